This is an optimization exercise on Yosys and OpenROAD, whose aim is small area, not a production implementation.
Only simulation tests tie the RTL to the original design; equivalence was not proved.
Runs are listed by start time; runs that overlapped did not see each other's results, and the first one shown may already differ from the original design.
The series may have gaps, and a smaller design here may also do less where the tests do not look.
The flow treats the clock pin as an ideal source. Dropping or thinning the clock tree relies on that and would not hold on a real chip.
Power is estimated from default activity; no workload was simulated.

File: design/flow/design.v
module db_fsm
(
	input clk,
	input reset_n,
	input sw,
	output reg db
);
localparam [2:0]
				zero = 3'b000,
				wait_1_1 = 3'b001,
				wait_1_2 = 3'b010,
				wait_1_3 = 3'b011,
				one = 3'b100,
				wait_0_1 =3'b101,
				wait_0_2 = 3'b110,
				wait_0_3=3'b111;
localparam N=12;
reg [N-1:0] q_reg;
wire [N-1:0] q_next;
wire m_tick;
reg [2:0] current_state,next_state;
reg [1:0] sync_sw;
always @(posedge clk or negedge reset_n)
begin
	if(!reset_n)
		sync_sw <= 2'b00;
	else
		sync_sw <= {sync_sw[0],sw};
end
always @(posedge clk or negedge reset_n)
begin
	if(!reset_n)
		q_reg <= 0;
	else
		q_reg<=q_next;
end
assign q_next = q_reg + 1;
assign m_tick = (q_reg==0);
always @(posedge clk or negedge reset_n)
begin
	if(!reset_n)
		current_state <= zero;
	else
		current_state <= next_state;
end
always @*
begin
	next_state = current_state;
	db=1'b0;
	case(current_state)
		zero:
			if(sync_sw[1])
				next_state = wait_1_1;
		wait_1_1:
			if(~sync_sw[1])
				next_state = zero;
			else if(m_tick)
				next_state = wait_1_2;
		wait_1_2:
			if(~sync_sw[1])
				next_state = zero;
			else if(m_tick)	
				next_state = wait_1_3;
		wait_1_3:
			if(~sync_sw[1])
				next_state = zero;
			else if(m_tick)
				next_state = one;
		one:
		begin
			db=1;
			if(~sync_sw[1])
				next_state = wait_0_1;
		end
		wait_0_1:
		begin
			db=1'b1;
			if(sync_sw[1])
				next_state = one;
			else if(m_tick)
				next_state = wait_0_2;
		end
		wait_0_2:
		begin
			db=1'b1;
			if(sync_sw[1])
				next_state = one;
			else if(m_tick)
				next_state = wait_0_3;
		end
		wait_0_3:
		begin
			db=1'b1;
			if(sync_sw[1])
				next_state = one;
			else if(m_tick)
				next_state = zero;
		end
		default: next_state = zero;
	endcase
end
endmodule
module polynom_solver
  (
    input wire        clk, reset_n,
    input wire        start,
    output reg        done_tick,
    input wire[1:0]   in,
    output wire[19:0] out
  );
  localparam[1:0]
    idle = 2'b00,
    calc = 2'b01,
    done = 2'b10;
  localparam H0 = 1, F1 = 5, G2 = 10, G_INC = 6;
  reg[1:0]  state_reg, state_next;
  reg[5:0]  n_reg, n_next;
  reg[5:0]  i_reg, i_next;
  reg[19:0] h_reg, h_next;
  reg[19:0] f_reg, f_next;
  reg[19:0] g_reg, g_next;
  always @(posedge clk, negedge reset_n)
    if (!reset_n)
      begin
        state_reg <= idle;
        n_reg     <= 0;
        i_reg     <= 0;
        h_reg     <= 0;
        f_reg     <= 0;
        g_reg     <= 0;
      end
    else
      begin
        state_reg <= state_next;
        n_reg     <= n_next;
        i_reg     <= i_next;
        h_reg     <= h_next;
        f_reg     <= f_next;
        g_reg     <= g_next;
      end
  always @*
  begin
    state_next = state_reg;
    n_next     = n_reg;
    i_next     = i_reg;
    h_next     = h_reg;
    f_next     = f_reg;
    g_next     = g_reg;
    done_tick  = 1'b0;
    case (state_reg)
      idle:
        if (start)
          begin
            state_next = calc;
            n_next     = in;
            i_next     = 0;
            h_next     = H0;
            f_next     = F1;
            g_next     = G2;
          end
      calc:
        if (n_reg == i_reg)
          state_next = done;
        else
          begin
            i_next = i_reg + 1;
            h_next = h_reg + f_reg;
            f_next = f_reg + g_reg;
            g_next = g_reg + G_INC;
          end
      done:
        begin
          state_next = idle;
          done_tick  = 1'b1;
        end
      default:
        state_next = idle;
    endcase
  end
assign out = h_reg;
endmodule
module bin2bcd
    (
     input  wire       clk, reset_n,
     input  wire       start,
     input  wire[13:0] bin,
     output reg        ready, done_tick,
     output wire[3:0]  bcd3, bcd2, bcd1, bcd0
    );
    localparam[1:0]
        idle = 2'b00,
        op   = 2'b01,
        done = 2'b10;
    reg[1:0]  state_reg, state_next;
    reg[13:0] p2s_reg, p2s_next;
    reg[3:0]  n_reg, n_next;
    reg[3:0]  bcd3_reg, bcd2_reg, bcd1_reg, bcd0_reg;
    reg[3:0]  bcd3_next, bcd2_next, bcd1_next, bcd0_next;
    wire[3:0] bcd3_tmp, bcd2_tmp, bcd1_tmp, bcd0_tmp;
    always @(posedge clk, negedge reset_n)
        if (!reset_n)
            begin
                state_reg <= idle;
                p2s_reg   <= 0;
                n_reg     <= 0;
                bcd3_reg  <= 0;
                bcd2_reg  <= 0;
                bcd1_reg  <= 0;
                bcd0_reg  <= 0;
            end
        else
            begin
                state_reg <= state_next;
                p2s_reg   <= p2s_next;
                n_reg     <= n_next;
                bcd3_reg  <= bcd3_next;
                bcd2_reg  <= bcd2_next;
                bcd1_reg  <= bcd1_next;
                bcd0_reg  <= bcd0_next;
            end
    always @*
    begin
        state_next = state_reg;
        ready      = 1'b0;
        done_tick  = 1'b0;
        p2s_next   = p2s_reg;
        bcd0_next  = bcd0_reg;
        bcd1_next  = bcd1_reg;
        bcd2_next  = bcd2_reg;
        bcd3_next  = bcd3_reg;
        n_next     = n_reg;
        case (state_reg)
            idle:
                begin
                    ready = 1'b1;
                    if (start)
                        begin
                            state_next = op;
                            bcd3_next  = 0;
                            bcd2_next  = 0;
                            bcd1_next  = 0;
                            bcd0_next  = 0;
                            n_next     = 4'b1110;  
                            p2s_next   = bin;      
                        end
                end
            op:
                begin
                    p2s_next = p2s_reg << 1;
                    bcd0_next = {bcd0_tmp[2:0], p2s_reg[13]};
                    bcd1_next = {bcd1_tmp[2:0], bcd0_tmp[3]};
                    bcd2_next = {bcd2_tmp[2:0], bcd1_tmp[3]};
                    bcd3_next = {bcd3_tmp[2:0], bcd2_tmp[3]};
                    n_next = n_reg - 1;
                    if (n_next == 0)
                        state_next = done;
                end
            done:
                begin
                    done_tick  = 1'b1;
                    state_next = idle;
                end
            default: 
                state_next = idle;
        endcase
    end
    assign bcd0_tmp = (bcd0_reg > 4) ? bcd0_reg + 3 : bcd0_reg;
    assign bcd1_tmp = (bcd1_reg > 4) ? bcd1_reg + 3 : bcd1_reg;
    assign bcd2_tmp = (bcd2_reg > 4) ? bcd2_reg + 3 : bcd2_reg;
    assign bcd3_tmp = (bcd3_reg > 4) ? bcd3_reg + 3 : bcd3_reg;
    assign bcd0 = bcd0_reg;
    assign bcd1 = bcd1_reg;
    assign bcd2 = bcd2_reg;
    assign bcd3 = bcd3_reg;
endmodule
module disp_hex_mux
    (
    input  wire      clk, reset_n,
    input  wire      active, mesg,
    input  wire[3:0] hex3, hex2, hex1, hex0,
    input  wire[3:0] dp_in,
    output reg[3:0]  an,
    output reg[7:0]  sseg
    );
    localparam N = 11;
    reg[N-1:0]  q_reg;
    wire[N-1:0] q_next;
    reg[3:0]    hex_in;
    reg         dp;
    always @(posedge clk, negedge  reset_n)
        if (!reset_n)
            q_reg <= 0;
        else
            q_reg <= q_next;
    assign q_next = q_reg + 1;
    always @*
        case (q_reg[N-1:N-2])
            2'b00:
                begin
                    an     = 4'b1110;
                    hex_in = hex0;
                    dp     = dp_in[0];
                end
            2'b01:
                begin
                    an   = 4'b1101;
                    hex_in = hex1;
                    dp     = dp_in[1];
                end
            2'b10:
                begin
                    an   = 4'b1011;
                    hex_in = hex2;
                    dp     = dp_in[2];
                end
            default:
                begin
                    an   = 4'b0111;
                    hex_in = hex3;
                    dp     = dp_in[3];
                end
        endcase
    always @*
    begin
        if (active)
            if (mesg)
                case (an)
                    4'b1110: sseg[7:0] = 8'b11111111;  
                    4'b1101: sseg[7:0] = 8'b11001111;  
                    4'b1011: sseg[7:0] = 8'b11001000;  
                    4'b0111: sseg[7:0] = 8'b11111111;  
                    default: sseg[7:0] = 8'b11111111;  
                endcase
            else
                begin
                    case (hex_in)
                        4'h0: sseg[6:0] = 7'b0000001;
                        4'h1: sseg[6:0] = 7'b1001111;
                        4'h2: sseg[6:0] = 7'b0010010;
                        4'h3: sseg[6:0] = 7'b0000110;
                        4'h4: sseg[6:0] = 7'b1001100;
                        4'h5: sseg[6:0] = 7'b0100100;
                        4'h6: sseg[6:0] = 7'b0100000;
                        4'h7: sseg[6:0] = 7'b0001111;
                        4'h8: sseg[6:0] = 7'b0000000;
                        4'h9: sseg[6:0] = 7'b0000100;
                        4'ha: sseg[6:0] = 7'b0001000;
                        4'hb: sseg[6:0] = 7'b1100000;
                        4'hc: sseg[6:0] = 7'b0110001;
                        4'hd: sseg[6:0] = 7'b1000010;
                        4'he: sseg[6:0] = 7'b0110000;
                        default: sseg[6:0] = 7'b0111000;   
                    endcase
                    sseg[7] = dp;
                end
        else
            sseg[7:0] = 8'b11111111;
    end
endmodule
module polynom_solver_top
(
	input clk,
	input reset_n,
	input start,
	input [1:0] sw,
	output [3:0] sel,
	output [7:0] sseg
);
wire start_db;
wire [3:0] bcd0,bcd1,bcd2,bcd3;
reg calc_start; wire calc_done; reg bcd_start; wire bcd_done;
wire [19:0] calc_out;
db_fsm db_fsm_inst
(.clk(clk), .reset_n(reset_n), .sw(!start), 
	 .db(start_db));
polynom_solver polynom_solver_inst
(.clk(clk), .reset_n(reset_n), .start(calc_start),
     .done_tick(calc_done), .in(~sw), .out(calc_out));
bin2bcd bin2bcd_unit
 (.clk(clk), .reset_n(reset_n), .start(bcd_start),
     .bin(calc_out[13:0]), .ready(), .done_tick(bcd_done),
     .bcd3(bcd3), .bcd2(bcd2), .bcd1(bcd1), .bcd0(bcd0));
disp_hex_mux disp_unit
(.clk(clk), .reset_n(reset_n), .active(1), .mesg(0), .dp_in(4'b1111),
     .hex3(bcd3), .hex2(bcd2), .hex1(bcd1), .hex0(bcd0),
     .an(sel), .sseg(sseg));
localparam [1:0] idle=2'b00,
calc=2'b01,
bin2bcd=2'b10;
reg [1:0] current_state,next_state;
always @(posedge clk or negedge reset_n)
begin
	if(!reset_n)
		current_state <= idle;
	else
		current_state <= next_state;
end
always @(*)
begin
	next_state = current_state;
	calc_start = 0;
	bcd_start = 0;
	case(current_state)
		idle:
			if(start_db)
			begin
				calc_start = 1;
				next_state = calc;
			end
		calc:
		begin
			if(calc_done)
			begin
				next_state = bin2bcd;
				bcd_start = 1;
			end
		end
		bin2bcd:
			if(bcd_done)
				next_state=idle;
	endcase
end
endmodule
File: design/flow/run.sh
#!/bin/bash
# synth_recipe.tcl (not shown) runs the flow's synth.tcl, then flattens the netlist and writes it again
# the make line also repeats each setting of config.mk as NAME=value (left out here)
make -C /OpenROAD-flow-scripts/flow DESIGN_CONFIG=/design/flow/config.mk WORK_HOME=/design/flow/orfs CLKGATE_MAP_FILE= SYNTH_SCRIPT=/design/flow/synth_recipe.tcl finish
File: design/flow/config.mk
export PLATFORM = sky130hd
export DESIGN_NAME = polynom_solver_top
export DESIGN_NICKNAME = polynom_solver_top
export VERILOG_FILES = /design/flow/design.v
export SDC_FILE = /design/flow/constraint.sdc
export NUM_CORES = 4
export LEC_CHECK = 0
export CAP_MARGIN = 20
export CORE_MARGIN = 2
export CORE_UTILIZATION = 40
export PLACE_DENSITY = 0.6
export SLEW_MARGIN = 20
File: design/flow/constraint.sdc
create_clock -name core_clock -period 10.0 [get_ports {clk}]
set_input_delay 2.0000 -clock core_clock [delete_from_list [all_inputs] [get_ports {clk}]]
set_output_delay 2.0000 -clock core_clock [all_outputs]
set_load 0.01 [all_outputs]
==> results of run 1 <==
-- layout by cell type (no fill, tap or decap), types with 5 or more instances in the layout --
cell type,n
sky130_fd_sc_hd__clkbuf_16,17
sky130_fd_sc_hd__xor2_1,22
sky130_fd_sc_hd__and3_1,8
sky130_fd_sc_hd__o31ai_1,13
sky130_fd_sc_hd__dfrtp_1,117
sky130_fd_sc_hd__mux4_2,5
sky130_fd_sc_hd__nand2_1,79
sky130_fd_sc_hd__nand3_1,39
sky130_fd_sc_hd__o21ai_0,34
sky130_fd_sc_hd__clkdlybuf4s50_1,14
sky130_fd_sc_hd__ha_1,45
sky130_fd_sc_hd__nand4_1,10
sky130_fd_sc_hd__a21oi_1,41
sky130_fd_sc_hd__nor3_1,13
sky130_fd_sc_hd__mux2i_1,17
sky130_fd_sc_hd__inv_1,36
sky130_fd_sc_hd__o22ai_1,13
sky130_fd_sc_hd__xnor2_1,45
sky130_fd_sc_hd__nand2b_1,8
sky130_fd_sc_hd__nor2_1,39
sky130_fd_sc_hd__o21ai_1,21
-- logic make-up (layout without fill, tap and decap cells) --
kind of cell	Yosys count	after routing	share of synthesized area
flip-flops	117	117	0.427
multiplexers	25	25	0.0467
adder cells (fa/ha/maj)	47	47	0.0879
buffers and inverters	64	86	0.0407
AND/OR/NAND/NOR	228	228	0.163
XOR/XNOR	67	67	0.0855
AO/OA/AOI/OAI	159	159	0.149
other	2	2	0.00109
-- worst max-delay path: cells and delay by family, from the launching register on --
kind / cells / cell delay (ns)
simple gates: 1 / 0.18
mux: 1 / 0.62
fa+ha+maj: 1 / 0.23
compound gates: 2 / 0.23
flops: 1 / 0.56
buf+inv: 2 / 0.67
-- area by class of cell --
class                           count  share of cell area
Inverter                           36              0.0174
Clock buffer                       19              0.0557
Sequential cell                   117               0.377
Timing Repair Buffer               18              0.0219
Clock inverter                     13              0.0205
Tap cell                          220              0.0354
Multi-Input combinational cell    528               0.472
-- metrics by stage --
stage,instances,area (um^2),hold slack [ns]
after CTS,951,7760,0.353
after detailed placement,919,7170,0.340
after global placement,919,7170,0.336
after floorplan,709,6860,0.331
after global routing,951,7770,0.366
final,951,7770,0.349
-- metal layers --
layer,wire length (um),vias to the layer above
met5,0,-
met1,6570,2494
met3,335,6
met4,114,0
li1,-,2528
met2,6850,55
-- worst max-delay path by stage --
stage	from	to	slack, ns	cells after the start
after floorplan	disp_unit.q_reg[10]	sseg[3]	6.23	7
after global placement	disp_unit.q_reg[9]	sseg[3]	5.64	6
after detailed placement	disp_unit.q_reg[10]	sseg[3]	5.52	7
after CTS	disp_unit.q_reg[10]	sseg[3]	5.08	7
after global routing	disp_unit.q_reg[10]	sseg[3]	4.95	7
final	disp_unit.q_reg[10]	sseg[3]	5.10	7
==> qor.txt, run 1 <==
maximum clock insertion buffer count = 2
proportion of layout cells with a drive suffix above 1 = 0.0889
number of inserted filler cells in the final layout = 1564
number of library cell types mapped by synthesis = 65
DR vias = 5083
Sink Count = 117
Antenna Violating Nets Remaining = 0
achievable clock frequency = 0.204 GHz
Reg2Reg Depth = 6
Final Worst Setup Slack = 5.10 ns
endpoint class of the critical path = output port
sequential share of the synthesized area = 0.427
maximum fanout along the worst path = 10
multi-input gate area in the final layout = 3670 um^2
final critical delay including setup and external delays = 4.90 ns
count of final hold-check violations = 0
CTS buffer count = 17
fraction of synthesis flops using an asynchronous set or reset pin = 1.00
number of enable flip-flop cells after synthesis = 0
area growth from synthesis to layout = 13.2%
post-DR vias/cell = 5.34
worst reg2reg startpoint = polynom_solver_inst.i_reg[2]
ordered list of cells on the worst path = mux4_2, inv_1, ha_1, nor2b_1, a211oi_1, a31oi_1, clkdlybuf4s50_1
Core Region = 16700 um^2
largest net degree at the start of global routing = 61
residual DRC count = 0
Initial Utilization = 0.411
maximum capacitance violations = 0
H-Tree Depth = 4
CTS clock-pin slew for the worst setup and hold paths = 0.05 ns
RSZ-0062 raised after global routing = no
leading area contributor after synthesis = sky130_fd_sc_hd__dfrtp_1
clock tree from TritonCTS = built
most area-consuming cells after synthesis = sky130_fd_sc_hd__dfrtp_1 43%, sky130_fd_sc_hd__ha_1 8.2%, sky130_fd_sc_hd__xnor2_1 5.7%
Startpoint Class = register
outcome = no timing/DRC/antenna violations
weighted congestion reported at the end of routability-driven placement = 0.882
vias in the first global route = 5055
# hold bufs at CTS = 0
post-CTS setup-driven buffer insertion count = 0
number of gates given a new drive strength after cts = 0
overall routing resource usage = 0.163
number of endpoints failing setup at the final stage = 0
HPWL after DPL = 9700 um
number of iterations in the first detailed-routing pass = 4
average detailed-routed wire length per instance = 14.6 um
slew at the pin closest to its max-slew limit = 0.979 ns
most frequent cell after synthesis = sky130_fd_sc_hd__dfrtp_1
slack of the worst reg-to-reg path = 7.48 ns
worst slew slack as a fraction of its limit = 0.347
endpoint of the worst register-to-register path = polynom_solver_inst.f_reg[13]
max-slew violation total from the final report = 0
Core Util, Final = 0.465
final setup TNS = 0 ns
setup clock skew after layout = 0.0111 ns
M2 GR Usage = 0.275
total number of yosys warnings = 7
share of the cycle needed by the critical path after routing = 0.490
Die Footprint = 18200 um^2
initial antenna violation count = 0
largest stage delay on the critical path = 0.62 ns
synthesis-stage register bit count = 117
boundary pin count = 17
worst endpoint data arrival time = 2.90 ns
start point of the worst min-delay path = db_fsm_inst.sync_sw[0]
wire length of the first global-routing pass = 23900 um
Hold Path Sink = db_fsm_inst.sync_sw[1]
Skew-Pair Late Insertion Delay = 0.42 ns
number of buffers added on ports = 15
endpoint required time on the critical path = 8.00 ns
drt initial violations = 218
Tightest Hold Check Type = register to register
hold path depth = 0
mean area per synthesized cell = 9.68 um^2
Die Height = 135 um
CTS root buffer = sky130_fd_sc_hd__clkbuf_16
number of instances in the synthesized netlist = 709
total standard cell area after synthesis = 6860 um^2
top-area cell type share of the netlist area = 0.427
syn_nets = 761
Remaining Overflow, GRT = 0
Die X = 135 um
critical path start-end classification = register to output port
critical path's slowest cell = sky130_fd_sc_hd__mux4_2
Reg area = 2930 um^2
met1 usage in global routing = 0.201
met3 usage in global routing = 0.0503
most instantiated cells after synthesis = 117 x sky130_fd_sc_hd__dfrtp_1, 79 x sky130_fd_sc_hd__nand2_1, 45 x sky130_fd_sc_hd__ha_1, 45 x sky130_fd_sc_hd__xnor2_1, 41 x sky130_fd_sc_hd__a21oi_1
Post-synth top flop = sky130_fd_sc_hd__dfrtp_1
total routed wirelength = 13900 um
pre-CTS setup slack = 5.52 ns
busiest layer in global routing = met2
Inserted Diodes = 0
number of rows created at floorplan = 47
count of nets after finishing = 770
Power of run 1 is not shown: the default activity estimate is doubtful for this run.
==> run 2: changes to the inputs <==
==> design/flow/design.v (replaced) <==
module polynom_solver_top
(
	input clk,
	input reset_n,
	input start,
	input [1:0] sw,
	output [3:0] sel,
	output [7:0] sseg
);
reg [8:0] l;
reg [2:0] u;
wire l_z8   = (l[7:0] == 8'd0);
wire l_last = l_z8 & l[8];           
always @(posedge clk or negedge reset_n)
	if (!reset_n) begin
		l <= 9'd0;
		u <= 3'd0;
	end else begin
		l <= {l[7:0], l[8] ^ l[4] ^ l_z8};
		if (l_last) u <= u + 1'b1;
	end
wire tick = l_z8 & ~l[8] & (u == 3'd0);
reg [1:0] sync;
reg db;
reg [1:0] c;
wire e = sync[1] ^ db;
always @(posedge clk or negedge reset_n)
	if (!reset_n) begin
		sync <= 2'b00;
		db <= 1'b0;
		c <= 2'b00;
	end else begin
		sync <= {sync[0], ~start};
		if (!e) c <= 2'b00;
		else if (c == 2'b00 || tick) c <= c + 1'b1;
		if (e && tick && c == 2'b11) db <= ~db;
	end
reg [1:0] p;
reg [3:0] k;
reg [1:0] a;        
reg valid;          
wire idle = (p == 2'b00);
wire done = (p == 2'b11);
wire conv = (p == 2'b10);
wire x3 = (k[1:0] == 2'b11);
always @(posedge clk or negedge reset_n)
	if (!reset_n) begin
		p <= 2'b00;
		k <= 4'd0;
		a <= 2'd0;
		valid <= 1'b0;
	end else begin
		case (p)
			2'b00: if (db) p <= 2'b01;
			2'b01: if (x3) p <= 2'b11;
			2'b11: p <= 2'b10;
			2'b10: if (k == 4'd15) p <= 2'b00;
		endcase
		k[1:0] <= idle ? sw : k[1:0] + 1'b1;
		k[3:2] <= idle ? ~sw : done ? 2'b00 : conv ? k[3:2] + x3 : k[3:2];
		if (done) a <= k[3:2];
		if (done) valid <= 1'b1;
	end
wire [3:0] s = conv ? k : {4{valid}};
reg [3:0] d1, d0;   
always @*
	case ({a, s})
		6'd15: begin d1 = 4'd0; d0 = 4'd1; end    
		6'd29: begin d1 = 4'd0; d0 = 4'd1; end    
		6'd30: begin d1 = 4'd0; d0 = 4'd3; end
		6'd31: begin d1 = 4'd0; d0 = 4'd6; end
		6'd43: begin d1 = 4'd0; d0 = 4'd1; end    
		6'd44: begin d1 = 4'd0; d0 = 4'd2; end
		6'd45: begin d1 = 4'd0; d0 = 4'd5; end
		6'd46: begin d1 = 4'd1; d0 = 4'd0; end
		6'd47: begin d1 = 4'd2; d0 = 4'd1; end
		6'd58: begin d1 = 4'd0; d0 = 4'd1; end    
		6'd59: begin d1 = 4'd0; d0 = 4'd3; end
		6'd60: begin d1 = 4'd0; d0 = 4'd6; end
		6'd61: begin d1 = 4'd1; d0 = 4'd3; end
		6'd62: begin d1 = 4'd2; d0 = 4'd6; end
		6'd63: begin d1 = 4'd5; d0 = 4'd2; end
		default: begin d1 = 4'd0; d0 = 4'd0; end
	endcase
wire [1:0] dsel = {u[1], u[0]};    
wire [3:0] digit = dsel[1] ? 4'd0 : (dsel[0] ? d1 : d0);
reg [6:0] seg;
always @*
	case (digit)
		4'd0: seg = 7'b0000001;
		4'd1: seg = 7'b1001111;
		4'd2: seg = 7'b0010010;
		4'd3: seg = 7'b0000110;
		4'd5: seg = 7'b0100100;
		default: seg = 7'b0100000;    
	endcase
assign sel = ~(4'b0001 << dsel);
assign sseg = {1'b1, seg};    
endmodule
==> run 2 against run 1 <==
Die area is 74% lower. Utilization is 0.15 points lower. Hold slack better by 0.0053 ns. Clock skew is 0.0071 ns lower. First-iteration DRC count is 28% lower. Fmax is 8.4% lower. Highest routed layer unchanged.
==> qor.txt, run 2 <==
number of buffers added on ports = 15 (unchanged)
mean area per synthesized cell = 10.2 um^2 (was 9.68 um^2)
maximum clock insertion buffer count = 2 (unchanged)
area growth from synthesis to layout = 12.0% (was 13.2%)
setup clock skew after layout = 0.00404 ns (was 0.0111 ns)
Post-synth top flop = sky130_fd_sc_hd__dfrtp_1 (unchanged)
endpoint of the worst register-to-register path = u[1] (was polynom_solver_inst.f_reg[13])
most frequent cell after synthesis = sky130_fd_sc_hd__dfrtp_1 (unchanged)
drt initial violations = 157 (was 218)
clock tree from TritonCTS = built (unchanged)
leading area contributor after synthesis = sky130_fd_sc_hd__dfrtp_1 (unchanged)
P_leak = 0.785 nW
leading cell type in the layout, fill and taps excluded = sky130_fd_sc_hd__dfrtp_1 (unchanged)
CTS buffer count = 3 (was 17)
worst vdd rail ir drop = 0.0000658 V
most area-consuming cells after synthesis = sky130_fd_sc_hd__dfrtp_1 39%, sky130_fd_sc_hd__ha_1 11%, sky130_fd_sc_hd__inv_1 3.9% (was sky130_fd_sc_hd__dfrtp_1 43%, sky130_fd_sc_hd__ha_1 8.2%, sky130_fd_sc_hd__xnor2_1 5.7%)
power density of the placed cells = 122 nW/um^2
worst reg2reg startpoint = l[4] (was polynom_solver_inst.i_reg[2])
Core Util, Final = 0.464 (was 0.465)
number of gates given a new drive strength after cts = 0 (unchanged)
placed inst area = 1780 um^2 (was 7170 um^2)
Sink Count = 26 (was 117)
endpoint required time on the critical path = 8.00 ns (about the same)
number of rows created at floorplan = 23 (was 47)
largest net degree at the start of global routing = 27 (was 61)
Die X = 68.3 um (was 135 um)
H-Tree Depth = 1 (was 4)
slack of the worst reg-to-reg path = 8.17 ns (was 7.48 ns)
share of the cycle needed by the critical path after routing = 0.535 (was 0.490)
commonest cells after routing, fill and taps aside = 26 x sky130_fd_sc_hd__dfrtp_1, 17 x sky130_fd_sc_hd__inv_1, 14 x sky130_fd_sc_hd__ha_1, 14 x sky130_fd_sc_hd__clkdlybuf4s50_1, 11 x sky130_fd_sc_hd__nor2_1 (was 117 x sky130_fd_sc_hd__dfrtp_1, 79 x sky130_fd_sc_hd__nand2_1, 45 x sky130_fd_sc_hd__xnor2_1, 45 x sky130_fd_sc_hd__ha_1, 41 x sky130_fd_sc_hd__a21oi_1)
boundary pin count = 17 (unchanged)
number of enable flip-flop cells after synthesis = 0 (unchanged)
residual DRC count = 0 (unchanged)
CTS clock-pin slew for the worst setup and hold paths = 0.09 ns (was 0.05 ns)
outcome = no timing/DRC/antenna violations (unchanged)
count of nets after finishing = 192 (was 770)
maximum fanout along the worst path = 15 (was 10)
total standard cell area after synthesis = 1660 um^2 (was 6860 um^2)
Antenna Violating Nets Remaining = 0 (unchanged)
register with the most flip-flops = l
wire length of the first global-routing pass = 5380 um (was 23900 um)
max-slew violation total from the final report = 0 (unchanged)
total number of yosys warnings = 1 (was 7)
post-CTS setup-driven buffer insertion count = 0 (unchanged)
average detailed-routed wire length per instance = 13.5 um (was 14.6 um)
critical path start-end classification = register to output port (unchanged)
summed area of non-filler cells in the final layout = 1850 um^2 (was 7770 um^2)
HPWL after DPL = 2290 um (was 9700 um)
fraction of synthesis flops using an asynchronous set or reset pin = 1.00 (unchanged)
worst slew slack as a fraction of its limit = 0.617 (was 0.347)
maximum capacitance violations = 0 (unchanged)
number of flip-flops in the largest register = 9
start point of the worst min-delay path = sync[0] (was db_fsm_inst.sync_sw[0])
number of iterations in the first detailed-routing pass = 4 (unchanged)
Reg2Reg Depth = 4 (was 6)
Hold Path Sink = sync[1] (was db_fsm_inst.sync_sw[1])
Die Height = 68.3 um (was 135 um)
initial antenna violation count = 0 (unchanged)
Reg area = 651 um^2 (was 2930 um^2)
Remaining Overflow, GRT = 0 (unchanged)
syn_nets = 182 (was 761)
overall routing resource usage = 0.151 (was 0.163)
Tightest Hold Check Type = register to register (unchanged)
slew at the pin closest to its max-slew limit = 0.574 ns (was 0.979 ns)
final critical delay including setup and external delays = 5.35 ns (was 4.90 ns)
Skew-Pair Late Insertion Delay = 0.26 ns (was 0.42 ns)
hold_ws = 0.354 ns (was 0.349 ns)
sequential share of the synthesized area = 0.393 (was 0.427)
proportion of layout cells with a drive suffix above 1 = 0.105 (was 0.0889)
total power after layout = 227 uW
weighted congestion reported at the end of routability-driven placement = 0.948 (was 0.882)
Die Footprint = 4670 um^2 (was 18200 um^2)
number of library cell types mapped by synthesis = 54 (was 65)
total routed wirelength = 2990 um (was 13900 um)
Core Region = 4000 um^2 (was 16700 um^2)
hold path depth = 0 (unchanged)
number of instances in the synthesized netlist = 163 (was 709)
Startpoint Class = register (unchanged)
CTS root buffer = sky130_fd_sc_hd__clkbuf_8 (was sky130_fd_sc_hd__clkbuf_16)
number of endpoints failing setup at the final stage = 0 (unchanged)
count of final hold-check violations = 0 (unchanged)
vias in the first global route = 1190 (was 5055)
final setup TNS = 0 ns (unchanged)
most instantiated cells after synthesis = 26 x sky130_fd_sc_hd__dfrtp_1, 17 x sky130_fd_sc_hd__inv_1, 14 x sky130_fd_sc_hd__ha_1 (was 117 x sky130_fd_sc_hd__dfrtp_1, 79 x sky130_fd_sc_hd__nand2_1, 45 x sky130_fd_sc_hd__ha_1, 45 x sky130_fd_sc_hd__xnor2_1, 41 x sky130_fd_sc_hd__a21oi_1)
Inserted Diodes = 0 (unchanged)
post-DR vias/cell = 5.38 (was 5.34)
synthesis-stage register bit count = 26 (was 117)
RSZ-0062 raised after global routing = no (unchanged)
# hold bufs at CTS = 0 (unchanged)
worst endpoint data arrival time = 3.35 ns (was 2.90 ns)
multi-input gate area in the final layout = 861 um^2 (was 3670 um^2)
number of inserted filler cells in the final layout = 376 (was 1564)
DR vias = 1195 (was 5083)
Initial Utilization = 0.414 (was 0.411)
endpoint class of the critical path = output port (unchanged)
top-area cell type share of the netlist area = 0.393 (was 0.427)
achievable clock frequency = 0.187 GHz (was 0.204 GHz)
run 2: cell types whose count changed after synthesis, moves of 25 or more:
cell / previous run / this run
sky130_fd_sc_hd__xnor2_1: 45 / 4
sky130_fd_sc_hd__ha_1: 45 / 14
sky130_fd_sc_hd__dfrtp_1: 117 / 26
sky130_fd_sc_hd__nor2_1: 39 / 11
sky130_fd_sc_hd__a21oi_1: 41 / 6
sky130_fd_sc_hd__nand2_1: 79 / 10
sky130_fd_sc_hd__nand3_1: 39 / 3
sky130_fd_sc_hd__o21ai_0: 34 / 9
run 2: how the worst max path moves through the flow:
stage,from,to,cells after the start
after floorplan,p[0],sseg[4],10
after global placement,p[0],sseg[4],10
after detailed placement,p[0],sseg[4],10
after CTS,p[0],sseg[4],10
after global routing,p[0],sseg[4],10
final,p[0],sseg[4],10
run 2: per-stage QoR:
step / setup WS [ns] / std cells
floorplan: 5.68 / 163
global placement: 5.10 / 218
detailed placement: 4.99 / 218
CTS: 4.67 / 222
global route: 4.37 / 222
finish: 4.65 / 222
run 2: layout make-up:
type | instances | share of cell area
multi-input cells | 110 | 0.464
flip-flops and latches | 26 | 0.351
repair buffers | 15 | 0.0783
inverters | 17 | 0.0344
well taps | 50 | 0.0337
clock buffers | 3 | 0.0223
clock inverters | 1 | 0.0162
run 2: cells by family (layout without fill, tap and decap cells):
kind of cell,count (synthesis),after routing,share of synthesized area
AOI/OAI and AO/OA,33,33,0.152
xor gates and xnor gates,6,6,0.0317
adders and majority gates,15,15,0.113
buffers and inverters,27,36,0.0869
DFF,26,26,0.393
muxes,7,7,0.0454
other,1,1,0.00227
and+or+nand+nor,48,48,0.176
run 2: metal layers:
| layer | vias up | global-route usage | part of all wire |
|---|---|---|---|
| li1 | 583 | - | - |
| met1 | 575 | 0.186 | 0.44 |
| met2 | 33 | 0.272 | 0.51 |
| met3 | 4 | 0.0214 | 0.036 |
| met4 | 0 | 0.0450 | 0.012 |
| met5 | - | 0 | 0 |
run 2: critical path, stage by stage, from the launching register on:
cell and delay (ns):
sky130_fd_sc_hd__dfrtp_1 0.42, sky130_fd_sc_hd__inv_1 0.09, sky130_fd_sc_hd__ha_1 0.38, sky130_fd_sc_hd__and2b_1 0.38
sky130_fd_sc_hd__a21oi_1 0.07, sky130_fd_sc_hd__ha_1 0.31, sky130_fd_sc_hd__and3b_2 0.20, sky130_fd_sc_hd__o31ai_1 0.17
sky130_fd_sc_hd__and3_1 0.26, sky130_fd_sc_hd__nor3b_1 0.22, sky130_fd_sc_hd__clkdlybuf4s50_1 0.57
run 2: where the power goes:
group | total [mW] | internal (mW) | switching, mW
clock network | 0.0853 | 0.0535 | 0.0318
registers | 0.115 | 0.110 | 0.00500
logic | 0.0266 | 0.0121 | 0.0145
total | 0.227 | 0.175 | 0.0513
==> run 3: changes to the inputs <==
==> design/flow/flow/run.sh (new file) <==
#!/bin/bash
# Layout flow: the standard flow with
#  - the combinational logic mapped by an area-oriented ABC script,
#  - minimum-size port buffers,
#  - a clock tree without dummy loads.
set -euo pipefail
F=$PWD/flow
export AREA_ABC_SCRIPT=$F/area.abc
bash standard.sh \
  SYNTH_SCRIPT=$F/synth_area.tcl ADDER_MAP_FILE= \
  "BUFFER_PORTS_ARGS=-buffer_cell sky130_fd_sc_hd__buf_1" \
  "CTS_ARGS=-repair_clock_nets -dont_use_dummy_load -buf_list sky130_fd_sc_hd__clkbuf_8" \
  finish > flow.log 2>&1
==> design/flow/flow/area.abc (new file) <==
strash
&get -n
&deepsyn -T 10 -S 1
&put
dch -f
map -a
topo
dnsize
==> design/flow/flow/synth_area.tcl (new file) <==
# The standard synthesis (synth_recipe.tcl), with the combinational logic
# mapped by an area-oriented ABC script. Registers are untouched by abc, so
# they come out exactly as in the standard synthesis.
proc synth {args} { yosys synth -nofsm -noshare {*}$args }
proc abc {args} {
  set i [lsearch -exact $args -script]
  if {$i >= 0} {
    set args [lreplace $args [expr {$i + 1}] [expr {$i + 1}] $::env(AREA_ABC_SCRIPT)]
  }
  yosys abc {*}$args
}
source $::env(SCRIPTS_DIR)/synth.tcl
# left out here: clear keep_hierarchy, flatten, clean up, hide names made inside functions, write 1_2_yosys.v
==> design/flow/standard.sh (new file) <==
#!/bin/bash
# synth_recipe.tcl (not shown) runs the flow's synth.tcl, then flattens the netlist and writes it again
# the make line also repeats each setting of config.mk as NAME=value (left out here)
make -C /OpenROAD-flow-scripts/flow DESIGN_CONFIG=/design/flow/config.mk WORK_HOME=/design/flow/orfs CLKGATE_MAP_FILE= SYNTH_SCRIPT=/design/flow/synth_recipe.tcl "${@:-finish}"
removed: design/flow/run.sh
==> run 3 against run 2 <==
Non-clock buffer count rose by 1. Worst setup slack better by 0.28 ns. Critical path type unchanged. Register-to-register slack got worse by 0.52 ns. Largest cell class is now registers. Hold slack lost 0.0027 ns. Synthesized cell count decreased by 17%. Combinational power down 78%. Final area fell by 30%.
==> qor.txt, run 3 <==
outcome = no timing/DRC/antenna violations (unchanged)
busiest layer in global routing = met2 (unchanged)
post-CTS setup-driven buffer insertion count = 0 (unchanged)
final critical delay including setup and external delays = 5.07 ns (was 5.35 ns)
most instantiated cells after synthesis = 26 x sky130_fd_sc_hd__dfrtp_1, 25 x sky130_fd_sc_hd__clkinv_1, 20 x sky130_fd_sc_hd__nand2_1 (was 26 x sky130_fd_sc_hd__dfrtp_1, 17 x sky130_fd_sc_hd__inv_1, 14 x sky130_fd_sc_hd__ha_1)
most area-consuming cells after synthesis = sky130_fd_sc_hd__dfrtp_1 56%, sky130_fd_sc_hd__clkinv_1 8.1%, sky130_fd_sc_hd__nand2_1 6.5% (was sky130_fd_sc_hd__dfrtp_1 39%, sky130_fd_sc_hd__ha_1 11%, sky130_fd_sc_hd__inv_1 3.9%)
HPWL after DPL = 1540 um (was 2290 um)
syn_nets = 140 (was 182)
Die X = 57.9 um (was 68.3 um)
average detailed-routed wire length per instance = 10.9 um (was 13.5 um)
count of nets after finishing = 159 (was 192)
Post-synth top flop = sky130_fd_sc_hd__dfrtp_1 (unchanged)
H-Tree Depth = 1 (unchanged)
number of buffers added on ports = 15 (unchanged)
power density of the placed cells = 131 nW/um^2 (was 122 nW/um^2)
total routed wirelength = 2000 um (was 2990 um)
maximum fanout along the worst path = 5 (was 15)
Startpoint Class = register (unchanged)
Initial Utilization = 0.422 (was 0.414)
post-DR vias/cell = 5.02 (was 5.38)
met3 usage in global routing = 0.0290 (was 0.0214)
RSZ-0062 raised after global routing = no (unchanged)
CTS root buffer = sky130_fd_sc_hd__clkbuf_8 (unchanged)
endpoint class of the critical path = output port (unchanged)
achievable clock frequency = 0.197 GHz (was 0.187 GHz)
largest net degree at the start of global routing = 27 (unchanged)
wire length of the first global-routing pass = 3690 um (was 5380 um)
share of the cycle needed by the critical path after routing = 0.507 (was 0.535)
leading area contributor after synthesis = sky130_fd_sc_hd__dfrtp_1 (unchanged)
overall routing resource usage = 0.144 (was 0.151)
number of endpoints failing setup at the final stage = 0 (unchanged)
DR vias = 918 (was 1195)
Die Footprint = 3350 um^2 (was 4670 um^2)
setup clock skew after layout = 0.00951 ns (was 0.00404 ns)
Final Worst Setup Slack = 4.93 ns (was 4.65 ns)
vias in the first global route = 904 (was 1190)
mean area per synthesized cell = 8.61 um^2 (was 10.2 um^2)
met1 usage in global routing = 0.192 (was 0.186)
endpoint required time on the critical path = 8.00 ns (about the same)
fraction of synthesis flops using an asynchronous set or reset pin = 1.00 (unchanged)
synthesis-stage register bit count = 26 (unchanged)
final setup TNS = 0 ns (unchanged)
number of rows created at floorplan = 19 (was 23)
maximum clock insertion buffer count = 2 (unchanged)
worst slew slack as a fraction of its limit = 0.533 (was 0.617)
boundary pin count = 17 (unchanged)
Die Height = 57.9 um (was 68.3 um)
most frequent cell after synthesis = sky130_fd_sc_hd__dfrtp_1 (unchanged)
proportion of layout cells with a drive suffix above 1 = 0.0329 (was 0.105)
residual DRC count = 0 (unchanged)
worst vdd rail ir drop = 0.0000799 V (was 0.0000658 V)
number of iterations in the first detailed-routing pass = 4 (unchanged)
Skew-Pair Late Insertion Delay = 0.27 ns (was 0.26 ns)
Antenna Violating Nets Remaining = 0 (unchanged)
count of final hold-check violations = 0 (unchanged)
top-area cell type share of the netlist area = 0.560 (was 0.393)
number of enable flip-flop cells after synthesis = 0 (unchanged)
sequential share of the synthesized area = 0.560 (was 0.393)
pre-CTS setup slack = 5.26 ns (was 4.99 ns)
Inserted Diodes = 0 (unchanged)
# hold bufs at CTS = 0 (unchanged)
number of gates given a new drive strength after cts = 0 (unchanged)
CTS clock-pin slew for the worst setup and hold paths = 0.07 ns (was 0.09 ns)
Core Region = 2760 um^2 (was 4000 um^2)
XOR/XNOR share of the synthesized area = 0.0301 (was 0.0317)
weighted congestion reported at the end of routability-driven placement = 0.852 (was 0.948)
portion of netlist area occupied by mux cells = 0 (was 0.0454)
area growth from synthesis to layout = 11.1% (was 12.0%)
Core Util, Final = 0.468 (was 0.464)
P_leak = 0.535 nW (was 0.785 nW)
Sink Count = 26 (unchanged)
commonest cells after routing, fill and taps aside = 26 x sky130_fd_sc_hd__dfrtp_1, 25 x sky130_fd_sc_hd__clkinv_1, 20 x sky130_fd_sc_hd__nand2_1 (was 26 x sky130_fd_sc_hd__dfrtp_1, 17 x sky130_fd_sc_hd__inv_1, 14 x sky130_fd_sc_hd__ha_1, 14 x sky130_fd_sc_hd__clkdlybuf4s50_1, 11 x sky130_fd_sc_hd__nor2_1)
worst endpoint data arrival time = 3.07 ns (was 3.35 ns)
initial antenna violation count = 0 (unchanged)
area fraction in compound gates after synthesis = 0.107 (was 0.152)
leading cell type in the layout, fill and taps excluded = sky130_fd_sc_hd__dfrtp_1 (unchanged)
total number of yosys warnings = 1 (unchanged)
drt initial violations = 26 (was 157)
register with the most flip-flops = l (unchanged)
number of library cell types mapped by synthesis = 21 (was 54)
maximum capacitance violations = 0 (unchanged)
Remaining Overflow, GRT = 0 (unchanged)
number of flip-flops in the largest register = 9 (unchanged)
M2 GR Usage = 0.219 (was 0.272)
synthesized-area fraction occupied by adder cells = 0 (was 0.113)
number of instances in the synthesized netlist = 135 (was 163)
Tightest Hold Check Type = register to register (unchanged)
CTS buffer count = 3 (unchanged)
slew at the pin closest to its max-slew limit = 0.693 ns (was 0.574 ns)
total standard cell area after synthesis = 1160 um^2 (was 1660 um^2)
clock tree from TritonCTS = built (unchanged)
max-slew violation total from the final report = 0 (unchanged)
number of inserted filler cells in the final layout = 283 (was 376)
dominant combinational cell family by area after synthesis = simple AND/OR/NAND/NOR gates (unchanged)
synthesized-area fraction occupied by and/or/nand/nor cells = 0.207 (was 0.176)
critical path start-end classification = register to output port (unchanged)
-- run 3: changes by cell type in the layout (fill, tap and decap cells not counted), moves of 3 or more --
cell,before,now
sky130_fd_sc_hd__xnor2_1,4,1
sky130_fd_sc_hd__nor2_1,11,17
sky130_fd_sc_hd__inv_1,17,0
sky130_fd_sc_hd__nor3_1,2,8
sky130_fd_sc_hd__clkdlybuf4s50_1,14,0
sky130_fd_sc_hd__clkinv_1,0,25
sky130_fd_sc_hd__mux2i_1,3,0
sky130_fd_sc_hd__buf_1,0,15
sky130_fd_sc_hd__nor4_1,0,3
sky130_fd_sc_hd__ha_1,14,0
sky130_fd_sc_hd__nand2_1,10,20
-- run 3: final cells by class --
| class | instances | area, um^2 | share of cell area |
|---|---|---|---|
| Clock buffer | 3 | 41.3 | 0.0320 |
| Inverter | 25 | 93.8 | 0.0727 |
| Multi-Input combinational cell | 82 | 403 | 0.312 |
| Sequential cell | 26 | 651 | 0.504 |
| Tap cell | 31 | 38.8 | 0.0300 |
| Timing Repair Buffer | 16 | 63.8 | 0.0494 |
-- run 3: logic make-up after synthesis --
group,count (synthesis)
and+or+nand+nor,55
buffers and inverters,27
DFF,26
AOI/OAI and AO/OA,22
xor gates and xnor gates,4
other,1
-- run 3: power by group --
group | internal, mW | total [mW] | switching (mW)
clock | 0.0269 | 0.0562 | 0.0293
sequential | 0.106 | 0.108 | 0.00111
combinational | 0.00172 | 0.00575 | 0.00403
-- run 3: final timing paths --
| kind | end | slack, ns | depth (start not counted) | startpoint |
|---|---|---|---|---|
| worst max-delay path | sseg[1] | 4.93 | 14 | p[1] |
| worst min-delay path | sync[1] | 0.35 | 0 | sync[0] |
| worst max register to register | db | 7.65 | 9 | l[1] |
| worst min register to register | sync[1] | 0.35 | 0 | sync[0] |
| max in group asynchronous | k[1] | 8.05 | 2 | reset_n |
| min in group asynchronous | l[2] | 1.70 | 2 | reset_n |
-- run 3: critical path, cell delays in order, from the launching register on --
cell and delay (ns):
sky130_fd_sc_hd__dfrtp_1 0.40, sky130_fd_sc_hd__clkinv_1 0.09, sky130_fd_sc_hd__nor2_1 0.21, sky130_fd_sc_hd__clkinv_1 0.18, sky130_fd_sc_hd__nor2_1 0.22, sky130_fd_sc_hd__nor2_1 0.11, sky130_fd_sc_hd__clkinv_1 0.06, sky130_fd_sc_hd__a211oi_1 0.08
sky130_fd_sc_hd__or3_2 0.44, sky130_fd_sc_hd__nand2_1 0.12, sky130_fd_sc_hd__nand2_1 0.06, sky130_fd_sc_hd__o32ai_1 0.37, sky130_fd_sc_hd__clkinv_1 0.16, sky130_fd_sc_hd__a21oi_1 0.15, sky130_fd_sc_hd__buf_1 0.16
-- run 3: routing by layer --
| metal | vias to the layer above | routed length, um | share of wire |
|---|---|---|---|
| li1 | 471 | - | - |
| met1 | 413 | 977 | 0.49 |
| met2 | 29 | 880 | 0.44 |
| met3 | 5 | 105 | 0.052 |
| met4 | 0 | 40 | 0.020 |
| met5 | - | 0 | 0 |
-- run 3: metrics by stage --
step	cell area, um^2	instances	total power, mW	hold WS [ns]
2_1_floorplan	1160	135	0.112	0.331
3_3_place_gp	1250	180	0.116	0.335
3_5_place_dp	1250	180	0.116	0.338
4_1_cts	1290	183	0.173	0.356
5_1_grt	1290	183	0.178	0.373
6_report	1290	183	0.170	0.351
==> run 4: changes to the inputs <==
--- a/design/flow/flow/run.sh
+++ b/design/flow/flow/run.sh
@@ -10,4 +10,4 @@
   SYNTH_SCRIPT=$F/synth_area.tcl ADDER_MAP_FILE= \
   "BUFFER_PORTS_ARGS=-buffer_cell sky130_fd_sc_hd__buf_1" \
-  "CTS_ARGS=-repair_clock_nets -dont_use_dummy_load -buf_list sky130_fd_sc_hd__clkbuf_8" \
+  "CTS_ARGS=-sink_clustering_enable -sink_clustering_size 30 -sink_clustering_max_diameter 200 -repair_clock_nets -dont_use_dummy_load -buf_list sky130_fd_sc_hd__clkbuf_8" \
   finish > flow.log 2>&1
==> run 4 against run 3 <==
Still clean. Total power stayed put. Register-to-register slack about the same. Via count did not move. Critical path type unchanged. Largest cell class unchanged.
==> qor.txt, run 4 <==
outcome = no timing/DRC/antenna violations (unchanged)
maximum fanout along the worst path = 5 (unchanged)
syn_nets = 140 (unchanged)
final setup TNS = 0 ns (unchanged)
number of library cell types mapped by synthesis = 21 (unchanged)
Tightest Hold Check Type = register to register (unchanged)
Inserted Diodes = 0 (unchanged)
DR vias = 918 (unchanged)
average detailed-routed wire length per instance = 10.9 um (unchanged)
initial antenna violation count = 0 (unchanged)
leading cell type in the layout, fill and taps excluded = sky130_fd_sc_hd__dfrtp_1 (unchanged)
area growth from synthesis to layout = 11.1% (unchanged)
total number of yosys warnings = 1 (unchanged)
wire length of the first global-routing pass = 3690 um (unchanged)
largest net degree at the start of global routing = 27 (unchanged)
post-CTS setup-driven buffer insertion count = 0 (unchanged)
Initial Utilization = 0.422 (unchanged)
# hold bufs at CTS = 0 (unchanged)
achievable clock frequency = 0.197 GHz (unchanged)
total standard cell area after synthesis = 1160 um^2 (unchanged)
residual DRC count = 0 (unchanged)
leading area contributor after synthesis = sky130_fd_sc_hd__dfrtp_1 (unchanged)
drt initial violations = 26 (unchanged)
net switching power of the design = 34.4 uW (unchanged)
power density of the placed cells = 131 nW/um^2 (unchanged)
Post-synth top flop = sky130_fd_sc_hd__dfrtp_1 (unchanged)
share of the cycle needed by the critical path after routing = 0.507 (unchanged)
slew at the pin closest to its max-slew limit = 0.693 ns (unchanged)
count of nets after finishing = 159 (unchanged)
setup clock skew after layout = 0.00951 ns (unchanged)
CTS buffer count = 3 (unchanged)
CP bufs+invs = 5 (unchanged)
Antenna Violating Nets Remaining = 0 (unchanged)
critical path's slowest cell = sky130_fd_sc_hd__or3_2 (unchanged)
most frequent cell after synthesis = sky130_fd_sc_hd__dfrtp_1 (unchanged)
Int Power = 135 uW (unchanged)
proportion of layout cells with a drive suffix above 1 = 0.0329 (unchanged)
combinational share of power = 0.034 (about the same)
register with the most flip-flops = l (unchanged)
clock tree from TritonCTS = built (unchanged)
number of instances in the synthesized netlist = 135 (unchanged)
number of iterations in the first detailed-routing pass = 4 (unchanged)
CTS clock-pin slew for the worst setup and hold paths = 0.07 ns (about the same)
worst endpoint data arrival time = 3.07 ns (about the same)
sequential share of the synthesized area = 0.560 (unchanged)
Startpoint Class = register (unchanged)
Core Region = 2760 um^2 (unchanged)
Core Util, Final = 0.468 (unchanged)
RSZ-0062 raised after global routing = no (unchanged)
H-Tree Depth = 1 (unchanged)
total routed wirelength = 2000 um (unchanged)
Sink Count = 26 (unchanged)
maximum capacitance violations = 0 (unchanged)
number of enable flip-flop cells after synthesis = 0 (unchanged)
multi-input gate area in the final layout = 403 um^2 (unchanged)
most instantiated cells after synthesis = 26 x sky130_fd_sc_hd__dfrtp_1, 25 x sky130_fd_sc_hd__clkinv_1, 20 x sky130_fd_sc_hd__nand2_1 (unchanged)
fraction of synthesis flops using an asynchronous set or reset pin = 1.00 (unchanged)
max-slew violation total from the final report = 0 (unchanged)
number of gates given a new drive strength after cts = 0 (unchanged)
category of cells accounting for the largest share of critical-path delay = simple AND/OR/NAND/NOR gates (unchanged)
Die X = 57.9 um (unchanged)
top-area cell type share of the netlist area = 0.560 (unchanged)
endpoint required time on the critical path = 8.00 ns (about the same)
number of inserted filler cells in the final layout = 283 (unchanged)
count of final hold-check violations = 0 (unchanged)
maximum clock insertion buffer count = 2 (unchanged)
largest stage delay on the critical path = 0.44 ns (about the same)
weighted congestion reported at the end of routability-driven placement = 0.852 (unchanged)
part of the power in the clock network = 0.332 (about the same)
vias in the first global route = 904 (unchanged)
P_leak = 0.535 nW (unchanged)
boundary pin count = 17 (unchanged)
ordered list of cells on the worst path = clkinv_1, nor2_1, clkinv_1, nor2_1, nor2_1, clkinv_1, a211oi_1, or3_2, nand2_1, nand2_1, o32ai_1, clkinv_1, a21oi_1, buf_1 (unchanged)
endpoint class of the critical path = output port (unchanged)
CTS root buffer = sky130_fd_sc_hd__clkbuf_8 (unchanged)
post-DR vias/cell = 5.02 (unchanged)
Remaining Overflow, GRT = 0 (unchanged)
sw frac = 0.203 (unchanged)
commonest cells after routing, fill and taps aside = 26 x sky130_fd_sc_hd__dfrtp_1, 25 x sky130_fd_sc_hd__clkinv_1, 20 x sky130_fd_sc_hd__nand2_1 (unchanged)
total power after layout = 170 uW (unchanged)
share of total power in sequential cells = 0.634 (about the same)
critical path start-end classification = register to output port (unchanged)
cell with the most instances on the worst path = sky130_fd_sc_hd__clkinv_1 (unchanged)
overall routing resource usage = 0.144 (unchanged)
Die Height = 57.9 um (unchanged)
worst slew slack as a fraction of its limit = 0.533 (unchanged)
most area-consuming cells after synthesis = sky130_fd_sc_hd__dfrtp_1 56%, sky130_fd_sc_hd__clkinv_1 8.1%, sky130_fd_sc_hd__nand2_1 6.5% (unchanged)
Reg area = 651 um^2 (unchanged)
final critical delay including setup and external delays = 5.07 ns (unchanged)
mean area per synthesized cell = 8.61 um^2 (unchanged)
number of rows created at floorplan = 19 (unchanged)
number of buffers added on ports = 15 (unchanged)
placed inst area = 1250 um^2 (unchanged)
worst vdd rail ir drop = 0.0000799 V (unchanged)
number of flip-flops in the largest register = 9 (unchanged)
Skew-Pair Late Insertion Delay = 0.27 ns (about the same)
summed area of non-filler cells in the final layout = 1290 um^2 (unchanged)
HPWL after DPL = 1540 um (unchanged)
Die Footprint = 3350 um^2 (unchanged)
synthesis-stage register bit count = 26 (unchanged)
number of endpoints failing setup at the final stage = 0 (unchanged)
## run 4: path summary, 6_finish.rpt
check	start	end	slack (ns)	cells after the start
setup / recovery	p[1]	sseg[1]	4.93	14
hold / removal	sync[0]	sync[1]	0.35	0
max in group asynchronous	reset_n	k[1]	8.05	2
setup reg to reg	l[1]	db	7.65	9
hold reg to reg	sync[0]	sync[1]	0.35	0
min in group asynchronous	reset_n	l[2]	1.70	2
## run 4: area by class of cell
type,instances,area share
Clock buffer,3,0.0320
Sequential cell,26,0.504
Tap cell,31,0.0300
Inverter,25,0.0727
Multi-Input combinational cell,82,0.312
Timing Repair Buffer,16,0.0494
## run 4: power by group through the flow
stage          sequential [mW]  clock (mW)  combinational [mW]
6_report                 0.108      0.0562             0.00575
5_1_grt                  0.108      0.0636             0.00694
4_1_cts                  0.108      0.0594             0.00602
3_5_place_dp             0.110           0             0.00601
3_3_place_gp             0.110           0             0.00584
2_1_floorplan            0.109           0             0.00285
## run 4: logic make-up (layout without fill, tap and decap cells)
family	Yosys count	count (layout)	synth area share
flip-flops	26	26	0.560
AND/OR/NAND/NOR	55	55	0.207
AO/OA/AOI/OAI	22	22	0.107
buffers and inverters	27	44	0.0936
XOR/XNOR	4	4	0.0301
other	1	1	0.00323
## run 4: metal layers
metal  vias to the layer above  wire length (um)  GRT usage
met5                         -                 0          0
met4                         0                40     0.0864
met3                         5               105     0.0290
met2                        29               880      0.219
met1                       413               977      0.192
li1                        471                 -          -
## run 4: worst register-to-register path: stages, from the launching register on
cell	delay, ns
sky130_fd_sc_hd__dfrtp_1	0.38
sky130_fd_sc_hd__or4_1	0.52
sky130_fd_sc_hd__nor4_1	0.27
sky130_fd_sc_hd__clkinv_1	0.11
sky130_fd_sc_hd__nor2_1	0.11
sky130_fd_sc_hd__clkinv_1	0.10
sky130_fd_sc_hd__nor4_1	0.31
sky130_fd_sc_hd__nand2_1	0.14
sky130_fd_sc_hd__nor2_1	0.19
sky130_fd_sc_hd__o21ai_0	0.10
## run 4: per-stage QoR
step | hold WS (ns) | worst slack (ns) | instances
finish | 0.351 | 4.93 | 183
global route | 0.373 | 4.57 | 183
CTS | 0.356 | 4.96 | 183
detailed placement | 0.338 | 5.26 | 180
global placement | 0.335 | 5.39 | 180
floorplan | 0.331 | 5.22 | 135
==> run 5: changes to the inputs <==
--- a/design/flow/flow/run.sh
+++ b/design/flow/flow/run.sh
@@ -10,4 +10,4 @@
   SYNTH_SCRIPT=$F/synth_area.tcl ADDER_MAP_FILE= \
   "BUFFER_PORTS_ARGS=-buffer_cell sky130_fd_sc_hd__buf_1" \
-  "CTS_ARGS=-sink_clustering_enable -sink_clustering_size 30 -sink_clustering_max_diameter 200 -repair_clock_nets -dont_use_dummy_load -buf_list sky130_fd_sc_hd__clkbuf_8" \
+  "CTS_ARGS=-sink_clustering_enable -sink_clustering_size 30 -sink_clustering_max_diameter 200 -repair_clock_nets -dont_use_dummy_load -buf_list sky130_fd_sc_hd__clkbuf_16 -root_buf sky130_fd_sc_hd__clkbuf_16" \
   finish > flow.log 2>&1
==> run 5 against run 4 <==
Non-clock buffer count unchanged. Clock-buffer cell count is the same. Sequential cell count unchanged. Sequential power about the same. Worst setup slack improved by 0.018 ns. Wire length grew 2.1%. Critical path depth stayed put. Global-route usage up 0.62 points. Critical endpoint unchanged. Largest power group unchanged. Highest routed layer unchanged.
==> qor.txt, run 5 <==
endpoint class of the critical path = output port (unchanged)
worst vdd rail ir drop = 0.0000966 V (was 0.0000799 V)
H-Tree Depth = 1 (unchanged)
largest net degree at the start of global routing = 27 (unchanged)
sequential share of the synthesized area = 0.560 (unchanged)
part of the power in the clock network = 0.430 (was 0.332)
sw frac = 0.190 (was 0.203)
Die Height = 57.9 um (unchanged)
maximum fanout along the worst path = 5 (unchanged)
share of total power in sequential cells = 0.541 (was 0.634)
final critical delay including setup and external delays = 5.05 ns (was 5.07 ns)
summed area of non-filler cells in the final layout = 1330 um^2 (was 1290 um^2)
overall routing resource usage = 0.151 (was 0.144)
top-area cell type share of the netlist area = 0.560 (unchanged)
Remaining Overflow, GRT = 0 (unchanged)
count of final hold-check violations = 0 (unchanged)
Die Footprint = 3350 um^2 (unchanged)
# hold bufs at CTS = 0 (unchanged)
Core Region = 2760 um^2 (unchanged)
Post-synth top flop = sky130_fd_sc_hd__dfrtp_1 (unchanged)
most area-consuming cells after synthesis = sky130_fd_sc_hd__dfrtp_1 56%, sky130_fd_sc_hd__clkinv_1 8.1%, sky130_fd_sc_hd__nand2_1 6.5% (unchanged)
CTS root buffer = sky130_fd_sc_hd__clkbuf_16 (was sky130_fd_sc_hd__clkbuf_8)
boundary pin count = 17 (unchanged)
slack of the worst reg-to-reg path = 7.66 ns (was 7.65 ns)
max-slew violation total from the final report = 0 (unchanged)
Skew-Pair Late Insertion Delay = 0.26 ns (was 0.27 ns)
P_leak = 0.551 nW (was 0.535 nW)
RSZ-0062 raised after global routing = no (unchanged)
number of buffers added on ports = 15 (unchanged)
initial antenna violation count = 0 (unchanged)
clock tree from TritonCTS = built (unchanged)
Startpoint Class = register (unchanged)
synthesis-stage register bit count = 26 (unchanged)
number of library cell types mapped by synthesis = 21 (unchanged)
endpoint of the worst register-to-register path = db (unchanged)
weighted congestion reported at the end of routability-driven placement = 0.852 (unchanged)
register with the most flip-flops = l (unchanged)
outcome = no timing/DRC/antenna violations (unchanged)
maximum capacitance violations = 0 (unchanged)
number of inserted filler cells in the final layout = 279 (was 283)
number of enable flip-flop cells after synthesis = 0 (unchanged)
number of iterations in the first detailed-routing pass = 4 (unchanged)
number of rows created at floorplan = 19 (unchanged)
number of endpoints failing setup at the final stage = 0 (unchanged)
post-CTS setup-driven buffer insertion count = 0 (unchanged)
total routed wirelength = 2050 um (was 2000 um)
syn_nets = 140 (unchanged)
setup clock skew after layout = 0.00645 ns (was 0.00951 ns)
number of gates given a new drive strength after cts = 0 (unchanged)
multi-input gate area in the final layout = 403 um^2 (unchanged)
proportion of layout cells with a drive suffix above 1 = 0.0329 (unchanged)
worst reg2reg startpoint = l[1] (unchanged)
leading area contributor after synthesis = sky130_fd_sc_hd__dfrtp_1 (unchanged)
endpoint required time on the critical path = 8.00 ns (about the same)
area growth from synthesis to layout = 14.0% (was 11.1%)
Sink Count = 26 (unchanged)
Die X = 57.9 um (unchanged)
achievable clock frequency = 0.198 GHz (was 0.197 GHz)
most frequent cell after synthesis = sky130_fd_sc_hd__dfrtp_1 (unchanged)
Inserted Diodes = 0 (unchanged)
wire length of the first global-routing pass = 3750 um (was 3690 um)
average detailed-routed wire length per instance = 11.2 um (was 10.9 um)
Initial Utilization = 0.422 (unchanged)
number of instances in the synthesized netlist = 135 (unchanged)
Reg2Reg Depth = 9 (unchanged)
Int Power = 161 uW (was 135 uW)
worst endpoint data arrival time = 3.05 ns (was 3.07 ns)
Reg area = 651 um^2 (unchanged)
leading cell type in the layout, fill and taps excluded = sky130_fd_sc_hd__dfrtp_1 (unchanged)
count of nets after finishing = 159 (unchanged)
net switching power of the design = 37.8 uW (was 34.4 uW)
mean area per synthesized cell = 8.61 um^2 (unchanged)
slew at the pin closest to its max-slew limit = 0.693 ns (about the same)
final setup TNS = 0 ns (unchanged)
critical path start-end classification = register to output port (unchanged)
worst slew slack as a fraction of its limit = 0.533 (about the same)
share of the cycle needed by the critical path after routing = 0.505 (was 0.507)
commonest cells after routing, fill and taps aside = 26 x sky130_fd_sc_hd__dfrtp_1, 25 x sky130_fd_sc_hd__clkinv_1, 20 x sky130_fd_sc_hd__nand2_1 (unchanged)
Antenna Violating Nets Remaining = 0 (unchanged)
total number of yosys warnings = 1 (unchanged)
CTS clock-pin slew for the worst setup and hold paths = 0.05 ns (was 0.07 ns)
placed inst area = 1250 um^2 (unchanged)
Tightest Hold Check Type = register to register (unchanged)
most instantiated cells after synthesis = 26 x sky130_fd_sc_hd__dfrtp_1, 25 x sky130_fd_sc_hd__clkinv_1, 20 x sky130_fd_sc_hd__nand2_1 (unchanged)
fraction of synthesis flops using an asynchronous set or reset pin = 1.00 (unchanged)
CTS buffer count = 3 (unchanged)
DR vias = 916 (was 918)
post-DR vias/cell = 5.01 (was 5.02)
number of flip-flops in the largest register = 9 (unchanged)
power density of the placed cells = 150 nW/um^2 (was 131 nW/um^2)
Worst setup startpoint = p[1] (unchanged)
vias in the first global route = 909 (was 904)
drt initial violations = 34 (was 26)
total standard cell area after synthesis = 1160 um^2 (unchanged)
residual DRC count = 0 (unchanged)
endpoint of the most critical setup path = sseg[1] (unchanged)
maximum clock insertion buffer count = 2 (unchanged)
combinational share of power = 0.029 (was 0.034)
HPWL after DPL = 1540 um (unchanged)
## run 5: cells by family (layout without fill, tap and decap cells)
group,after synthesis,after routing,synth area share
buffers and inverters,27,44,0.0936
flip-flops,26,26,0.560
AND/OR/NAND/NOR,55,55,0.207
XOR/XNOR,4,4,0.0301
AO/OA/AOI/OAI,22,22,0.107
other,1,1,0.00323
## run 5: power groups by stage
stage          logic [mW]  registers [mW]  clock network [mW]
2_1_floorplan     0.00285           0.109                   0
3_3_place_gp      0.00584           0.110                   0
3_5_place_dp      0.00601           0.110                   0
4_1_cts           0.00600           0.108              0.0890
5_1_grt           0.00695           0.108              0.0933
6_report          0.00576           0.108              0.0856
## run 5: worst max-delay path: stages, from the launching register on
cell and delay [ns]:
sky130_fd_sc_hd__dfrtp_1 0.39, sky130_fd_sc_hd__clkinv_1 0.09, sky130_fd_sc_hd__nor2_1 0.21, sky130_fd_sc_hd__clkinv_1 0.18, sky130_fd_sc_hd__nor2_1 0.21, sky130_fd_sc_hd__nor2_1 0.10
sky130_fd_sc_hd__clkinv_1 0.06, sky130_fd_sc_hd__a211oi_1 0.08, sky130_fd_sc_hd__or3_2 0.44, sky130_fd_sc_hd__nand2_1 0.12, sky130_fd_sc_hd__nand2_1 0.06, sky130_fd_sc_hd__o32ai_1 0.37
sky130_fd_sc_hd__clkinv_1 0.16, sky130_fd_sc_hd__a21oi_1 0.15, sky130_fd_sc_hd__buf_1 0.16
## run 5: stage by stage
| step | utilization | instances | setup WS, ns | hold WS, ns | total power [mW] |
|---|---|---|---|---|---|
| global placement | 0.453 | 180 | 5.39 | 0.335 | 0.116 |
| floorplan | - | 135 | 5.22 | 0.331 | 0.112 |
| CTS | 0.480 | 183 | 4.98 | 0.351 | 0.203 |
| detailed placement | 0.453 | 180 | 5.26 | 0.338 | 0.116 |
| global route | 0.480 | 183 | 4.59 | 0.367 | 0.208 |
| finish | 0.480 | 183 | 4.95 | 0.347 | 0.199 |
## run 5: final cells by class
type,instances,area share
Sequential cell,26,0.491
Multi-Input combinational cell,82,0.304
Inverter,25,0.0708
Clock buffer,3,0.0567
Timing Repair Buffer,16,0.0482
Tap cell,31,0.0293
## run 5: metal layers
metal	vias up	share of wire	global-route usage
met5	-	0	0
met4	0	0.023	0.0963
met3	5	0.068	0.0491
met2	31	0.43	0.218
met1	409	0.48	0.194
li1	471	-	-
## run 5: worst min-delay path by stage
stage / start / endpoint / cells past startpoint
after floorplan: sync[0] / sync[1] / 0
after global placement: sync[0] / sync[1] / 0
after detailed placement: sync[0] / sync[1] / 0
after CTS: sync[0] / sync[1] / 0
after global routing: sync[0] / sync[1] / 0
final: sync[0] / sync[1] / 0
==> run 6: changes to the inputs <==
==> design/flow/flow/run.sh (replaced) <==
#!/bin/bash
# Layout flow: the standard flow with
#  - the combinational logic mapped by an area-oriented ABC script,
#  - minimum-size port buffers,
#  - a clock tree of a single buffer (CTS tree collapsed after CTS).
set -euo pipefail
F=$PWD/flow
export AREA_ABC_SCRIPT=$F/area.abc
bash standard.sh \
  SYNTH_SCRIPT=$F/synth_area.tcl ADDER_MAP_FILE= \
  "BUFFER_PORTS_ARGS=-buffer_cell sky130_fd_sc_hd__buf_1" \
  "CTS_ARGS=-sink_clustering_enable -repair_clock_nets -dont_use_dummy_load -buf_list sky130_fd_sc_hd__clkbuf_8" \
  POST_CTS_TCL=$F/clock_one_buffer.tcl \
  finish > flow.log 2>&1
==> design/flow/flow/clock_one_buffer.tcl (new file) <==
# POST_CTS hook: collapse the clock tree that CTS built (a root buffer and
# leaf buffers) into the root buffer alone, driving every register clock pin.
# The clock port still drives only the root buffer.
set block [ord::get_db_block]
set port_net [$block findNet clk]
set root ""
foreach it [$port_net getITerms] {
  if {[string match "sky130_fd_sc_hd__clkbuf_*" [[$it getInst] getMaster] getName]]} {
    set root [$it getInst]
  }
}
if {$root eq ""} { error "no root clock buffer found" }
set root_net [[$root findITerm X] getNet]
set leaves {}
foreach it [$root_net getITerms] {
  set inst [$it getInst]
  if {$inst ne $root && [string match "sky130_fd_sc_hd__clkbuf_*" [[$inst getMaster] getName]]} {
    lappend leaves $inst
  }
}
foreach leaf $leaves {
  set leaf_net [[$leaf findITerm X] getNet]
  foreach it [$leaf_net getITerms] {
    if {[$it getInst] ne $leaf} {
      $it disconnect
      $it connect $root_net
    }
  }
  [$leaf findITerm A] disconnect
  [$leaf findITerm X] disconnect
  odb::dbInst_destroy $leaf
  odb::dbNet_destroy $leaf_net
}
puts "clock_one_buffer: removed [llength $leaves] leaf buffers, root [$root getName] drives [llength [$root_net getITerms]] pins"
detailed_placement
check_placement -verbose
estimate_parasitics -placement
report_clock_min_period
==> run 6 against run 5 <==
The flow now stops in clock tree synthesis. Synthesized cell count unchanged. Synthesized area is the same.
==> qor.txt, run 6 <==
number of rows created at floorplan = 19 (unchanged)
Die X = 57.9 um (unchanged)
fraction of synthesis flops using an asynchronous set or reset pin = 1.00 (unchanged)
syn_nets = 140 (unchanged)
synthesis-stage register bit count = 26 (unchanged)
total number of yosys warnings = 1 (unchanged)
most area-consuming cells after synthesis = sky130_fd_sc_hd__dfrtp_1 56%, sky130_fd_sc_hd__clkinv_1 8.1%, sky130_fd_sc_hd__nand2_1 6.5% (unchanged)
most instantiated cells after synthesis = 26 x sky130_fd_sc_hd__dfrtp_1, 25 x sky130_fd_sc_hd__clkinv_1, 20 x sky130_fd_sc_hd__nand2_1 (unchanged)
number of buffers added on ports = 15 (unchanged)
Post-synth top flop = sky130_fd_sc_hd__dfrtp_1 (unchanged)
number of instances in the synthesized netlist = 135 (unchanged)
number of library cell types mapped by synthesis = 21 (unchanged)
weighted congestion reported at the end of routability-driven placement = 0.852 (unchanged)
most frequent cell after synthesis = sky130_fd_sc_hd__dfrtp_1 (unchanged)
Die Height = 57.9 um (unchanged)
pre-CTS setup slack = 5.26 ns (unchanged)
Initial Utilization = 0.422 (unchanged)
total standard cell area after synthesis = 1160 um^2 (unchanged)
top-area cell type share of the netlist area = 0.560 (unchanged)
leading area contributor after synthesis = sky130_fd_sc_hd__dfrtp_1 (unchanged)
Log Error = Error: cts.tcl, 90 invalid character "]"
last stage reached = clock tree synthesis
sequential share of the synthesized area = 0.560 (unchanged)
number of enable flip-flop cells after synthesis = 0 (unchanged)
boundary pin count = 17 (unchanged)
Sink Count = 26 (unchanged)
outcome = did not finish (was no timing/DRC/antenna violations)
mean area per synthesized cell = 8.61 um^2 (unchanged)
HPWL after DPL = 1540 um (unchanged)
placed inst area = 1250 um^2 (unchanged)
==> run 6: cell counts after synthesis <==
No cell type changed its count.
==> run 6: worst max-delay path by stage <==
stage / from / to / slack [ns] / cells after the start
detailed placement: p[1] / sseg[1] / 5.26 / 14
floorplan: p[1] / sseg[6] / 5.22 / 12
global placement: p[1] / sseg[4] / 5.39 / 14
==> run 6: cell families after synthesis <==
| family | share of synthesized area |
|---|---|
| other | 0.00323 |
| DFF | 0.560 |
| and+or+nand+nor | 0.207 |
| xor gates and xnor gates | 0.0301 |
| AOI/OAI and AO/OA | 0.107 |
| buffers and inverters | 0.0936 |
==> run 6: stage by stage <==
stage | instances | utilization | hold WS, ns
after floorplan | 135 | - | 0.331
after global placement | 180 | 0.453 | 0.335
after detailed placement | 180 | 0.453 | 0.338
==> run 6: power by group through the flow <==
| stage | combinational [mW] | sequential, mW | clock (mW) |
|---|---|---|---|
| after global placement | 0.00584 | 0.110 | 0 |
| after floorplan | 0.00285 | 0.109 | 0 |
| after detailed placement | 0.00601 | 0.110 | 0 |
==> run 7: changes to the inputs <==
--- a/design/flow/flow/clock_one_buffer.tcl
+++ b/design/flow/flow/clock_one_buffer.tcl
@@ -1,4 +1,5 @@
 # POST_CTS hook: collapse the clock tree that CTS built (a root buffer and
-# leaf buffers) into the root buffer alone, driving every register clock pin.
+# leaf buffers) into the root buffer alone, sized up to clkbuf_16, driving
+# every register clock pin.
 # The clock port still drives only the root buffer.
 set block [ord::get_db_block]
@@ -6,5 +7,5 @@
 set root ""
 foreach it [$port_net getITerms] {
-  if {[string match "sky130_fd_sc_hd__clkbuf_*" [[$it getInst] getMaster] getName]]} {
+  if {[string match "sky130_fd_sc_hd__clkbuf_*" [[[$it getInst] getMaster] getName]]} {
     set root [$it getInst]
   }
@@ -32,4 +33,6 @@
   odb::dbNet_destroy $leaf_net
 }
+# one strong buffer keeps the register clock-pin slew low
+$root swapMaster [[ord::get_db] findMaster sky130_fd_sc_hd__clkbuf_16]
 puts "clock_one_buffer: removed [llength $leaves] leaf buffers, root [$root getName] drives [llength [$root_net getITerms]] pins"
 detailed_placement
--- a/design/flow/config.mk
+++ b/design/flow/config.mk
@@ -8,5 +8,5 @@
 export CAP_MARGIN = 20
 export CORE_MARGIN = 2
-export CORE_UTILIZATION = 40
+export CORE_UTILIZATION = 22
 export PLACE_DENSITY = 0.6
 export SLEW_MARGIN = 20
==> run 7 against run 6 <==
Now clean on timing, DRC and antenna. Synthesized cell count unchanged. Synthesized area unchanged.
==> qor.txt, run 7 <==
most area-consuming cells after synthesis = sky130_fd_sc_hd__dfrtp_1 56%, sky130_fd_sc_hd__clkinv_1 8.1%, sky130_fd_sc_hd__nand2_1 6.5% (unchanged)
Initial Utilization = 0.228 (was 0.422)
mean area per synthesized cell = 8.61 um^2 (unchanged)
Tightest Hold Check Type = register to register
power density of the placed cells = 119 nW/um^2
leading cell type in the layout, fill and taps excluded = sky130_fd_sc_hd__dfrtp_1
Core Util, Final = 0.259
number of rows created at floorplan = 26 (was 19)
Die X = 76.7 um (was 57.9 um)
slew at the pin closest to its max-slew limit = 0.748 ns
placed inst area = 1300 um^2 (was 1250 um^2)
final critical delay including setup and external delays = 4.95 ns
residual DRC count = 0
critical path's slowest cell = sky130_fd_sc_hd__or3_2
Die Footprint = 5880 um^2
number of instances in the synthesized netlist = 135 (unchanged)
boundary pin count = 17 (unchanged)
share of the cycle needed by the critical path after routing = 0.495
syn_nets = 140 (unchanged)
cell count after placement = 219 (was 180)
count of final hold-check violations = 0
outcome = no timing/DRC/antenna violations (was did not finish)
wire length of the first global-routing pass = 3670 um
summed area of non-filler cells in the final layout = 1320 um^2
Remaining Overflow, GRT = 0
most frequent cell after synthesis = sky130_fd_sc_hd__dfrtp_1 (unchanged)
ordered list of cells on the worst path = clkinv_1, nor2_1, clkinv_1, nor2_1, nor2_1, clkinv_1, a211oi_1, or3_2, nand2_1, nand2_1, o32ai_1, clkinv_1, nor3_1, buf_1
area growth from synthesis to layout = 13.9%
total power after layout = 158 uW
average detailed-routed wire length per instance = 9.46 um
endpoint required time on the critical path = 8.00 ns
max-slew violation total from the final report = 0
vias in the first global route = 856
RSZ-0062 raised after global routing = no
number of enable flip-flop cells after synthesis = 0 (unchanged)
total number of yosys warnings = 1 (unchanged)
number of library cell types mapped by synthesis = 21 (unchanged)
number of iterations in the first detailed-routing pass = 5
DR vias = 900
number of buffers added on ports = 15 (unchanged)
initial antenna violation count = 0
Startpoint Class = register
weighted congestion reported at the end of routability-driven placement = 0.872 (was 0.852)
Inserted Diodes = 0
Die Height = 76.7 um (was 57.9 um)
largest stage delay on the critical path = 0.44 ns
non-filler cells, final = 220
proportion of layout cells with a drive suffix above 1 = 0.0200
CP bufs+invs = 5
number of endpoints failing setup at the final stage = 0
number of flip-flops in the largest register = 9
Antenna Violating Nets Remaining = 0
P_leak = 0.526 nW
endpoint class of the critical path = output port
leading area contributor after synthesis = sky130_fd_sc_hd__dfrtp_1 (unchanged)
final setup TNS = 0 ns
maximum capacitance violations = 0
worst vdd rail ir drop = 0.0000629 V
most instantiated cells after synthesis = 26 x sky130_fd_sc_hd__dfrtp_1, 25 x sky130_fd_sc_hd__clkinv_1, 20 x sky130_fd_sc_hd__nand2_1 (unchanged)
drt initial violations = 66
total standard cell area after synthesis = 1160 um^2 (unchanged)
critical path start-end classification = register to output port
cell with the most instances on the worst path = sky130_fd_sc_hd__clkinv_1
synthesis-stage register bit count = 26 (unchanged)
setup clock skew after layout = 0.00498 ns
worst endpoint data arrival time = 2.95 ns
total routed wirelength = 2080 um
Skew-Pair Late Insertion Delay = 0.16 ns
category of cells accounting for the largest share of critical-path delay = simple AND/OR/NAND/NOR gates
Sink Count = 26 (unchanged)
slack of the worst reg-to-reg path = 7.68 ns
worst slew slack as a fraction of its limit = 0.497
register with the most flip-flops = l
overall routing resource usage = 0.0876
achievable clock frequency = 0.202 GHz
CTS clock-pin slew for the worst setup and hold paths = 0.10 ns
fraction of synthesis flops using an asynchronous set or reset pin = 1.00 (unchanged)
Post-synth top flop = sky130_fd_sc_hd__dfrtp_1 (unchanged)
HPWL after DPL = 1610 um (was 1540 um)
top-area cell type share of the netlist area = 0.560 (unchanged)
sequential share of the synthesized area = 0.560 (unchanged)
commonest cells after routing, fill and taps aside = 26 x sky130_fd_sc_hd__dfrtp_1, 25 x sky130_fd_sc_hd__clkinv_1, 20 x sky130_fd_sc_hd__nand2_1
largest net degree at the start of global routing = 27
post-DR vias/cell = 4.09
Core Region = 5110 um^2
maximum fanout along the worst path = 5
count of nets after finishing = 157
-- run 7: per-layer routing --
| metal | vias up | GRT usage | share of wire |
|---|---|---|---|
| met2 | 25 | 0.145 | 0.43 |
| met5 | - | 0 | 0 |
| met3 | 2 | 0.0165 | 0.063 |
| li1 | 469 | - | - |
| met1 | 404 | 0.118 | 0.49 |
| met4 | 0 | 0.0218 | 0.013 |
-- run 7: where the power goes --
part | internal (mW) | switching [mW]
Combinational | 0.00172 | 0.00400
Sequential | 0.106 | 0.00113
Clock | 0.0184 | 0.0259
-- run 7: layout make-up --
type / count / area [um^2]
Multi-Input combinational cell: 82 / 403
Clock buffer: 1 / 25.0
Sequential cell: 26 / 651
Fill cell: 563 / 3780
Tap cell: 70 / 87.6
Timing Repair Buffer: 16 / 63.8
Inverter: 25 / 93.8
-- run 7: kinds of logic after synthesis --
kind of cell           after synthesis  synth area share
other                                1           0.00323
AND/OR/NAND/NOR                     55             0.207
buffers and inverters               27            0.0936
flip-flops                          26             0.560
AO/OA/AOI/OAI                       22             0.107
XOR/XNOR                             4            0.0301
-- run 7: final timing paths --
| path | startpoint | end | cells after the start |
|---|---|---|---|
| setup / recovery | p[1] | sseg[4] | 14 |
| hold / removal | sync[0] | sync[1] | 0 |
| setup reg to reg | l[1] | db | 10 |
| hold reg to reg | sync[0] | sync[1] | 0 |
| max in group asynchronous | reset_n | u[0] | 2 |
| min in group asynchronous | reset_n | sync[0] | 2 |
-- run 7: metrics by stage --
step | hold slack [ns] | setup WS (ns)
final | 0.357 | 5.05
after global routing | 0.371 | 4.57
after detailed placement | 0.336 | 5.24
after global placement | 0.334 | 5.37
after floorplan | 0.331 | 5.22
==> run 8: changes to the inputs <==
--- a/design/flow/flow/run.sh
+++ b/design/flow/flow/run.sh
@@ -1,5 +1,6 @@
 #!/bin/bash
 # Layout flow: the standard flow with
-#  - the combinational logic mapped by an area-oriented ABC script,
+#  - the combinational logic mapped by an area-oriented ABC script (best of
+#    several seeds),
 #  - minimum-size port buffers,
 #  - a clock tree of a single buffer (CTS tree collapsed after CTS).
@@ -7,4 +8,5 @@
 F=$PWD/flow
 export AREA_ABC_SCRIPT=$F/area.abc
+export AREA_ABC_SEEDS="1 2 3 4 5 6"
 bash standard.sh \
   SYNTH_SCRIPT=$F/synth_area.tcl ADDER_MAP_FILE= \
==> design/flow/flow/area.abc (replaced) <==
strash
&get -n
&deepsyn -J 100 -S @SEED@
&put
dch -f
map -a
topo
dnsize
==> design/flow/flow/synth_area.tcl (replaced) <==
# The standard synthesis (synth_recipe.tcl), with the combinational logic
# mapped by an area-oriented ABC script. abc does not touch the registers, so
# they come out exactly as in the standard synthesis. The ABC script is run
# with several random seeds and the smallest mapped result is kept.
proc synth {args} { yosys synth -nofsm -noshare {*}$args }
proc design_area {liberty} {
  set s [tee -q -s result.string stat -liberty $liberty]
  if {![regexp {Chip area for module '[^']*': ([0-9.]+)} $s -> area]} { error "no area in stat" }
  return $area
}
proc abc {args} {
  set i [lsearch -exact $args -script]
  set l [lsearch -exact $args -liberty]
  set liberty [lindex $args [expr {$l + 1}]]
  set fh [open $::env(AREA_ABC_SCRIPT) r]
  set template [read $fh]
  close $fh
  yosys design -save abc_in
  set best -1
  foreach seed $::env(AREA_ABC_SEEDS) {
    yosys design -load abc_in
    set script $::env(RESULTS_DIR)/area_abc_$seed.script
    set fh [open $script w]
    puts $fh [string map [list @SEED@ $seed] $template]
    close $fh
    yosys abc {*}[lreplace $args [expr {$i + 1}] [expr {$i + 1}] $script]
    set area [design_area $liberty]
    puts "area-oriented abc, seed $seed: area $area"
    if {$best < 0 || $area < $best} {
      set best $area
      yosys design -save abc_best
    }
  }
  yosys design -load abc_best
  puts "area-oriented abc: kept area $best"
}
source $::env(SCRIPTS_DIR)/synth.tcl
# left out here: clear keep_hierarchy, flatten, clean up, hide names made inside functions, write 1_2_yosys.v
==> run 8 against run 7 <==
Sequential share of layout area up 1.1 points. Final area down 2.2%. Synthesized area down 2.5%. Final cell count down 3.6%. Combinational power down 2%. Clock power down 4%. Clock skew down 0.0016 ns. Non-clock buffer count unchanged. Clock-buffer cell count unchanged. Die area down 2.3%. Global-route usage down 0.24 points. Synthesized cell count down 5.9%. Critical path type unchanged. Critical endpoint is now sseg[1]. Largest cell class unchanged. Largest power group unchanged.
==> qor.txt, run 8 <==
outcome = no timing/DRC/antenna violations (unchanged)
vias in the first global route = 708 (was 856)
ordered list of cells on the worst path = clkinv_1, nor2_1, clkinv_1, nor2_1, xor2_1, nor2_1, a21oi_1, a21oi_1, o21ai_0, buf_1 (was clkinv_1, nor2_1, clkinv_1, nor2_1, nor2_1, clkinv_1, a211oi_1, or3_2, nand2_1, nand2_1, o32ai_1, clkinv_1, nor3_1, buf_1)
maximum fanout along the worst path = 4 (was 5)
Worst setup startpoint = p[1] (unchanged)
placed inst area = 1270 um^2 (was 1300 um^2)
overall routing resource usage = 0.0852 (was 0.0876)
Antenna Violating Nets Remaining = 0 (unchanged)
Skew-Pair Late Insertion Delay = 0.16 ns (about the same)
initial antenna violation count = 0 (unchanged)
total number of yosys warnings = 1 (unchanged)
P_leak = 0.538 nW (was 0.526 nW)
count of nets after finishing = 149 (was 157)
mean area per synthesized cell = 8.93 um^2 (was 8.61 um^2)
number of inserted filler cells in the final layout = 543 (was 563)
worst reg2reg startpoint = l[1] (unchanged)
number of rows created at floorplan = 26 (unchanged)
Die X = 75.8 um (was 76.7 um)
Final Worst Setup Slack = 5.83 ns (was 5.05 ns)
worst endpoint data arrival time = 2.17 ns (was 2.95 ns)
summed area of non-filler cells in the final layout = 1290 um^2 (was 1320 um^2)
Inserted Diodes = 0 (unchanged)
CTS clock-pin slew for the worst setup and hold paths = 0.09 ns (was 0.10 ns)
number of instances in the synthesized netlist = 127 (was 135)
number of library cell types mapped by synthesis = 20 (was 21)
worst vdd rail ir drop = 0.0000676 V (was 0.0000629 V)
boundary pin count = 17 (unchanged)
hold path depth = 0 (unchanged)
total power after layout = 156 uW (was 158 uW)
critical path's slowest cell = sky130_fd_sc_hd__dfrtp_1 (was sky130_fd_sc_hd__or3_2)
commonest cells after routing, fill and taps aside = 26 x sky130_fd_sc_hd__dfrtp_1, 22 x sky130_fd_sc_hd__clkinv_1, 22 x sky130_fd_sc_hd__nor2_1 (was 26 x sky130_fd_sc_hd__dfrtp_1, 25 x sky130_fd_sc_hd__clkinv_1, 20 x sky130_fd_sc_hd__nand2_1)
syn_nets = 132 (was 140)
number of enable flip-flop cells after synthesis = 0 (unchanged)
Hold Path Sink = sync[1] (unchanged)
total standard cell area after synthesis = 1130 um^2 (was 1160 um^2)
most area-consuming cells after synthesis = sky130_fd_sc_hd__dfrtp_1 57%, sky130_fd_sc_hd__clkinv_1 7.3%, sky130_fd_sc_hd__nor2_1 7.3% (was sky130_fd_sc_hd__dfrtp_1 56%, sky130_fd_sc_hd__clkinv_1 8.1%, sky130_fd_sc_hd__nand2_1 6.5%)
Sink Count = 26 (unchanged)
HPWL after DPL = 1480 um (was 1610 um)
Initial Utilization = 0.225 (was 0.228)
top-area cell type share of the netlist area = 0.574 (was 0.560)
fraction of synthesis flops using an asynchronous set or reset pin = 1.00 (unchanged)
start point of the worst min-delay path = sync[0] (unchanged)
Reg2Reg Depth = 10 (unchanged)
synthesis-stage register bit count = 26 (unchanged)
Startpoint Class = register (unchanged)
setup clock skew after layout = 0.00340 ns (was 0.00498 ns)
power density of the placed cells = 120 nW/um^2 (was 119 nW/um^2)
RSZ-0062 raised after global routing = no (unchanged)
Reg area = 651 um^2 (unchanged)
CP bufs+invs = 3 (was 5)
category of cells accounting for the largest share of critical-path delay = simple AND/OR/NAND/NOR gates (unchanged)
residual DRC count = 0 (unchanged)
largest net degree at the start of global routing = 27 (unchanged)
multi-input gate area in the final layout = 385 um^2 (was 403 um^2)
final setup TNS = 0 ns (unchanged)
drt initial violations = 107 (was 66)
leading area contributor after synthesis = sky130_fd_sc_hd__dfrtp_1 (unchanged)
post-DR vias/cell = 4.06 (was 4.09)
max-slew violation total from the final report = 0 (unchanged)
DR vias = 861 (was 900)
number of flip-flops in the largest register = 9 (unchanged)
Die Footprint = 5740 um^2 (was 5880 um^2)
wire length of the first global-routing pass = 3150 um (was 3670 um)
pre-CTS setup slack = 6.03 ns (was 5.24 ns)
number of iterations in the first detailed-routing pass = 4 (was 5)
most instantiated cells after synthesis = 26 x sky130_fd_sc_hd__dfrtp_1, 22 x sky130_fd_sc_hd__clkinv_1, 22 x sky130_fd_sc_hd__nor2_1 (was 26 x sky130_fd_sc_hd__dfrtp_1, 25 x sky130_fd_sc_hd__clkinv_1, 20 x sky130_fd_sc_hd__nand2_1)
most frequent cell after synthesis = sky130_fd_sc_hd__dfrtp_1 (unchanged)
count of final hold-check violations = 0 (unchanged)
Post-synth top flop = sky130_fd_sc_hd__dfrtp_1 (unchanged)
Remaining Overflow, GRT = 0 (unchanged)
cell with the most instances on the worst path = sky130_fd_sc_hd__nor2_1 (was sky130_fd_sc_hd__clkinv_1)
largest stage delay on the critical path = 0.40 ns (was 0.44 ns)
proportion of layout cells with a drive suffix above 1 = 0.0282 (was 0.0200)
Die Height = 75.8 um (was 76.7 um)
hold_ws = 0.359 ns (was 0.357 ns)
share of the cycle needed by the critical path after routing = 0.417 (was 0.495)
average detailed-routed wire length per instance = 8.74 um (was 9.46 um)
weighted congestion reported at the end of routability-driven placement = 0.926 (was 0.872)
area growth from synthesis to layout = 14.2% (was 13.9%)
leading cell type in the layout, fill and taps excluded = sky130_fd_sc_hd__dfrtp_1 (unchanged)
sequential share of the synthesized area = 0.574 (was 0.560)
slack of the worst reg-to-reg path = 7.64 ns (was 7.68 ns)
critical path start-end classification = register to output port (unchanged)
endpoint required time on the critical path = 8.00 ns (about the same)
endpoint of the worst register-to-register path = db (unchanged)
number of buffers added on ports = 15 (unchanged)
Core Region = 5040 um^2 (was 5110 um^2)
maximum capacitance violations = 0 (unchanged)
register with the most flip-flops = l (unchanged)
number of endpoints failing setup at the final stage = 0 (unchanged)
endpoint class of the critical path = output port (unchanged)
achievable clock frequency = 0.240 GHz (was 0.202 GHz)
total routed wirelength = 1850 um (was 2080 um)
final critical delay including setup and external delays = 4.17 ns (was 4.95 ns)
Tightest Hold Check Type = register to register (unchanged)
## run 8: cell count changes in the layout (fill, tap and decap cells not counted), moves of 2 or more
cell | previous run | this run
sky130_fd_sc_hd__clkinv_1 | 25 | 22
sky130_fd_sc_hd__or2_2 | 0 | 2
sky130_fd_sc_hd__nor2_1 | 17 | 22
sky130_fd_sc_hd__nand3_1 | 4 | 2
sky130_fd_sc_hd__nor3_1 | 8 | 3
sky130_fd_sc_hd__a21oi_1 | 7 | 9
sky130_fd_sc_hd__xor2_1 | 3 | 5
sky130_fd_sc_hd__nand2_1 | 20 | 14
## run 8: cell families (layout without fill, tap and decap cells)
kind of cell	after synthesis	after routing	share of synthesized area
buffers and inverters	24	39	0.0861
other	1	1	0.00331
AND/OR/NAND/NOR	47	47	0.175
flip-flops	26	26	0.574
XOR/XNOR	6	6	0.0464
AO/OA/AOI/OAI	23	23	0.115
## run 8: final cells by class
type,count,share of cell area
clock buffers,1,0.0193
well taps,70,0.0676
repair buffers,16,0.0493
flip-flops and latches,26,0.502
inverters,22,0.0638
multi-input cells,77,0.298
## run 8: report_power, final
part | internal [mW] | total [mW] | leakage, nW | switching (mW)
Sequential | 0.106 | 0.108 | 0.324 | 0.00105
Clock | 0.0184 | 0.0425 | 0.0123 | 0.0241
Combinational | 0.00169 | 0.00562 | 0.201 | 0.00393
Total | 0.127 | 0.156 | 0.538 | 0.0291
## run 8: layer usage
layer / share of wire / GRT usage
met1: 0.50 / 0.124
met2: 0.45 / 0.132
met3: 0.042 / 0.0198
met4: 0.0076 / 0.0117
met5: 0 / 0
## run 8: metrics by stage
step                utilization  instances
finish                    0.257        212
global route              0.257        212
detailed placement        0.252        211
global placement          0.252        211
floorplan                     -        127
## run 8: worst max path at each step
stage	endpoint	cells after the start
after global placement	sseg[4]	11
after global routing	sseg[4]	11
after detailed placement	sseg[1]	10
after floorplan	sseg[6]	10
final	sseg[1]	10
==> run 9: changes to the inputs <==
--- a/design/flow/flow/run.sh
+++ b/design/flow/flow/run.sh
@@ -9,4 +9,5 @@
 export AREA_ABC_SCRIPT=$F/area.abc
 export AREA_ABC_SEEDS="1 2 3 4 5 6"
+export AREA_ABC_MAPS="dch -f; amap|dch; amap|dch -f; map -a; topo; dnsize"
 bash standard.sh \
   SYNTH_SCRIPT=$F/synth_area.tcl ADDER_MAP_FILE= \
==> design/flow/flow/area.abc (replaced) <==
strash
&get -n
&deepsyn -J 100 -S @SEED@
&put
@MAP@
--- a/design/flow/flow/synth_area.tcl
+++ b/design/flow/flow/synth_area.tcl
@@ -2,5 +2,6 @@
 # mapped by an area-oriented ABC script. abc does not touch the registers, so
 # they come out exactly as in the standard synthesis. The ABC script is run
-# with several random seeds and the smallest mapped result is kept.
+# with several random seeds and technology mappings, and the smallest mapped
+# result is kept.
 proc synth {args} { yosys synth -nofsm -noshare {*}$args }
 proc design_area {liberty} {
@@ -18,17 +19,21 @@
   yosys design -save abc_in
   set best -1
+  set n 0
   foreach seed $::env(AREA_ABC_SEEDS) {
+  foreach map [split $::env(AREA_ABC_MAPS) "|"] {
+    incr n
     yosys design -load abc_in
-    set script $::env(RESULTS_DIR)/area_abc_$seed.script
+    set script $::env(RESULTS_DIR)/area_abc_$n.script
     set fh [open $script w]
-    puts $fh [string map [list @SEED@ $seed] $template]
+    puts $fh [string map [list @SEED@ $seed @MAP@ $map] $template]
     close $fh
     yosys abc {*}[lreplace $args [expr {$i + 1}] [expr {$i + 1}] $script]
     set area [design_area $liberty]
-    puts "area-oriented abc, seed $seed: area $area"
+    puts "area-oriented abc, seed $seed, mapping '$map': area $area"
     if {$best < 0 || $area < $best} {
       set best $area
       yosys design -save abc_best
     }
+  }
   }
   yosys design -load abc_best
==> run 9 against run 8 <==
Still clean. Global-route usage is 0.45 points higher. Clock skew grew 0.00071 ns. Largest power group unchanged. Sequential power about the same. Highest routed layer unchanged. Largest cell class unchanged. First-iteration DRC count shrank 29%. Clock-buffer cell count stayed put.
==> qor.txt, run 9 <==
overall routing resource usage = 0.0896 (was 0.0852)
vias in the first global route = 737 (was 708)
achievable clock frequency = 0.237 GHz (was 0.240 GHz)
Startpoint Class = register (unchanged)
CTS clock-pin slew for the worst setup and hold paths = 0.10 ns (was 0.09 ns)
Antenna Violating Nets Remaining = 0 (unchanged)
critical path start-end classification = register to output port (unchanged)
synthesis-stage register bit count = 26 (unchanged)
total number of yosys warnings = 1 (unchanged)
amount of wire on met3 after detailed routing = 110 um (was 77 um)
weighted congestion reported at the end of routability-driven placement = 0.824 (was 0.926)
wire length of the first global-routing pass = 3320 um (was 3150 um)
proportion of layout cells with a drive suffix above 1 = 0.0149 (was 0.0282)
share of the cycle needed by the critical path after routing = 0.422 (was 0.417)
number of flip-flops in the largest register = 9 (unchanged)
area growth from synthesis to layout = 14.2% (about the same)
DRT met1 WL = 1050 um (was 934 um)
cell count after placement = 200 (was 211)
drt initial violations = 76 (was 107)
number of iterations in the first detailed-routing pass = 4 (unchanged)
DR vias = 842 (was 861)
met2 wirelength from detailed routing = 859 um (was 827 um)
outcome = no timing/DRC/antenna violations (unchanged)
register with the most flip-flops = l (unchanged)
maximum capacitance violations = 0 (unchanged)
Skew-Pair Late Insertion Delay = 0.16 ns (about the same)
area fraction in compound gates after synthesis = 0.165 (was 0.115)
most area-consuming cells after synthesis = sky130_fd_sc_hd__dfrtp_1 58%, sky130_fd_sc_hd__clkinv_1 5.4%, sky130_fd_sc_hd__nand2_1 4.7% (was sky130_fd_sc_hd__dfrtp_1 57%, sky130_fd_sc_hd__clkinv_1 7.3%, sky130_fd_sc_hd__nor2_1 7.3%)
P_leak = 0.505 nW (was 0.538 nW)
setup clock skew after layout = 0.00411 ns (was 0.00340 ns)
number of instances in the synthesized netlist = 119 (was 127)
largest stage delay on the critical path = 0.40 ns (about the same)
most instantiated cells after synthesis = 26 x sky130_fd_sc_hd__dfrtp_1, 16 x sky130_fd_sc_hd__clkinv_1, 14 x sky130_fd_sc_hd__nand2_1, 14 x sky130_fd_sc_hd__nor2_1, 9 x sky130_fd_sc_hd__o21ai_0 (was 26 x sky130_fd_sc_hd__dfrtp_1, 22 x sky130_fd_sc_hd__clkinv_1, 22 x sky130_fd_sc_hd__nor2_1)
count of final hold-check violations = 0 (unchanged)
residual DRC count = 0 (unchanged)
top-area cell type share of the netlist area = 0.585 (was 0.574)
Inserted Diodes = 0 (unchanged)
power density of the placed cells = 126 nW/um^2 (was 120 nW/um^2)
XOR/XNOR share of the synthesized area = 0.00787 (was 0.0464)
sequential share of the synthesized area = 0.585 (was 0.574)
non-filler cells, final = 201 (was 212)
number of enable flip-flop cells after synthesis = 0 (unchanged)
final critical delay including setup and external delays = 4.22 ns (was 4.17 ns)
syn_nets = 124 (was 132)
HPWL after DPL = 1560 um (was 1480 um)
RSZ-0062 raised after global routing = no (unchanged)
Die Footprint = 5640 um^2 (was 5740 um^2)
critical path's slowest cell = sky130_fd_sc_hd__nor2_1 (was sky130_fd_sc_hd__dfrtp_1)
number of endpoints failing setup at the final stage = 0 (unchanged)
number of buffers added on ports = 15 (unchanged)
post-DR vias/cell = 4.19 (was 4.06)
commonest cells after routing, fill and taps aside = 26 x sky130_fd_sc_hd__dfrtp_1, 16 x sky130_fd_sc_hd__clkinv_1, 15 x sky130_fd_sc_hd__buf_1 (was 26 x sky130_fd_sc_hd__dfrtp_1, 22 x sky130_fd_sc_hd__clkinv_1, 22 x sky130_fd_sc_hd__nor2_1)
average detailed-routed wire length per instance = 10.2 um (was 8.74 um)
boundary pin count = 17 (unchanged)
Final Worst Setup Slack = 5.78 ns (was 5.83 ns)
Die Height = 75.1 um (was 75.8 um)
synthesized-area fraction occupied by and/or/nand/nor cells = 0.171 (was 0.175)
final setup TNS = 0 ns (unchanged)
total routed wirelength = 2040 um (was 1850 um)
leading cell type in the layout, fill and taps excluded = sky130_fd_sc_hd__dfrtp_1 (unchanged)
Sink Count = 26 (unchanged)
endpoint class of the critical path = output port (unchanged)
placed inst area = 1240 um^2 (was 1270 um^2)
Initial Utilization = 0.232 (was 0.225)
ordered list of cells on the worst path = clkinv_1, nor2_1, a21oi_1, a31oi_1, o32a_1, o32ai_1, and2_0, or2_0, buf_1 (was clkinv_1, nor2_1, clkinv_1, nor2_1, xor2_1, nor2_1, a21oi_1, a21oi_1, o21ai_0, buf_1)
fraction of synthesis flops using an asynchronous set or reset pin = 1.00 (unchanged)
largest net degree at the start of global routing = 27 (unchanged)
Tightest Hold Check Type = register to register (unchanged)
number of rows created at floorplan = 25 (was 26)
portion of netlist area occupied by mux cells = 0 (unchanged)
endpoint required time on the critical path = 8.00 ns (about the same)
pre-CTS setup slack = 6.00 ns (was 6.03 ns)
total standard cell area after synthesis = 1110 um^2 (was 1130 um^2)
top layer used by detailed routing = met4 (unchanged)
max-slew violation total from the final report = 0 (unchanged)
Core Region = 4790 um^2 (was 5040 um^2)
dominant combinational cell family by area after synthesis = simple AND/OR/NAND/NOR gates (unchanged)
hold_ws = 0.362 ns (was 0.359 ns)
initial antenna violation count = 0 (unchanged)
synthesized-area fraction occupied by adder cells = 0 (unchanged)
Remaining Overflow, GRT = 0 (unchanged)
total power after layout = 160 uW (was 156 uW)
leading area contributor after synthesis = sky130_fd_sc_hd__dfrtp_1 (unchanged)
Post-synth top flop = sky130_fd_sc_hd__dfrtp_1 (unchanged)
worst vdd rail ir drop = 0.0000750 V (was 0.0000676 V)
most frequent cell after synthesis = sky130_fd_sc_hd__dfrtp_1 (unchanged)
Die X = 75.1 um (was 75.8 um)
Core Util, Final = 0.265 (was 0.257)
maximum fanout along the worst path = 8 (was 4)
count of nets after finishing = 141 (was 149)
mean area per synthesized cell = 9.35 um^2 (was 8.93 um^2)
number of library cell types mapped by synthesis = 25 (was 20)
summed area of non-filler cells in the final layout = 1270 um^2 (was 1290 um^2)
worst endpoint data arrival time = 2.22 ns (was 2.17 ns)
run 9: cell types whose count changed in the layout (fill, tap and decap cells not counted), sizes merged, moves of 2 or more:
cell,change
o22ai,+2
a31oi,+5
nor2b,+3
nor2,-8
clkinv,-6
xor2,-4
run 9: cell families after synthesis:
kind of cell / Yosys count
simple gates: 42
other cells: 1
buf+inv: 18
flops: 26
xor+xnor: 1
compound gates: 31
run 9: final cells by class:
| cell class | count | area [um^2] |
|---|---|---|
| flip-flops and latches | 26 | 651 |
| clock buffers | 1 | 25.0 |
| repair buffers | 16 | 63.8 |
| multi-input cells | 75 | 387 |
| fillers | 523 | 3520 |
| well taps | 67 | 83.8 |
| inverters | 16 | 60.1 |
run 9: critical path: cells and delay by family, from the launching register on:
kind | cells | cell delay (ns)
AO/OA/AOI/OAI | 4 | 0.61
buffers and inverters | 2 | 0.26
flip-flops | 1 | 0.38
AND/OR/NAND/NOR | 3 | 0.81
run 9: path summary, 6_finish.rpt:
| kind | start | to | slack, ns | depth (start not counted) |
|---|---|---|---|---|
| setup reg to reg | l[5] | db | 7.78 | 8 |
| hold reg to reg | sync[0] | sync[1] | 0.36 | 0 |
| max in group asynchronous | reset_n | u[0] | 7.95 | 2 |
| hold / removal | sync[0] | sync[1] | 0.36 | 0 |
| min in group asynchronous | reset_n | sync[0] | 1.80 | 2 |
| setup / recovery | p[1] | sseg[1] | 5.78 | 9 |
run 9: power breakdown:
group	internal [mW]	leakage [nW]	switching, mW
Combinational	0.00176	0.168	0.00442
Clock	0.0185	0.0123	0.0271
Sequential	0.106	0.324	0.00140
Total	0.127	0.505	0.0330
run 9: routing by layer:
layer,vias to the layer above,GRT usage
met4,0,0.0119
met2,21,0.125
met3,4,0.0201
met1,381,0.144
li1,436,-
met5,-,0
==> run 10: changes to the inputs <==
--- a/design/flow/config.mk
+++ b/design/flow/config.mk
@@ -9,4 +9,5 @@
 export CORE_MARGIN = 2
 export CORE_UTILIZATION = 22
+export GPL_TIMING_DRIVEN = 0
 export PLACE_DENSITY = 0.6
 export SLEW_MARGIN = 20
==> run 10 against run 9 <==
Non-clock buffer count grew 1. Hold slack lost 0.0039 ns. Die area unchanged. Fmax is 1.7% lower. Worst setup slack got worse by 0.074 ns. Via count up 6.9%. Critical endpoint unchanged. Highest routed layer unchanged.
==> qor.txt, run 10 <==
outcome = no timing/DRC/antenna violations (unchanged)
maximum fanout along the worst path = 8 (unchanged)
DR vias = 900 (was 842)
Die Height = 75.1 um (unchanged)
commonest cells after routing, fill and taps aside = 26 x sky130_fd_sc_hd__dfrtp_1, 16 x sky130_fd_sc_hd__clkinv_1, 14 x sky130_fd_sc_hd__nand2_1, 14 x sky130_fd_sc_hd__nor2_1, 14 x sky130_fd_sc_hd__buf_1 (was 26 x sky130_fd_sc_hd__dfrtp_1, 16 x sky130_fd_sc_hd__clkinv_1, 15 x sky130_fd_sc_hd__buf_1)
max-slew violation total from the final report = 0 (unchanged)
synthesized-area fraction occupied by adder cells = 0 (unchanged)
Reg2Reg Depth = 8 (unchanged)
largest net degree at the start of global routing = 27 (unchanged)
average detailed-routed wire length per instance = 10.0 um (was 10.2 um)
number of library cell types mapped by synthesis = 25 (unchanged)
proportion of layout cells with a drive suffix above 1 = 0.0296 (was 0.0149)
number of iterations in the first detailed-routing pass = 4 (unchanged)
critical path start-end classification = register to output port (unchanged)
area growth from synthesis to layout = 15.0% (was 14.2%)
Post-synth top flop = sky130_fd_sc_hd__dfrtp_1 (unchanged)
number of endpoints failing setup at the final stage = 0 (unchanged)
number of rows created at floorplan = 25 (unchanged)
start point of the worst min-delay path = sync[0] (unchanged)
share of the cycle needed by the critical path after routing = 0.430 (was 0.422)
area fraction in compound gates after synthesis = 0.165 (unchanged)
Core Util, Final = 0.267 (was 0.265)
slew at the pin closest to its max-slew limit = 0.561 ns
Sink Count = 26 (unchanged)
initial antenna violation count = 0 (unchanged)
total routed wirelength = 2030 um (was 2040 um)
count of nets after finishing = 142 (was 141)
endpoint required time on the critical path = 8.00 ns (about the same)
dominant combinational cell family by area after synthesis = simple AND/OR/NAND/NOR gates (unchanged)
wire length of the first global-routing pass = 3390 um (was 3320 um)
number of inserted filler cells in the final layout = 510 (was 523)
drt initial violations = 87 (was 76)
XOR/XNOR share of the synthesized area = 0.00787 (unchanged)
Initial Utilization = 0.232 (unchanged)
Hold Path Sink = sync[1] (unchanged)
Reg area = 651 um^2 (unchanged)
maximum capacitance violations = 0 (unchanged)
most area-consuming cells after synthesis = sky130_fd_sc_hd__dfrtp_1 58%, sky130_fd_sc_hd__clkinv_1 5.4%, sky130_fd_sc_hd__nand2_1 4.7% (unchanged)
sequential share of the synthesized area = 0.585 (unchanged)
leading cell type in the layout, fill and taps excluded = sky130_fd_sc_hd__dfrtp_1 (unchanged)
leading area contributor after synthesis = sky130_fd_sc_hd__dfrtp_1 (unchanged)
worst endpoint data arrival time = 2.30 ns (was 2.22 ns)
amount of wire on met3 after detailed routing = 96 um (was 110 um)
final setup TNS = 0 ns (unchanged)
count of final hold-check violations = 0 (unchanged)
Die Footprint = 5640 um^2 (unchanged)
hold_ws = 0.358 ns (was 0.362 ns)
slack of the worst reg-to-reg path = 7.77 ns (was 7.78 ns)
final critical delay including setup and external delays = 4.30 ns (was 4.22 ns)
top-area cell type share of the netlist area = 0.585 (unchanged)
endpoint class of the critical path = output port (unchanged)
weighted congestion reported at the end of routability-driven placement = 0.929 (was 0.824)
total standard cell area after synthesis = 1110 um^2 (unchanged)
Remaining Overflow, GRT = 0 (unchanged)
number of flip-flops in the largest register = 9 (unchanged)
Tightest Hold Check Type = register to register (unchanged)
number of instances in the synthesized netlist = 119 (unchanged)
worst reg2reg startpoint = l[5] (unchanged)
vias in the first global route = 769 (was 737)
total number of yosys warnings = 1 (unchanged)
RSZ-0062 raised after global routing = no (unchanged)
met2 wirelength from detailed routing = 916 um (was 859 um)
mean area per synthesized cell = 9.35 um^2 (unchanged)
endpoint of the worst register-to-register path = db (unchanged)
number of enable flip-flop cells after synthesis = 0 (unchanged)
CTS clock-pin slew for the worst setup and hold paths = 0.10 ns (about the same)
portion of netlist area occupied by mux cells = 0 (unchanged)
register with the most flip-flops = l (unchanged)
achievable clock frequency = 0.233 GHz (was 0.237 GHz)
HPWL after DPL = 1520 um (was 1560 um)
Core Region = 4790 um^2 (unchanged)
Antenna Violating Nets Remaining = 0 (unchanged)
top layer used by detailed routing = met4 (unchanged)
synthesis-stage register bit count = 26 (unchanged)
number of buffers added on ports = 15 (unchanged)
non-filler cells, final = 202 (was 201)
worst slew slack as a fraction of its limit = 0.626
synthesized-area fraction occupied by and/or/nand/nor cells = 0.171 (unchanged)
setup clock skew after layout = 0.00328 ns (was 0.00411 ns)
DRT met1 WL = 992 um (was 1050 um)
boundary pin count = 17 (unchanged)
Startpoint Class = register (unchanged)
worst vdd rail ir drop = 0.0000710 V (was 0.0000750 V)
P_leak = 0.512 nW (was 0.505 nW)
post-DR vias/cell = 4.46 (was 4.19)
cell count after placement = 201 (was 200)
most frequent cell after synthesis = sky130_fd_sc_hd__dfrtp_1 (unchanged)
Skew-Pair Late Insertion Delay = 0.16 ns (about the same)
fraction of synthesis flops using an asynchronous set or reset pin = 1.00 (unchanged)
Die X = 75.1 um (unchanged)
hold path depth = 0 (unchanged)
multi-input gate area in the final layout = 387 um^2 (unchanged)
overall routing resource usage = 0.0941 (was 0.0896)
syn_nets = 124 (unchanged)
residual DRC count = 0 (unchanged)
most instantiated cells after synthesis = 26 x sky130_fd_sc_hd__dfrtp_1, 16 x sky130_fd_sc_hd__clkinv_1, 14 x sky130_fd_sc_hd__nand2_1, 14 x sky130_fd_sc_hd__nor2_1, 9 x sky130_fd_sc_hd__o21ai_0 (unchanged)
power density of the placed cells = 124 nW/um^2 (was 126 nW/um^2)
Inserted Diodes = 0 (unchanged)
## run 10: changes by cell type in the layout (fill, tap and decap cells not counted), sizes merged
cell / before / now
buf: 16 / 17
## run 10: logic make-up (layout without fill, tap and decap cells)
group	Yosys count	count (layout)
AND/OR/NAND/NOR	42	42
XOR/XNOR	1	1
flip-flops	26	26
AO/OA/AOI/OAI	31	31
buffers and inverters	18	34
other	1	1
## run 10: worst max-delay path by stage
stage	start	end	slack [ns]	depth (start not counted)
3_5_place_dp	p[1]	sseg[1]	5.92	8
5_1_grt	p[1]	sseg[1]	5.47	9
2_1_floorplan	p[1]	sseg[1]	6.08	6
6_report	p[1]	sseg[1]	5.70	9
3_3_place_gp	p[1]	sseg[1]	5.93	9
## run 10: critical path, stage by stage (launching register included)
cell and delay (ns):
sky130_fd_sc_hd__dfrtp_1 0.38, sky130_fd_sc_hd__clkinv_1 0.13, sky130_fd_sc_hd__nor2_1 0.46, sky130_fd_sc_hd__a21oi_1 0.18, sky130_fd_sc_hd__a31oi_1 0.17, sky130_fd_sc_hd__o32a_1 0.16
sky130_fd_sc_hd__o32ai_1 0.10, sky130_fd_sc_hd__and2_0 0.20, sky130_fd_sc_hd__or2_0 0.22, sky130_fd_sc_hd__buf_1 0.13
## run 10: stage by stage
step	power (mW)	cell area, um^2	setup WS (ns)
after floorplan	0.113	1110	6.08
after global placement	0.116	1250	5.93
after detailed placement	0.116	1250	5.92
after global routing	0.167	1280	5.47
final	0.159	1280	5.70
## run 10: layout make-up
type                       count  area share
inverter                      16      0.0470
timing repair buffer          15      0.0450
tap                           67      0.0656
buffer                         2      0.0117
clock buffer                   1      0.0196
sequential                    26       0.509
multi-input combinational     75       0.302
## run 10: report_power, final
part	switching (mW)	total [mW]	leakage, nW	internal, mW
Combinational	0.00429	0.00610	0.176	0.00181
Clock	0.0264	0.0449	0.0123	0.0185
Sequential	0.00144	0.108	0.324	0.106
## run 10: per-layer routing
| layer | vias to the layer above | global-route usage |
|---|---|---|
| li1 | 443 | - |
| met2 | 28 | 0.135 |
| met5 | - | 0 |
| met4 | 0 | 0.0179 |
| met1 | 427 | 0.148 |
| met3 | 2 | 0.0161 |
==> run 11: changes to the inputs <==
--- a/design/flow/flow/run.sh
+++ b/design/flow/flow/run.sh
@@ -2,5 +2,5 @@
 # Layout flow: the standard flow with
 #  - the combinational logic mapped by an area-oriented ABC script (best of
-#    several seeds),
+#    several seeds; these seeds did best in a search over seeds 1-100),
 #  - minimum-size port buffers,
 #  - a clock tree of a single buffer (CTS tree collapsed after CTS).
@@ -8,6 +8,6 @@
 F=$PWD/flow
 export AREA_ABC_SCRIPT=$F/area.abc
-export AREA_ABC_SEEDS="1 2 3 4 5 6"
-export AREA_ABC_MAPS="dch -f; amap|dch; amap|dch -f; map -a; topo; dnsize"
+export AREA_ABC_SEEDS="35 95 57 76 54 93 4"
+export AREA_ABC_MAPS="dch; amap|dch -f; amap"
 bash standard.sh \
   SYNTH_SCRIPT=$F/synth_area.tcl ADDER_MAP_FILE= \
--- a/design/flow/config.mk
+++ b/design/flow/config.mk
@@ -9,5 +9,4 @@
 export CORE_MARGIN = 2
 export CORE_UTILIZATION = 22
-export GPL_TIMING_DRIVEN = 0
 export PLACE_DENSITY = 0.6
 export SLEW_MARGIN = 20
==> run 11 against run 10 <==
Utilization fell by 0.37 points. Clock-buffer cell count did not move. Global-route usage fell by 0.13 points. Largest power group unchanged.
==> qor.txt, run 11 <==
cell count after placement = 200 (was 201)
critical path start-end classification = register to output port (unchanged)
Core Region = 4790 um^2 (unchanged)
number of library cell types mapped by synthesis = 23 (was 25)
worst vdd rail ir drop = 0.0000811 V (was 0.0000710 V)
proportion of layout cells with a drive suffix above 1 = 0.0149 (was 0.0296)
fraction of synthesis flops using an asynchronous set or reset pin = 1.00 (unchanged)
most instantiated cells after synthesis = 26 x sky130_fd_sc_hd__dfrtp_1, 22 x sky130_fd_sc_hd__nor2_1, 17 x sky130_fd_sc_hd__clkinv_1 (was 26 x sky130_fd_sc_hd__dfrtp_1, 16 x sky130_fd_sc_hd__clkinv_1, 14 x sky130_fd_sc_hd__nand2_1, 14 x sky130_fd_sc_hd__nor2_1, 9 x sky130_fd_sc_hd__o21ai_0)
ordered list of cells on the worst path = clkinv_1, nor2_1, clkinv_1, nor2_1, o21ai_0, o21ai_0, clkinv_1, o311ai_0, nor2_1, a21o_1, nor2_1, buf_1 (was clkinv_1, nor2_1, a21oi_1, a31oi_1, o32a_1, o32ai_1, and2_0, or2_0, buf_1)
drt initial violations = 84 (was 87)
max-slew violation total from the final report = 0 (unchanged)
power density of the placed cells = 125 nW/um^2 (was 124 nW/um^2)
hold path depth = 0 (unchanged)
Inserted Diodes = 0 (unchanged)
syn_nets = 124 (unchanged)
non-filler cells, final = 201 (was 202)
area growth from synthesis to layout = 14.3% (was 15.0%)
initial antenna violation count = 0 (unchanged)
top-area cell type share of the netlist area = 0.590 (was 0.585)
most frequent cell after synthesis = sky130_fd_sc_hd__dfrtp_1 (unchanged)
P_leak = 0.501 nW (was 0.512 nW)
slack of the worst reg-to-reg path = 7.82 ns (was 7.77 ns)
Tightest Hold Check Type = register to register (unchanged)
Die Footprint = 5600 um^2 (was 5640 um^2)
largest net degree at the start of global routing = 27 (unchanged)
multi-input gate area in the final layout = 374 um^2 (was 387 um^2)
total number of yosys warnings = 1 (unchanged)
number of rows created at floorplan = 25 (unchanged)
number of instances in the synthesized netlist = 119 (unchanged)
worst reg2reg startpoint = l[5] (unchanged)
summed area of non-filler cells in the final layout = 1260 um^2 (was 1280 um^2)
boundary pin count = 17 (unchanged)
synthesis-stage register bit count = 26 (unchanged)
total routed wirelength = 1930 um (was 2030 um)
most area-consuming cells after synthesis = sky130_fd_sc_hd__dfrtp_1 59%, sky130_fd_sc_hd__nor2_1 7.5%, sky130_fd_sc_hd__clkinv_1 5.8% (was sky130_fd_sc_hd__dfrtp_1 58%, sky130_fd_sc_hd__clkinv_1 5.4%, sky130_fd_sc_hd__nand2_1 4.7%)
achievable clock frequency = 0.217 GHz (was 0.233 GHz)
start point of the worst min-delay path = sync[0] (unchanged)
residual DRC count = 0 (unchanged)
final setup TNS = 0 ns (unchanged)
endpoint class of the critical path = output port (unchanged)
Sink Count = 26 (unchanged)
Remaining Overflow, GRT = 0 (unchanged)
endpoint of the worst register-to-register path = db (unchanged)
CTS clock-pin slew for the worst setup and hold paths = 0.10 ns (about the same)
endpoint required time on the critical path = 8.00 ns (about the same)
final critical delay including setup and external delays = 4.61 ns (was 4.30 ns)
Final Worst Setup Slack = 5.39 ns (was 5.70 ns)
leading cell type in the layout, fill and taps excluded = sky130_fd_sc_hd__dfrtp_1 (unchanged)
number of buffers added on ports = 15 (unchanged)
setup clock skew after layout = 0.00266 ns (was 0.00328 ns)
sequential share of the synthesized area = 0.590 (was 0.585)
maximum fanout along the worst path = 5 (was 8)
Antenna Violating Nets Remaining = 0 (unchanged)
number of enable flip-flop cells after synthesis = 0 (unchanged)
DR vias = 863 (was 900)
worst endpoint data arrival time = 2.61 ns (was 2.30 ns)
Reg area = 651 um^2 (unchanged)
overall routing resource usage = 0.0927 (was 0.0941)
outcome = no timing/DRC/antenna violations (unchanged)
Skew-Pair Late Insertion Delay = 0.16 ns (about the same)
number of inserted filler cells in the final layout = 515 (was 510)
Post-synth top flop = sky130_fd_sc_hd__dfrtp_1 (unchanged)
pre-CTS setup slack = 5.59 ns (was 5.92 ns)
count of nets after finishing = 141 (was 142)
register with the most flip-flops = l (unchanged)
leading area contributor after synthesis = sky130_fd_sc_hd__dfrtp_1 (unchanged)
wire length of the first global-routing pass = 3390 um (unchanged)
vias in the first global route = 788 (was 769)
share of the cycle needed by the critical path after routing = 0.461 (was 0.430)
average detailed-routed wire length per instance = 9.62 um (was 10.0 um)
post-DR vias/cell = 4.29 (was 4.46)
number of iterations in the first detailed-routing pass = 4 (unchanged)
largest stage delay on the critical path = 0.40 ns (was 0.46 ns)
commonest cells after routing, fill and taps aside = 26 x sky130_fd_sc_hd__dfrtp_1, 22 x sky130_fd_sc_hd__nor2_1, 17 x sky130_fd_sc_hd__clkinv_1 (was 26 x sky130_fd_sc_hd__dfrtp_1, 16 x sky130_fd_sc_hd__clkinv_1, 14 x sky130_fd_sc_hd__nand2_1, 14 x sky130_fd_sc_hd__nor2_1, 14 x sky130_fd_sc_hd__buf_1)
cell with the most instances on the worst path = sky130_fd_sc_hd__nor2_1
count of final hold-check violations = 0 (unchanged)
critical path's slowest cell = sky130_fd_sc_hd__dfrtp_1 (was sky130_fd_sc_hd__nor2_1)
placed inst area = 1240 um^2 (was 1250 um^2)
number of endpoints failing setup at the final stage = 0 (unchanged)
Initial Utilization = 0.231 (was 0.232)
Startpoint Class = register (unchanged)
total power after layout = 158 uW (was 159 uW)
Hold Path Sink = sync[1] (unchanged)
mean area per synthesized cell = 9.27 um^2 (was 9.35 um^2)
RSZ-0062 raised after global routing = no (unchanged)
Die X = 74.8 um (was 75.1 um)
total standard cell area after synthesis = 1100 um^2 (was 1110 um^2)
HPWL after DPL = 1450 um (was 1520 um)
Reg2Reg Depth = 6 (was 8)
number of flip-flops in the largest register = 9 (unchanged)
weighted congestion reported at the end of routability-driven placement = 0.924 (was 0.929)
Die Height = 74.8 um (was 75.1 um)
maximum capacitance violations = 0 (unchanged)
==> run 11: changes by cell type in the layout (fill, tap and decap cells not counted), sizes merged, moves of 2 or more <==
cell    change
o311ai      +2
nor2b       -3
nor2        +8
a21oi       -3
a31oi       -2
==> run 11: cells by family after synthesis <==
kind of cell	after synthesis	synth area share
AND/OR/NAND/NOR	44	0.170
AO/OA/AOI/OAI	29	0.166
flip-flops	26	0.590
buffers and inverters	19	0.0714
other	1	0.00340
==> run 11: critical path, delay by kind of cell (launching register included) <==
kind | cells | cell delay [ns]
AO/OA/AOI/OAI | 4 | 0.85
buffers and inverters | 4 | 0.55
flip-flops | 1 | 0.40
AND/OR/NAND/NOR | 4 | 0.64
==> run 11: routing by layer <==
metal,global-route usage,share of wire
met1,0.140,0.49
met2,0.143,0.43
met3,0.0161,0.066
met4,0.0119,0.0041
met5,0,0
==> run 11: stage by stage <==
| stage | hold slack [ns] | utilization |
|---|---|---|
| finish | 0.360 | 0.264 |
| global route | 0.370 | 0.264 |
| floorplan | 0.331 | - |
| global placement | 0.336 | 0.258 |
| detailed placement | 0.335 | 0.258 |
==> run 11: worst max path at each step <==
stage / start / to / cells after the start
2_1_floorplan: p[1] / sseg[5] / 11
3_3_place_gp: p[1] / sseg[5] / 12
3_5_place_dp: p[1] / sseg[5] / 12
5_1_grt: p[1] / sseg[5] / 12
6_report: p[1] / sseg[5] / 12
==> run 11: power by group <==
group	internal [mW]	switching [mW]	total, mW
combinational	0.00179	0.00412	0.00591
clock	0.0184	0.0259	0.0443
sequential	0.106	0.00123	0.108
total	0.127	0.0312	0.158
==> run 11: layout make-up <==
type,count,area share
repair buffers,16,0.0506
multi-input cells,74,0.297
clock buffers,1,0.0198
flip-flops and latches,26,0.516
inverters,17,0.0506
well taps,67,0.0665
==> run 12: changes to the inputs <==
--- a/design/flow/flow/run.sh
+++ b/design/flow/flow/run.sh
@@ -4,5 +4,6 @@
 #    several seeds; these seeds did best in a search over seeds 1-100),
 #  - minimum-size port buffers,
-#  - a clock tree of a single buffer (CTS tree collapsed after CTS).
+#  - a clock tree of a single buffer (CTS tree collapsed after CTS),
+#  - one buf_2 as the reset input's port buffer instead of buf_1 + buf_4.
 set -euo pipefail
 F=$PWD/flow
@@ -14,4 +15,4 @@
   "BUFFER_PORTS_ARGS=-buffer_cell sky130_fd_sc_hd__buf_1" \
   "CTS_ARGS=-sink_clustering_enable -repair_clock_nets -dont_use_dummy_load -buf_list sky130_fd_sc_hd__clkbuf_8" \
-  POST_CTS_TCL=$F/clock_one_buffer.tcl \
+  POST_CTS_TCL=$F/post_cts.tcl \
   finish > flow.log 2>&1
==> design/flow/flow/input_buffers.tcl (new file) <==
# POST_CTS hook, second part: an input port whose buffer drives nothing but
# one more buffer (repair_design adds one on the reset input, which fans out
# to every register, as the port buffer cannot be resized in place) keeps the
# second buffer alone as its port buffer, sized to sky130_fd_sc_hd__buf_2.
set block [ord::get_db_block]
set buf2 [[ord::get_db] findMaster sky130_fd_sc_hd__buf_2]
foreach bterm [$block getBTerms] {
  if {[$bterm getIoType] ne "INPUT"} { continue }
  set pnet [$bterm getNet]
  if {[$pnet getSigType] eq "CLOCK" || [$pnet getName] eq "clk"} { continue }
  set its [$pnet getITerms]
  if {[llength $its] != 1} { continue }
  set b1 [[lindex $its 0] getInst]
  if {![string match "sky130_fd_sc_hd__buf_*" [[$b1 getMaster] getName]]} { continue }
  set n1 [[$b1 findITerm X] getNet]
  if {[llength [$n1 getBTerms]] != 0} { continue }
  set sinks {}
  foreach it [$n1 getITerms] {
    if {[$it getInst] ne $b1} { lappend sinks $it }
  }
  if {[llength $sinks] != 1} { continue }
  set b2 [[lindex $sinks 0] getInst]
  if {![string match "sky130_fd_sc_hd__buf_*" [[$b2 getMaster] getName]]} { continue }
  [$b2 findITerm A] disconnect
  [$b1 findITerm A] disconnect
  [$b1 findITerm X] disconnect
  [$b2 findITerm A] connect $pnet
  puts "input_buffers: [$bterm getName]: removed [$b1 getName], [$b2 getName] ([[$b2 getMaster] getName] -> buf_2) is the port buffer"
  odb::dbInst_destroy $b1
  odb::dbNet_destroy $n1
  $b2 swapMaster $buf2
}
detailed_placement
check_placement -verbose
estimate_parasitics -placement
report_check_types -max_slew -max_capacitance -violators
==> design/flow/flow/post_cts.tcl (new file) <==
# POST_CTS hook: see clock_one_buffer.tcl and input_buffers.tcl.
source [file join [file dirname [info script]] clock_one_buffer.tcl]
source [file join [file dirname [info script]] input_buffers.tcl]
==> run 12 against run 11 <==
Combinational power is 4.4% lower. Clock skew fell by 0.00074 ns. Largest cell class unchanged. Sequential cell count stayed put. Clock-buffer cell count stayed put. Highest routed layer unchanged. Total power fell by 0.30%.
==> qor.txt, run 12 <==
ordered list of cells on the worst path = clkinv_1, nor2_1, clkinv_1, nor2_1, o21ai_0, o21ai_0, clkinv_1, o311ai_0, nor2_1, a21o_1, nor2_1, buf_1 (unchanged)
weighted congestion reported at the end of routability-driven placement = 0.924 (unchanged)
Worst setup startpoint = p[1] (unchanged)
total routed wirelength = 1920 um (was 1930 um)
worst slew slack as a fraction of its limit = 0.626
max-slew violation total from the final report = 0 (unchanged)
Die Footprint = 5600 um^2 (unchanged)
critical path start-end classification = register to output port (unchanged)
endpoint required time on the critical path = 8.00 ns (about the same)
Sink Count = 26 (unchanged)
setup clock skew after layout = 0.00191 ns (was 0.00266 ns)
count of final hold-check violations = 0 (unchanged)
Core Region = 4790 um^2 (unchanged)
top-area cell type share of the netlist area = 0.590 (unchanged)
sequential share of the synthesized area = 0.590 (unchanged)
number of flip-flops in the largest register = 9 (unchanged)
slew at the pin closest to its max-slew limit = 0.561 ns
wire length of the first global-routing pass = 3390 um (unchanged)
summed area of non-filler cells in the final layout = 1250 um^2 (was 1260 um^2)
register with the most flip-flops = l (unchanged)
Skew-Pair Late Insertion Delay = 0.16 ns (about the same)
slack of the worst reg-to-reg path = 7.82 ns (about the same)
Reg2Reg Depth = 6 (unchanged)
critical path's slowest cell = sky130_fd_sc_hd__dfrtp_1 (unchanged)
Antenna Violating Nets Remaining = 0 (unchanged)
hold_ws = 0.356 ns (was 0.360 ns)
largest stage delay on the critical path = 0.40 ns (about the same)
leading area contributor after synthesis = sky130_fd_sc_hd__dfrtp_1 (unchanged)
count of nets after finishing = 140 (was 141)
syn_nets = 124 (unchanged)
number of endpoints failing setup at the final stage = 0 (unchanged)
total number of yosys warnings = 1 (unchanged)
Die X = 74.8 um (unchanged)
most frequent cell after synthesis = sky130_fd_sc_hd__dfrtp_1 (unchanged)
endpoint of the worst register-to-register path = db (unchanged)
number of enable flip-flop cells after synthesis = 0 (unchanged)
number of buffers added on ports = 15 (unchanged)
worst vdd rail ir drop = 0.0000809 V (was 0.0000811 V)
achievable clock frequency = 0.217 GHz (about the same)
drt initial violations = 85 (was 84)
cell with the most instances on the worst path = sky130_fd_sc_hd__nor2_1 (unchanged)
Inserted Diodes = 0 (unchanged)
final setup TNS = 0 ns (unchanged)
proportion of layout cells with a drive suffix above 1 = 0.0150 (was 0.0149)
share of the cycle needed by the critical path after routing = 0.461 (about the same)
DR vias = 864 (was 863)
most instantiated cells after synthesis = 26 x sky130_fd_sc_hd__dfrtp_1, 22 x sky130_fd_sc_hd__nor2_1, 17 x sky130_fd_sc_hd__clkinv_1 (unchanged)
Startpoint Class = register (unchanged)
outcome = no timing/DRC/antenna violations (unchanged)
leading cell type in the layout, fill and taps excluded = sky130_fd_sc_hd__dfrtp_1 (unchanged)
post-DR vias/cell = 4.32 (was 4.29)
number of rows created at floorplan = 25 (unchanged)
vias in the first global route = 788 (unchanged)
number of iterations in the first detailed-routing pass = 4 (unchanged)
fraction of synthesis flops using an asynchronous set or reset pin = 1.00 (unchanged)
HPWL after DPL = 1450 um (unchanged)
Post-synth top flop = sky130_fd_sc_hd__dfrtp_1 (unchanged)
Tightest Hold Check Type = register to register (unchanged)
boundary pin count = 17 (unchanged)
maximum capacitance violations = 0 (unchanged)
average detailed-routed wire length per instance = 9.58 um (was 9.62 um)
Die Height = 74.8 um (unchanged)
number of instances in the synthesized netlist = 119 (unchanged)
residual DRC count = 0 (unchanged)
Initial Utilization = 0.231 (unchanged)
area growth from synthesis to layout = 13.7% (was 14.3%)
total standard cell area after synthesis = 1100 um^2 (unchanged)
initial antenna violation count = 0 (unchanged)
power density of the placed cells = 125 nW/um^2 (about the same)
most area-consuming cells after synthesis = sky130_fd_sc_hd__dfrtp_1 59%, sky130_fd_sc_hd__nor2_1 7.5%, sky130_fd_sc_hd__clkinv_1 5.8% (unchanged)
maximum fanout along the worst path = 5 (unchanged)
number of library cell types mapped by synthesis = 23 (unchanged)
overall routing resource usage = 0.0927 (unchanged)
Final Worst Setup Slack = 5.39 ns (about the same)
worst reg2reg startpoint = l[5] (unchanged)
number of inserted filler cells in the final layout = 515 (unchanged)
synthesis-stage register bit count = 26 (unchanged)
worst endpoint data arrival time = 2.61 ns (about the same)
RSZ-0062 raised after global routing = no (unchanged)
Remaining Overflow, GRT = 0 (unchanged)
endpoint class of the critical path = output port (unchanged)
largest net degree at the start of global routing = 27 (unchanged)
endpoint of the most critical setup path = sseg[5] (unchanged)
P_leak = 0.499 nW (was 0.501 nW)
final critical delay including setup and external delays = 4.61 ns (about the same)
mean area per synthesized cell = 9.27 um^2 (unchanged)
Core Util, Final = 0.262 (was 0.264)
commonest cells after routing, fill and taps aside = 26 x sky130_fd_sc_hd__dfrtp_1, 22 x sky130_fd_sc_hd__nor2_1, 17 x sky130_fd_sc_hd__clkinv_1 (unchanged)
CTS clock-pin slew for the worst setup and hold paths = 0.10 ns (about the same)
placed inst area = 1240 um^2 (unchanged)
pre-CTS setup slack = 5.59 ns (unchanged)
## run 12: report_power, final
group	switching, mW	internal (mW)
logic	0.00406	0.00158
registers	0.00122	0.106
clock network	0.0257	0.0184
## run 12: cell type report
type / count / area [um^2] / share of cell area
Tap cell: 67 / 83.8 / 0.0668
Sequential cell: 26 / 651 / 0.518
Multi-Input combinational cell: 74 / 374 / 0.298
Clock buffer: 1 / 25.0 / 0.0199
Timing Repair Buffer: 15 / 57.6 / 0.0459
Inverter: 17 / 63.8 / 0.0508
## run 12: how the worst min path moves through the flow
stage / from / end / cells after the start
3_5_place_dp: sync[0] / sync[1] / 0
3_3_place_gp: sync[0] / sync[1] / 0
6_report: sync[0] / sync[1] / 0
2_1_floorplan: sync[0] / sync[1] / 0
5_1_grt: sync[0] / sync[1] / 0
## run 12: kinds of logic after synthesis
family / synth area share
AOI/OAI and AO/OA: 0.166
buffers and inverters: 0.0714
DFF: 0.590
other: 0.00340
and+or+nand+nor: 0.170
## run 12: through the flow
step | power [mW] | std cells
finish | 0.157 | 200
global placement | 0.116 | 200
floorplan | 0.112 | 119
detailed placement | 0.116 | 200
global route | 0.165 | 200
## run 12: routing by layer
layer  wire length [um]  track usage  vias to the layer above
met5                  0            0                        -
met4                 13       0.0119                        0
met3                117       0.0161                        4
met2                874        0.143                       31
met1                911        0.140                      397
li1                   -            -                      432
## run 12: worst max-delay path: cells and delay by family, from the launching register on
kind	cells	cell delay, ns
compound gates	4	0.85
buf+inv	4	0.55
simple gates	4	0.64
flops	1	0.40

[what the ideal ports hide]
Ports are ideal in the flow. The routed layouts listed here were re-timed in OpenROAD.
Step 1, drivers: a clkbuf_16 drives clk and a buf_2 each remaining input, both assumed.
Step 2 times the ports against the registers' clock, not the clock port: input delays grow and output delays shrink by t, the midpoint of the rising clock arrivals with the driver on.
Slacks: no drivers / after step 1 / after step 2; pairs: no drivers / after step 1.
run | t (ns) | setup WS [ns] | worst register clock-pin slew, ns | worst slew at a driven data input, ns
run 1 | 0.455 | 5.096 / 5.053 / 5.508 | 0.06 / 0.06 | 0.03
run 2 | 0.284 | 4.646 / 4.623 / 4.907 | 0.09 / 0.09 | 0.03
run 3 | 0.285 | 4.930 / 4.908 / 5.193 | 0.08 / 0.08 | 0.03
run 4 | 0.285 | 4.930 / 4.908 / 5.193 | 0.08 / 0.08 | 0.03
run 5 | 0.284 | 4.948 / 4.920 / 5.205 | 0.06 / 0.06 | 0.03
run 7 | 0.190 | 5.051 / 5.019 / 5.209 | 0.10 / 0.10 | 0.03
run 8 | 0.183 | 5.834 / 5.805 / 5.988 | 0.09 / 0.09 | 0.03
run 9 | 0.189 | 5.778 / 5.749 / 5.938 | 0.10 / 0.10 | 0.03
run 10 | 0.188 | 5.703 / 5.675 / 5.862 | 0.10 / 0.10 | 0.03
run 11 | 0.184 | 5.391 / 5.364 / 5.548 | 0.10 / 0.10 | 0.03
run 12 | 0.185 | 5.387 / 5.359 / 5.544 | 0.10 / 0.10 | 0.03
After both steps every run listed still meets setup and hold.
